Background: an optimization exercise with open tools, aiming at small area, a short achievable clock period and few clock cycles. Do not read the settings as production practice.
Function was checked by simulation only, so behaviour that the tests miss may differ from the original.
Order is by start time. A run may have started before the one above it ended, and the first run may already hold edits.
Some runs may be left out. An edit can pass the tests and still lose a function that they never use.
Power figures rest on the tool's default switching activity, not on a simulated workload.

==> design.v <==
`timescale 1ns / 1ps
module register 
    #(
        parameter width = 32
    )
    (
    input clk, rst, WE,
    input [width-1:0] din,
    output reg [width-1:0] dout
    );
    always @(posedge clk) begin
        if (rst)
            dout <= {width{1'b0}};
        else if (WE) begin
            dout[width-1:0] <= din[width-1:0];
        end
    end
endmodule
`timescale 1ns / 1ps
module ALU(
    input [3:0] ALUop,
    input [31:0] x, y,
    output reg [31:0] R, 
    output equal
    );
    always @(*) begin
        case (ALUop)
            4'h0: R = x << y[4:0];
            4'h1: R = $signed(x) >>> y[4:0];
            4'h2: R = x >> y[4:0];
            4'h5: R = x + y;
            4'h6: R = x - y;
            4'h7: R = x & y;
            4'h8: R = x | y;
            4'h9: R = x ^ y;
            4'ha: R = ~(x | y);
            4'hb: R = {31'b0, $signed(x) < $signed(y)};
            4'hc: R = {31'b0, x < y};
            default: R = 32'h0;
        endcase
    end
    assign equal = (x==y);
endmodule
`timescale 1ns / 1ps
module ControlUnit(
    input [5:0] op,
    input [5:0] func,
    input [4:0] rs,
    output Read_rt,Beq,Bne,Bgez,MemWrite,MemtoReg,Unsigned,ALUsrc,I_ins,Jr,Shift,
    output [3:0] ALUop,
    output Jump,Jal,RegWrite,Syscall,Sh
    );
    wire add,addu,and_,sll,srl,sra,jr,syscall,sub,or_,nor_,slt,subu,sltu;
    wire j,jal,beq,bne,addi,addiu,slti,andi,ori,sltiu,bgez,lw,sw,sh;
    assign add=(op==6'b0)&&(func==6'b100000);
    assign addu=(op==6'b0)&&(func==6'b100001);
    assign and_=(op==6'b0)&&(func==6'b100100);
    assign sll=(op==6'b0)&&(func==6'b000000);
    assign srl=(op==6'b0)&&(func==6'b000010);
    assign sra=(op==6'b0)&&(func==6'b000011);
    assign jr=(op==6'b0)&&(func==6'b001000);
    assign syscall=(op==6'b0)&&(func==6'b001100);
    assign sub=(op==6'b0)&&(func==6'b100010);
    assign or_=(op==6'b0)&&(func==6'b100101);
    assign nor_=(op==6'b0)&&(func==6'b100111);
    assign slt=(op==6'b0)&&(func==6'b101010);
    assign subu=(op==6'b0)&&(func==6'b100011);
    assign sltu=(op==6'b0)&&(func==6'b101011);
    assign j=(op==6'b000010);
    assign jal=(op==6'b000011);
    assign beq=(op==6'b000100);
    assign bne=(op==6'b000101);
    assign addi=(op==6'b001000);
    assign addiu=(op==6'b001001);
    assign slti=(op==6'b001010);
    assign andi=(op==6'b001100);  
    assign ori=(op==6'b001101);
    assign sltiu=(op==6'b001011);
    assign bgez=(op==6'b000001);
    assign lw=(op==6'b100011);
    assign sw=(op==6'b101011);
    assign sh=(op==6'b101001); 
    assign Shift=sll|srl|sra;
    assign Read_rt=Shift;
    assign Jal=jal;
    assign Jr=jr;
    assign Jump=j|jal;
    assign I_ins=addi|addiu|lw|slti|andi|ori|sltiu;
    assign Bne=bne;
    assign Beq=beq;
    assign Bgez=bgez;
    assign ALUsrc=addi|addiu|lw|sw|sh|slti|andi|ori|sltiu;
    assign MemWrite=sh|sw;
    assign MemtoReg=lw;
    assign Sh=sh;
    assign Unsigned=sltu|addiu|sltiu|addu|subu;
    assign Syscall=syscall;
    assign RegWrite=jal|lw|sltu|addu|add|and_|sub|or_|nor_|slt|addi|addiu|lw|slti|andi|ori|sll|srl|sra|subu|sltiu;
    assign ALUop=(sll?4'd0:0)|
    (add|addu|addi|sh|addiu|sw|lw?4'd5:0)|
    (sra?4'd1:0)|
    (beq|bne|sub|subu?4'd6:0)|
    (srl?4'd2:0)|
    (andi|and_?4'd7:0)|
    (nor_?4'd10:0)|
    (or_|ori?4'd8:0)|
    (sltu|sltiu?4'd12:0)|
    (slti|slt|bgez?4'd11:0);
endmodule
`timescale 1ns / 1ps
module Hazard_Unit(
    input [4:0] WR_EX,WR_MEM,R1_ID,R2_ID,
    input I_ins,Shift,LW,
    input RegWrite_EX,RegWrite_MEM,
    output Stall_ID,LOCK_ID,LOCK_IF,Forward_R1,Forward_R2,Forward_R1_2,Forward_R2_2
    );
    wire [4:0] R1_F=Shift?5'b0:R1_ID;
    wire [4:0] R2_F=I_ins?5'b0:R2_ID;
    assign Forward_R1=RegWrite_EX&(WR_EX!=5'b0)&(WR_EX==R1_F);
    assign Forward_R1_2=RegWrite_MEM&(WR_MEM!=5'b0)&(WR_MEM==R1_F);
    assign Forward_R2=RegWrite_EX&(WR_EX!=5'b0)&(WR_EX==R2_F);
    assign Forward_R2_2=RegWrite_MEM&(WR_MEM!=5'b0)&(WR_MEM==R2_F);
    assign Stall_ID=LW&(Forward_R1|Forward_R2);
    assign LOCK_ID=LW&(Forward_R1|Forward_R2);
    assign LOCK_IF=LW&(Forward_R1|Forward_R2);
endmodule
`timescale 1ns / 1ps
module RegFile(
    input CLK, WE,
    input [4:0] R1, R2, RW,
    input [31:0] Din,
    output [31:0] A,B
    );
    reg [31:0] regs[1:31];
    wire W = WE & (RW != 5'd0);
    assign A = (R1 == 5'd0) ? 32'b0 : (W && RW == R1) ? Din : regs[R1];
    assign B = (R2 == 5'd0) ? 32'b0 : (W && RW == R2) ? Din : regs[R2];
    always @(posedge CLK) begin
        if (W) begin
            regs[RW] <= Din;
        end
    end
endmodule
`timescale 1ns / 1ps
module IF_ID(
    input CLK,rst,ENABLE,CLR,
    input [31:0] PC_in,IR_in,
    input predict_IF,
    output [31:0] PC_out,IR_out,
    output predict_ID
    );
    wire predict_in_temp=CLR?1'b0:predict_IF;
    wire predict_out_temp;
    register #(.width(1)) predict(CLK, rst, ENABLE, predict_in_temp, predict_out_temp);
    assign predict_ID=predict_out_temp;
    wire [31:0] PC_in_temp=CLR?32'b0:PC_in;
    wire [31:0] PC_out_temp;
    register #(.width(32)) PC(CLK, rst, ENABLE, PC_in_temp, PC_out_temp);
    assign PC_out=PC_out_temp;
    wire [31:0] IR_in_temp=CLR?32'b0:IR_in;
    wire [31:0] IR_out_temp;
    register #(.width(32)) IR(CLK, rst, ENABLE, IR_in_temp, IR_out_temp);
    assign IR_out=IR_out_temp;
endmodule
`timescale 1ns / 1ps
module ID_EX(
    input CLK,rst,CLR,
    input [31:0] PC_in,IR_in,R1_in,R2_in,IMM_in,
    input [4:0] WR_in,
    input [12:0] EX_in,
    input [3:0] M_in,
    input [1:0] WB_in,
    input predict_ID,
    output [31:0] PC_out,IR_out,R1_out,R2_out,IMM_out,
    output [4:0] WR_out,
    output [12:0] EX_out,
    output [3:0] M_out,
    output [1:0] WB_out,
    output predict_EX
    );
    wire ENABLE=1'b1;
    wire predict_in_temp=CLR?1'b0:predict_ID;
    wire predict_out_temp;
    register #(.width(1)) predict(CLK, rst, ENABLE, predict_in_temp, predict_out_temp);
    assign predict_EX=predict_out_temp;
    wire [31:0] PC_in_temp=CLR?32'b0:PC_in;
    wire [31:0] PC_out_temp;
    register #(.width(32)) PC(CLK, rst, ENABLE, PC_in_temp, PC_out_temp);
    assign PC_out=PC_out_temp;
    wire [31:0] IR_in_temp=CLR?32'b0:IR_in;
    wire [31:0] IR_out_temp;
    register #(.width(32)) IR(CLK, rst, ENABLE, IR_in_temp, IR_out_temp);
    assign IR_out=IR_out_temp;
    wire [31:0] R1_in_temp=CLR?32'b0:R1_in;
    wire [31:0] R1_out_temp;
    register #(.width(32)) R1(CLK, rst, ENABLE, R1_in_temp, R1_out_temp);
    assign R1_out=R1_out_temp;
    wire [31:0] R2_in_temp=CLR?32'b0:R2_in;
    wire [31:0] R2_out_temp;
    register #(.width(32)) R2(CLK, rst, ENABLE, R2_in_temp, R2_out_temp);
    assign R2_out=R2_out_temp;
    wire [31:0] IMM_in_temp=CLR?32'b0:IMM_in;
    wire [31:0] IMM_out_temp;
    register #(.width(32)) IMM(CLK, rst, ENABLE, IMM_in_temp, IMM_out_temp);
    assign IMM_out=IMM_out_temp;
    wire [4:0] WR_in_temp=CLR?5'b0:WR_in;
    wire [4:0] WR_out_temp;
    register #(.width(5)) WR(CLK, rst, ENABLE, WR_in_temp, WR_out_temp);
    assign WR_out=WR_out_temp;     
    wire [12:0] EX_in_temp=CLR?13'b0:EX_in;
    wire [12:0] EX_out_temp;
    register #(.width(13)) EX(CLK, rst, ENABLE, EX_in_temp, EX_out_temp);
    assign EX_out=EX_out_temp;  
    wire [3:0] M_in_temp=CLR?4'b0:M_in;
    wire [3:0] M_out_temp;
    register #(.width(4)) M(CLK, rst, ENABLE, M_in_temp, M_out_temp);
    assign M_out=M_out_temp;  
    wire [1:0] WB_in_temp=CLR?2'b0:WB_in;
    wire [1:0] WB_out_temp;
    register #(.width(2)) WB(CLK, rst, ENABLE, WB_in_temp, WB_out_temp);
    assign WB_out=WB_out_temp;  
endmodule
`timescale 1ns / 1ps
module EX_MEM(
    input CLK,rst,
    input [31:0] PC_in,IR_in,B_in,ALUout_in,
    input [4:0] WR_in,
    input [3:0] M_in,
    input [1:0] WB_in,
    input HALT_in,
    input [31:0] Jal_data_in,
    output [31:0] PC_out,IR_out,B_out,ALUout_out,
    output [4:0] WR_out,
    output [3:0] M_out,
    output [1:0] WB_out,
    output HALT_out,
    output [31:0] Jal_data_out
    );
    wire ENABLE=1'b1;
    wire CLR=1'b0;
    wire [31:0] Jal_data_in_temp=CLR?32'b0:Jal_data_in;
    wire [31:0] Jal_data_out_temp;
    register #(.width(32)) Jal_data(CLK, rst, ENABLE, Jal_data_in_temp, Jal_data_out_temp);
    assign Jal_data_out=Jal_data_out_temp;
    wire [31:0] PC_in_temp=CLR?32'b0:PC_in;
    wire [31:0] PC_out_temp;
    register #(.width(32)) PC(CLK, rst, ENABLE, PC_in_temp, PC_out_temp);
    assign PC_out=PC_out_temp;
    wire [31:0] IR_in_temp=CLR?32'b0:IR_in;
    wire [31:0] IR_out_temp;
    register #(.width(32)) IR(CLK, rst, ENABLE, IR_in_temp, IR_out_temp);
    assign IR_out=IR_out_temp;
    wire [31:0] B_in_temp=CLR?32'b0:B_in;
    wire [31:0] B_out_temp;
    register #(.width(32)) B(CLK, rst, ENABLE, B_in_temp, B_out_temp);
    assign B_out=B_out_temp;
    wire [31:0] ALUout_in_temp=CLR?32'b0:ALUout_in;
    wire [31:0] ALUout_out_temp;
    register #(.width(32)) ALUout(CLK, rst, ENABLE, ALUout_in_temp, ALUout_out_temp);
    assign ALUout_out=ALUout_out_temp;
    wire [4:0] WR_in_temp=CLR?5'b0:WR_in;
    wire [4:0] WR_out_temp;
    register #(.width(5)) WR(CLK, rst, ENABLE, WR_in_temp, WR_out_temp);
    assign WR_out=WR_out_temp;     
    wire [3:0] M_in_temp=CLR?4'b0:M_in;
    wire [3:0] M_out_temp;
    register #(.width(4)) M(CLK, rst, ENABLE, M_in_temp, M_out_temp);
    assign M_out=M_out_temp;  
    wire [1:0] WB_in_temp=CLR?2'b0:WB_in;
    wire [1:0] WB_out_temp;
    register #(.width(2)) WB(CLK, rst, ENABLE, WB_in_temp, WB_out_temp);
    assign WB_out=WB_out_temp; 
    wire HALT_in_temp=CLR?1'b0:HALT_in;
    wire HALT_out_temp;
    register #(.width(1)) HALT(CLK, rst, ENABLE, HALT_in_temp, HALT_out_temp);
    assign HALT_out=HALT_out_temp; 
endmodule
`timescale 1ns / 1ps
module MEM_WB(
    input CLK,rst,
    input [31:0] PC_in,IR_in,WriteData_in,Display_in,
    input [4:0] WR_in,
    input [1:0] WB_in,
    input HALT_in,
    output [31:0] PC_out,IR_out,WriteData_out,Display_out,
    output [4:0] WR_out,
    output [1:0] WB_out,
    output HALT_out
    );
    wire ENABLE=1'b1;
    wire CLR=1'b0;
    wire [31:0] PC_in_temp=CLR?32'b0:PC_in;
    wire [31:0] PC_out_temp;
    register #(.width(32)) PC(CLK, rst, ENABLE, PC_in_temp, PC_out_temp);
    assign PC_out=PC_out_temp;
    wire [31:0] IR_in_temp=CLR?32'b0:IR_in;
    wire [31:0] IR_out_temp;
    register #(.width(32)) IR(CLK, rst, ENABLE, IR_in_temp, IR_out_temp);
    assign IR_out=IR_out_temp;
    wire [31:0] WriteData_in_temp=CLR?32'b0:WriteData_in;
    wire [31:0] WriteData_out_temp;
    register #(.width(32)) WriteData(CLK, rst, ENABLE, WriteData_in_temp, WriteData_out_temp);
    assign WriteData_out=WriteData_out_temp;
    wire [31:0] Display_in_temp=CLR?32'b0:Display_in;
    wire [31:0] Display_out_temp;
    register #(.width(32)) Display(CLK, rst, ENABLE, Display_in_temp, Display_out_temp);
    assign Display_out=Display_out_temp;
    wire [4:0] WR_in_temp=CLR?5'b0:WR_in;
    wire [4:0] WR_out_temp;
    register #(.width(5)) WR(CLK, rst, ENABLE, WR_in_temp, WR_out_temp);
    assign WR_out=WR_out_temp;     
    wire [1:0] WB_in_temp=CLR?2'b0:WB_in;
    wire [1:0] WB_out_temp;
    register #(.width(2)) WB(CLK, rst, ENABLE, WB_in_temp, WB_out_temp);
    assign WB_out=WB_out_temp; 
    wire HALT_in_temp=CLR?1'b0:HALT_in;
    wire HALT_out_temp;
    register #(.width(1)) HALT(CLK, rst, ENABLE, HALT_in_temp, HALT_out_temp);
    assign HALT_out=HALT_out_temp; 
endmodule
`timescale 1ns / 1ps
module predictor(
    input CLK, rst,
    input [31:0] PC_now,PC_to,PC_happen,
    input branch_jump,predict_EX,
    output [31:0] preaddr,
    output predict_IF
    );
    reg [7:0] valid;
    reg [31:0] PC [0:7];
    reg [31:0] PC_TO [0:7];
    reg [1:0] state [0:7];
    reg [2:0] count;
    wire match0=(PC[0]==PC_now)&valid[0]?1'b1:1'b0;
    wire match1=(PC[1]==PC_now)&valid[1]?1'b1:1'b0;
    wire match2=(PC[2]==PC_now)&valid[2]?1'b1:1'b0;
    wire match3=(PC[3]==PC_now)&valid[3]?1'b1:1'b0;
    wire match4=(PC[4]==PC_now)&valid[4]?1'b1:1'b0;
    wire match5=(PC[5]==PC_now)&valid[5]?1'b1:1'b0;
    wire match6=(PC[6]==PC_now)&valid[6]?1'b1:1'b0;
    wire match7=(PC[7]==PC_now)&valid[7]?1'b1:1'b0;
    wire match=match0|match1|match2|match3|match4|match5|match6|match7;
    wire [2:0] match_No=match7?3'd7:match6?3'd6:match5?3'd5:match4?3'd4:
                        match3?3'd3:match2?3'd2:match1?3'd1:match0?3'd0:3'd0;
    wire match0_EX=(PC[0]==PC_happen)&valid[0]?1'b1:1'b0;
    wire match1_EX=(PC[1]==PC_happen)&valid[1]?1'b1:1'b0;
    wire match2_EX=(PC[2]==PC_happen)&valid[2]?1'b1:1'b0;
    wire match3_EX=(PC[3]==PC_happen)&valid[3]?1'b1:1'b0;
    wire match4_EX=(PC[4]==PC_happen)&valid[4]?1'b1:1'b0;
    wire match5_EX=(PC[5]==PC_happen)&valid[5]?1'b1:1'b0;
    wire match6_EX=(PC[6]==PC_happen)&valid[6]?1'b1:1'b0;
    wire match7_EX=(PC[7]==PC_happen)&valid[7]?1'b1:1'b0;
    wire match_EX=match0_EX|match1_EX|match2_EX|match3_EX|match4_EX|match5_EX|match6_EX|match7_EX;
    wire [2:0] match_No_EX=match7_EX?3'd7:match6_EX?3'd6:match5_EX?3'd5:match4_EX?3'd4:
                        match3_EX?3'd3:match2_EX?3'd2:match1_EX?3'd1:match0_EX?3'd0:3'd0;
    wire [1:0] old_state = state[match_No_EX];
    wire [1:0] new_state = match_EX ?
                              (predict_EX ?
                                (old_state==2'b00)?2'b00:old_state-2'b1:
                                (old_state==2'b11)?2'b11:old_state+2'b1) :
                              2'b01;
    always @ (posedge CLK)
    begin
        if (rst)
        begin
            valid <= 8'b0;
            count <= 3'd0;
        end
        else if(branch_jump)
        begin
            if(match_EX)
                valid[match_No_EX] <= 1'b0;
            valid[count] <= 1'b1;
            count <= count+3'd1;
        end
    end
    always @ (posedge CLK)
    begin
        if(branch_jump)
        begin
            PC[count] <= PC_happen;
            PC_TO[count] <= PC_to;
            state[count] <= new_state;
        end
    end
    assign predict_IF=match&(state[match_No][1]==1'b1)?1'b1:1'b0;
    assign preaddr=predict_IF?PC_TO[match_No]:32'b0;
endmodule
`timescale 1ns / 1ps
module cpu(
        input clk,
        input rst,
        output [9:0] imem_addr,
        input [31:0] imem_rdata,
        output [9:0] dmem_addr,
        output [31:0] dmem_wdata,
        output [1:0] dmem_we,
        input [31:0] dmem_rdata,
        output reg [31:0] display_out,
        output reg display_valid,
        output halted
    );
    wire CLK=clk;
    wire HALT;
    wire Syscall_Display;
    wire [31:0] Display;
    always @(posedge CLK)
        begin
            if (rst) display_valid <= 1'b0;
            else display_valid <= Syscall_Display;
            if(Syscall_Display) display_out <= Display;
        end
    wire branch;
    wire [31:0] PC_jump;
    wire [31:0] PC_in_temp;
    wire [31:0] PC_out_temp;
    wire LOCK_IF;
    register #(.width(32)) PC(CLK, rst, ~LOCK_IF, PC_in_temp, PC_out_temp);
    wire [31:0] PC_IF;
    wire [31:0] IR_IF;
    wire [31:0] PC_EX,preaddr;
    wire predict_IF;
    wire predict_ID;
    wire predict_EX;
    wire branch_jump=branch^predict_EX;
    wire Jr;
    predictor predictor(CLK,rst,PC_IF,PC_in_temp,PC_EX,branch_jump&~Jr,predict_EX,preaddr,predict_IF);
    assign PC_in_temp=branch_jump?(predict_EX?PC_EX:PC_jump):predict_IF?preaddr:(PC_out_temp+32'h4);
    assign PC_IF=PC_out_temp+32'h4;
    assign imem_addr=PC_out_temp[11:2];
    assign IR_IF=imem_rdata;
    wire [31:0] PC_ID;
    wire [31:0] IR_ID;
    wire LOCK_ID;
    IF_ID IF_ID(
        CLK,rst,~LOCK_ID,branch_jump,
        PC_IF,IR_IF,predict_IF,
        PC_ID,IR_ID,predict_ID
        );
    wire [5:0] op=IR_ID[31:26];
    wire [4:0] rs=IR_ID[25:21];
    wire [4:0] rt=IR_ID[20:16];
    wire [4:0] rd=IR_ID[15:11];
    wire [5:0] func=IR_ID[5:0];
    wire Read_rt,Beq_ID,Bne_ID,Bgez_ID,MemWrite_ID,MemtoReg_ID,Unsigned,ALUsrc_ID,I_ins,Jr_ID,Shift_ID;
    wire [3:0] ALUop_ID;
    wire Jump_ID,Jal,RegWrite_ID,Syscall,Sh_ID;
    ControlUnit ControlUnit(
        op,
        func,
        rs,
        Read_rt,Beq_ID,Bne_ID,Bgez_ID,MemWrite_ID,MemtoReg_ID,Unsigned,ALUsrc_ID,I_ins,Jr_ID,Shift_ID,
        ALUop_ID,
        Jump_ID,Jal,RegWrite_ID,Syscall,Sh_ID
        );
    wire [12:0] EX_in={1'b0,Syscall,ALUop_ID,Jump_ID,Shift_ID,Jr_ID,ALUsrc_ID,Bgez_ID,Bne_ID,Beq_ID};
    wire [3:0] M_in_ID={Sh_ID,Jal,MemtoReg_ID,MemWrite_ID};
    wire [1:0] WB_in_ID={Syscall,RegWrite_ID};
    wire RegWrite;
    wire [4:0] R1_ID=Syscall?5'h2:rs;
    wire [4:0] R2_ID=Syscall?5'h4:rt;
    wire [4:0] RW;
    wire [31:0] Din;
    wire WE=RegWrite?1'b1:1'b0;
    wire [31:0] A,B;
    RegFile RegFile(
            CLK, WE,
            R1_ID, R2_ID, RW,
            Din,
            A,B
            );
    wire [31:0] R;
    wire [31:0] Fwd_EX;
    wire [31:0] WriteData_in;
    wire Forward_R1,Forward_R2,Forward_R1_2,Forward_R2_2;
    wire [31:0] IMM_in=Unsigned?
                        {{16{1'b0}}, IR_ID[15:0]}:
                        {{16{IR_ID[15]}}, IR_ID[15:0]};
    wire [4:0] WR_in_ID=Jal?5'h1f:I_ins?rt:rd;
    wire [31:0] R1_in=Forward_R1?Fwd_EX:Forward_R1_2?WriteData_in:A;
    wire [31:0] R2_in=Forward_R2?Fwd_EX:Forward_R2_2?WriteData_in:B;
    wire [31:0] IR_EX;
    wire [31:0] R1;
    wire [31:0] R2;
    wire [12:0] EX_out;
    wire [4:0] WR_out_EX;
    wire [3:0] M_out_EX;
    wire [1:0] WB_out_EX;
    wire Stall_ID;
    wire [31:0] imm;
    wire HALT_in;
    wire stop;
    ID_EX ID_EX(
         CLK,rst,branch_jump|Stall_ID|HALT_in|stop,
         PC_ID,IR_ID,R1_in,R2_in,IMM_in,
         WR_in_ID,
         EX_in,
         M_in_ID,
         WB_in_ID,
         predict_ID,
         PC_EX,IR_EX,R1,R2,imm,
         WR_out_EX,
         EX_out,
         M_out_EX,
         WB_out_EX,
         predict_EX
         );
    wire [31:0] sa={{27{1'b0}},IR_EX[10:6]};
    wire [25:0] addr=IR_EX[25:0];
    wire Beq=EX_out[0];
    wire Bne=EX_out[1];    
    wire Bgez=EX_out[2];    
    wire ALUsrc=EX_out[3];    
    assign Jr=EX_out[4];    
    wire Shift=EX_out[5];    
    wire Jump=EX_out[6];    
    wire [10:7] ALUop=EX_out[10:7]; 
    wire Syscall_EX=EX_out[11]; 
    wire [4:0] WR_EX=WR_out_EX[4:0];
    wire LW=M_out_EX[1];
    wire Jal_EX=M_out_EX[2];
    wire [31:0] X=Shift?R2:R1;
    wire [31:0] Y=Bgez?32'b0:Shift?sa:ALUsrc?imm:Syscall_EX?32'ha:R2;
    wire Equal;
    ALU ALU(
        ALUop,
        X, Y,
        R,
        Equal
        );
    assign Fwd_EX=Jal_EX?PC_EX:R;
    wire bne_beq=(Bgez&~R[0])|(Beq&Equal)|(Bne&~Equal);
    assign branch=Jr|Jump|bne_beq;
    assign PC_jump=Jr?R1:bne_beq?PC_EX+(imm<<2):Jump?{PC_EX[31:28],addr,2'b00}:PC_EX;
    assign HALT_in=Equal&Syscall_EX;
    wire [31:0] Jal_data_in=PC_EX;
    register #(.width(1)) stop_reg(CLK, rst, HALT_in, 1'b1, stop);
    wire [31:0] PC_MEM;
    wire [31:0] IR_MEM;
    wire [31:0] B_out;
    wire [31:0] ALUout_out;
    wire [4:0] WR_out_MEM;
    wire [3:0] M_out_MEM;
    wire [1:0] WB_out_MEM;
    wire HALT_out_MEM;
    wire [31:0] Jal_data_out;
    EX_MEM EX_MEM(
        CLK,rst,
        PC_jump,IR_EX,R2,R,
        WR_out_EX,
        M_out_EX,
        WB_out_EX,
        HALT_in,
        Jal_data_in,
        PC_MEM,IR_MEM,B_out,ALUout_out,
        WR_out_MEM,
        M_out_MEM,
        WB_out_MEM,
        HALT_out_MEM,
        Jal_data_out
        );
    wire MemWrite=M_out_MEM[0];
    wire MemtoReg=M_out_MEM[1];
    wire Jal_MEM=M_out_MEM[2];
    wire sh=M_out_MEM[3];
    wire [31:0] Data=dmem_rdata;
    assign dmem_addr=ALUout_out[11:2];
    assign dmem_wdata=B_out;
    assign dmem_we={MemWrite, sh?1'b0:MemWrite};
    wire [4:0] WR_MEM=WR_out_MEM;
    assign WriteData_in=Jal_MEM?Jal_data_out:MemtoReg?Data:ALUout_out;
    wire [31:0] PC_WB;
    wire [31:0] IR_WB;
    wire [31:0] WriteData_out;
    wire [31:0] Display_out;
    wire [4:0] WR_out_WB;
    wire [1:0] WB_out_WB;
    wire HALT_out_WB;
    MEM_WB MEM_WB(
        CLK,rst,
        PC_MEM,IR_MEM,WriteData_in,B_out,
        WR_out_MEM,
        WB_out_MEM,
        HALT_out_MEM,
        PC_WB,IR_WB,WriteData_out,Display_out,
        WR_out_WB,
        WB_out_WB,
        HALT_out_WB
        );
     assign RegWrite=WB_out_WB[0];
     assign Syscall_Display=WB_out_WB[1];
     assign Din=WriteData_out;
     assign Display=Display_out;
     assign RW=WR_out_WB;
     register #(.width(1)) HALT_reg(CLK, rst, HALT_out_WB, 1'b1, HALT);
     assign halted=HALT;
    Hazard_Unit Hazard_Unit( 
        WR_EX,WR_MEM,R1_ID,R2_ID,
        I_ins,Read_rt,LW,
        WB_out_EX[0],WB_out_MEM[0],
        Stall_ID,LOCK_ID,LOCK_IF,Forward_R1,Forward_R2,Forward_R1_2,Forward_R2_2
        );
endmodule
==> run.sh <==
#!/bin/bash
# synth_recipe.tcl (not shown) runs the flow's synth.tcl, then flattens the netlist and writes it again
# the make line also repeats each setting of config.mk as NAME=value (left out here)
make -C /OpenROAD-flow-scripts/flow DESIGN_CONFIG=/design/flow/config.mk WORK_HOME=/design/flow/orfs CLKGATE_MAP_FILE= SYNTH_SCRIPT=/design/flow/synth_recipe.tcl finish
==> config.mk <==
export PLATFORM = sky130hd
export DESIGN_NAME = cpu
export DESIGN_NICKNAME = cpu
export VERILOG_FILES = /design/flow/design.v
export SDC_FILE = /design/flow/constraint.sdc
export NUM_CORES = 4
export LEC_CHECK = 0
export CAP_MARGIN = 20
export CORE_MARGIN = 2
export CORE_UTILIZATION = 40
export SLEW_MARGIN = 20
==> constraint.sdc <==
create_clock -name core_clock -period 10.0 [get_ports {clk}]
set_input_delay 2.0000 -clock core_clock [delete_from_list [all_inputs] [get_ports {clk}]]
set_output_delay 2.0000 -clock core_clock [all_outputs]
set_load 0.01 [all_outputs]
==> results of run 1 <==
-- cell type report --
type	instances	area, sq um
antenna	19	47.55
clock buffer	278	5997
clock inverter	124	1446
fill	24990	147800
inverter	190	713.2
multi-input combinational	7571	50050
sequential	1989	55400
tap	3570	4467
timing repair buffer	539	4622
-- layout by cell type (no fill, tap or decap), types with 40 or more instances in the layout --
cell type and instances:
nand3_1 478, clkbuf_16 219, o221ai_1 102, nand2b_1 57, clkdlybuf4s50_1 152, o211ai_1 118, buf_4 369, and3_1 49
nand4_1 112, mux2i_1 517, mux2_2 202, a21oi_1 650, a221o_1 84, o21ai_0 456, nor2b_1 192, xor2_1 275
a2111oi_0 80, and2_1 89, a311oi_1 40, nor3_1 159, inv_1 184, a211oi_1 176, dfxtp_1 408, nor2_4 41
or3_1 45, o22ai_1 122, nor2_1 758, a221oi_1 140, ha_1 135, o2111ai_1 66, nand2_1 1196, nor4_1 130
a31oi_1 157, xnor2_1 233, edfxtp_1 1552
-- cell families (layout without fill, tap and decap cells) --
family | Yosys count | in the layout
flip-flops | 1989 | 1989
buffers and inverters | 1050 | 1131
AND/OR/NAND/NOR | 3538 | 3538
other | 0 | 19
AO/OA/AOI/OAI | 2603 | 2603
multiplexers | 729 | 729
adder cells (fa/ha/maj) | 140 | 140
XOR/XNOR | 561 | 561
-- stage by stage --
stage	utilization [%]	cells	cell area [sq um]	setup TNS (ns)
2_1_floorplan	-	10610	108700	-9.259
3_3_place_gp	42.55	13860	115100	0
3_5_place_dp	42.58	13860	115200	0
4_1_cts	45.33	14260	122600	0
5_1_grt	45.36	14260	122700	0
6_report	45.37	14280	122700	0
-- cell usage after synthesis (39+ instances only) --
cell type / n
edfxtp_1: 1552
nand2_1: 1205
nor2_1: 804
clkbuf_1: 653
a21oi_1: 651
mux2i_1: 519
nand3_1: 478
o21ai_0: 460
dfxtp_1: 437
xor2_1: 276
xnor2_1: 242
mux2_2: 202
nor2b_1: 192
inv_1: 185
a211oi_1: 179
nor3_1: 164
a31oi_1: 158
a221oi_1: 141
nor4_1: 138
ha_1: 135
buf_1: 132
o22ai_1: 122
o211ai_1: 118
nand4_1: 112
o221ai_1: 102
and2_1: 97
a221o_1: 84
a2111oi_0: 83
o2111ai_1: 66
nand2b_1: 60
and3_1: 49
or3_1: 47
a311oi_1: 41
o21a_1: 39
-- worst max path at each step --
stage / from / to / cells past startpoint
finish: ID_EX.EX.dout[3]$_SDFF_PP0_ / predictor.PC[7][12]$_DFFE_PP_ / 24
CTS: ID_EX.EX.dout[3]$_SDFF_PP0_ / predictor.PC[7][12]$_DFFE_PP_ / 24
detailed placement: ID_EX.EX.dout[3]$_SDFF_PP0_ / predictor.PC[7][12]$_DFFE_PP_ / 24
floorplan: ID_EX.EX.dout[3]$_SDFF_PP0_ / predictor.PC[3][0]$_DFFE_PP_ / 24
global placement: ID_EX.EX.dout[3]$_SDFF_PP0_ / predictor.PC[7][7]$_DFFE_PP_ / 24
global route: ID_EX.EX.dout[3]$_SDFF_PP0_ / predictor.PC[7][12]$_DFFE_PP_ / 24
-- routing by layer --
metal	up-vias	GRT usage, %
li1	39670	-
met1	48000	50.73
met2	7210	54.30
met3	1405	10.36
met4	22	18.91
met5	-	0
-- where the power goes --
group / leakage, nW / total (mW) / switching [mW] / internal, mW
Combinational: 21.4 / 4.13 / 2.93 / 1.20
Sequential: 18.0 / 9.57 / 0.372 / 9.20
Clock: 3.64 / 8.49 / 3.57 / 4.92
Total: 43.1 / 22.2 / 6.87 / 15.3
-- registers in the layout, summed over array words and instances, names as in the netlist, 16 cells and up --
register	count
ID_EX.R2.dout	32
PC.dout	32
IF_ID.PC.dout	32
display_out	32
ID_EX.R1.dout	32
EX_MEM.Jal_data.dout	32
EX_MEM.ALUout.dout	32
IF_ID.IR.dout	32
predictor.PC_TO	256
predictor.state	16
MEM_WB.Display.dout	32
ID_EX.PC.dout	32
predictor.PC	256
RegFile.regs	992
EX_MEM.B.dout	32
MEM_WB.WriteData.dout	32
ID_EX.IMM.dout	16
-- worst reg2reg max path, cell delays in order, from the launching register on --
cell,delay [ns]
dfxtp_1,0.96
buf_4,0.38
a221oi_1,0.13
or3_2,0.54
ha_1,0.43
inv_1,0.12
o21ai_0,0.10
a21o_1,0.25
a221oi_1,0.52
o31ai_1,0.17
buf_4,0.19
a31o_2,0.27
a2111oi_0,0.47
mux2_2,0.41
o2111ai_1,0.32
buf_4,0.23
o21a_1,0.11
buf_4,0.30
nand3_1,0.15
buf_4,0.24
xnor2_2,0.15
nor2_1,0.57
nand2_1,0.40
nor2_4,0.77
buf_4,0.56
==> run_results.csv, run 1 <==
group,metric,value,unit
synthesis,synth_ff_type,"edfxtp_1",
critical_path,worst-path-buf-inv,7,
clocking,cts_made_buffers,217,
hold_path,whs_endpoint,"ID_EX.PC.dout[12]$_SDFF_PP0_",
critical_path,critPathMaxFanout,33,
job,maxCapViolCount,0,
critical_path,r2r_start,"ID_EX.EX.dout[3]$_SDFF_PP0_",
route,route.met3.wl,69410,microns
sta,period_needed,9.180,ns
clocking,root_buffer,"clkbuf_16",
sta,slew_headroom,10.01,%
synthesis,synthArstFlopShare,0,%
sta,hold_viol_final,0,
sta,clock_skew,0.1225,ns
synthesis,synth_xor_area_share,5.050,%
critical_path,critPathSlowestCell,"dfxtp_1",
placement,place.gp.congestion,1.054,
synthesis,syn_nets,10810,
synthesis,synthAdderAreaFrac,1.627,%
critical_path,timing.critical_path.mode_cell,"buf_4",
route,num_vias,96300,
critical_path,crit_type,"reg2reg",
synthesis,synth_edf_count,1552,
floorplanning,row_count,191,
synthesis,netlist.area_leader.share,42.87,%
final_layout,nets,10710,
route,drt-initial-drc-count,15770,
synthesis,synthMuxAreaShare,6.964,%
sta,fmax,108.9,MHz
placement,io_buffers,153,
route,first_pass_iters,9,
clocking,cts_resized,0,
grt,grt_max_degree,126,
route,wl_per_cell,37.66,microns
route,drt-total-wl,537800,microns
power,power.leakage,43.05,nW
synthesis,synth-simple-area-share,15.46,%
critical_path,reg2reg_depth,24,
critical_path,cp-start-kind,"flip-flop",
power,power_density,180.8,nW/um^2
sta,hold_slack,0.3792,ns
hold_path,hp-class,"reg2reg",
clocking,postCtsSetupBuffers,0,
floorplanning,dieArea,276000,sq um
synthesis,synth_top_family_by_area,"compound AO/OA/AOI/OAI gates",
critical_path,crit_family,"simple AND/OR/NAND/NOR gates",
route,met1_length,210600,microns
sta,setup_viol,0,
placement,hpwl,364500,microns
synthesis,syn_avg_cell_area,10.25,sq um
hold_path,holdCritStartpoint,"IF_ID.PC.dout[12]$_SDFFE_PP0N_",
synthesis,yosysWarnings,10,
placement,post-place-ws,1.139,ns
synthesis,ys_seq_elements,1989,
clocking,clock_latency,0.96,ns
critical_path,r2r_setup_slack,0.82,ns
synthesis,synth_area_leaders,"edfxtp_1 43%, dfxtp_1 8.0%, mux2i_1 4.8%",
critical_path,end_kind,"flip-flop",
grt,grt_overflow,0,
floorplanning,die_h,525.3,microns
grt,grt_pass1_vias,89000,
clocking,htree_num_levels,4,
sta,min_period_over_period,91.80,%
route,route.met2.wl,225400,microns
sta,rsz0062_at_grt,"false",
hold_path,whs_path_depth,1,
floorplanning,top_level_ports,154,
floorplanning,die_w,525.3,microns
clocking,hold_buffers,0,
grt,grt_pass1_wl,731100,microns
route,viasPerCell,6.744,
floorplanning,core,270500,sq um
clocking,cts.sinks,1989,
grt,track_usage,37.36,%
sta,slew_violations,0,
route,detail-route-antenna-nets,0,
route,drcViolationCount,0,
synthesis,synth.distinct_cells,105,
final_layout,area_growth,12.90,%
critical_path,reg2reg_to,"predictor.PC[7][12]$_DFFE_PP_",
grt,grt_antenna_before_repair,39,
synthesis,synth_compound_area_share,16.19,%
clocking,cts.path.max_buffers,4,
synthesis,yosysSeqAreaShare,50.91,%
critical_path,cp_data_required_time,10.50,ns
clocking,clk_pin_slew,0.07,ns
critical_path,worst_path_largest_cell_delay,0.96,ns
floorplanning,initial_core_util,40.19,%
synthesis,syn_area,108700,sq um
critical_path,path_cells,"buf_4 -> a221oi_1 -> or3_2 -> ha_1 -> inv_1 -> o21ai_0 -> a21o_1 -> a221oi_1 -> o31ai_1 -> buf_4 -> a31o_2 -> a2111oi_0 -> mux2_2 -> o2111ai_1 -> buf_4 -> o21a_1 -> buf_4 -> nand3_1 -> buf_4 -> xnor2_2 -> nor2_1 -> nand2_1 -> nor2_4 -> buf_4",
outcome,outcome,"finished clean",
sta,finalWorstSetupSlack,0.8199,ns
critical_path,arrival,9.68,ns
power,vdd_drop_max,0.1629,mV
power,finalPower,22.19,mW
final_layout,drive_above_1_share,10.93,%
route,highest_layer,"met5",
synthesis,syn_inst,10610,
synthesis,synth_top_cell_by_area,"edfxtp_1",
clocking,cts_tree,"yes",
sta,tightestPinTransition,1.331,ns
Testbench counts, summed over its fixed seeds: cycles 90,814.
==> run 2, diff against run 1 <==
==> design.v (replaced) <==
`timescale 1ns / 1ps
module ALU(
    input [9:0] op,
    input [31:0] x, y,
    input [4:0] sa,
    output [31:0] R
    );
    wire sub = op[1] | op[5] | op[6];
    wire [32:0] s = {1'b0, x} + {1'b0, sub ? ~y : y} + {32'b0, sub};
    wire ltu = ~s[32];
    wire lts = (x[31] ^ y[31]) ? x[31] : s[31];
    wire [31:0] shl = y << sa;
    wire [31:0] shr = $signed({op[9] & y[31], y}) >>> sa;
    assign R = ({32{op[0] | op[1]}} & s[31:0])
             | ({32{op[2]}} & (x & y))
             | ({32{op[3]}} & (x | y))
             | ({32{op[4]}} & ~(x | y))
             | {31'b0, (op[5] & lts) | (op[6] & ltu)}
             | ({32{op[7]}} & shl)
             | ({32{op[8] | op[9]}} & shr[31:0]);
endmodule
`timescale 1ns / 1ps
module RegFile(
    input CLK, WE,
    input [4:0] R1, R2, RW,
    input [31:0] Din,
    output [31:0] A, B,
    output [31:0] R2v, R4v, R31v
    );
    reg [31:0] regs[1:31];
    assign A = (R1 == 5'd0) ? 32'b0 : regs[R1];
    assign B = (R2 == 5'd0) ? 32'b0 : regs[R2];
    assign R2v  = regs[2];
    assign R4v  = regs[4];
    assign R31v = regs[31];
    always @(posedge CLK) begin
        if (WE && RW != 5'd0)
            regs[RW] <= Din;
    end
endmodule
`timescale 1ns / 1ps
module cpu(
        input clk,
        input rst,
        output [9:0] imem_addr,
        input [31:0] imem_rdata,
        output [9:0] dmem_addr,
        output [31:0] dmem_wdata,
        output [1:0] dmem_we,
        input [31:0] dmem_rdata,
        output reg [31:0] display_out,
        output reg display_valid,
        output halted
    );
    reg [31:0] pc;       
    reg [31:0] ir;       
    reg        valid;    
    reg        pred;     
    reg [31:0] alt;      
    reg        halt_r;
    assign halted = halt_r;
    wire [5:0] op = ir[31:26];
    wire [5:0] fn = ir[5:0];
    wire [4:0] rs = ir[25:21];
    wire [4:0] rt = ir[20:16];
    wire [4:0] rd = ir[15:11];
    wire rtype  = (op == 6'h00);
    wire e_add  = rtype & ((fn == 6'h20) | (fn == 6'h21));
    wire e_sub  = rtype & ((fn == 6'h22) | (fn == 6'h23));
    wire e_and  = rtype & (fn == 6'h24);
    wire e_or   = rtype & (fn == 6'h25);
    wire e_nor  = rtype & (fn == 6'h27);
    wire e_slt  = rtype & (fn == 6'h2a);
    wire e_sltu = rtype & (fn == 6'h2b);
    wire e_sll  = rtype & (fn == 6'h00);
    wire e_srl  = rtype & (fn == 6'h02);
    wire e_sra  = rtype & (fn == 6'h03);
    wire e_jr   = rtype & (fn == 6'h08);
    wire e_sys  = rtype & (fn == 6'h0c);
    wire e_jal  = (op == 6'h03);
    wire e_beq  = (op == 6'h04);
    wire e_bne  = (op == 6'h05);
    wire e_bgez = (op == 6'h01);
    wire e_addi = (op == 6'h08);
    wire e_addiu= (op == 6'h09);
    wire e_slti = (op == 6'h0a);
    wire e_sltiu= (op == 6'h0b);
    wire e_andi = (op == 6'h0c);
    wire e_ori  = (op == 6'h0d);
    wire e_lw   = (op == 6'h23);
    wire e_sw   = (op == 6'h2b);
    wire e_sh   = (op == 6'h29);
    wire r_alu  = e_add | e_sub | e_and | e_or | e_nor | e_slt | e_sltu | e_sll | e_srl | e_sra;
    wire i_alu  = e_addi | e_addiu | e_slti | e_sltiu | e_andi | e_ori;
    wire zext   = e_addiu | e_sltiu;
    wire [31:0] A, B, R2v, R4v, R31v;
    wire [31:0] wdata;
    wire [4:0]  wr = e_jal ? 5'd31 : rtype ? rd : rt;
    wire        we = valid & (r_alu | i_alu | e_lw | e_jal);
    RegFile RegFile(
        .CLK(clk), .WE(we),
        .R1(rs), .R2(rt), .RW(wr),
        .Din(wdata),
        .A(A), .B(B),
        .R2v(R2v), .R4v(R4v), .R31v(R31v)
    );
    wire [31:0] imm = {{16{ir[15] & ~zext}}, ir[15:0]};
    wire [31:0] y = i_alu ? imm : B;
    wire [9:0] aluop = {e_sra, e_srl, e_sll, e_sltu | e_sltiu, e_slt | e_slti,
                        e_nor, e_or | e_ori, e_and | e_andi, e_sub, e_add | e_addi | e_addiu};
    wire [31:0] R;
    ALU ALU(.op(aluop), .x(A), .y(y), .sa(ir[10:6]), .R(R));
    assign wdata = e_lw ? dmem_rdata : e_jal ? alt : R;
    wire [11:0] ea = A[11:0] + ir[11:0];
    assign dmem_addr  = ea[11:2];
    assign dmem_wdata = B;
    assign dmem_we    = {2{valid & (e_sw | e_sh)}} & {1'b1, ~e_sh};
    wire taken    = (e_beq & (A == B)) | (e_bne & (A != B)) | (e_bgez & ~A[31]);
    wire br_miss  = (e_beq | e_bne | e_bgez) & (taken ^ pred);
    wire jr_miss  = e_jr & (A != pc);
    wire redirect = valid & (br_miss | jr_miss);
    wire [31:0] rtgt = e_jr ? A : alt;
    wire sys      = valid & e_sys;
    wire halt_now = sys & (R2v == 32'd10);
    assign imem_addr = pc[11:2];
    wire [31:0] inst = imem_rdata;
    wire [31:0] pc4  = pc + 32'd4;
    wire [31:0] btgt = pc4 + {{14{inst[15]}}, inst[15:0], 2'b00};
    wire [31:0] jtgt = {pc4[31:28], inst[25:0], 2'b00};
    wire f_j   = (inst[31:27] == 5'b00001);
    wire f_br  = ((inst[31:26] == 6'h04) | (inst[31:26] == 6'h05) | (inst[31:26] == 6'h01)) & inst[15];
    wire f_jr  = (inst[31:26] == 6'h00) & (inst[5:0] == 6'h08);
    wire f_taken = f_j | f_br | f_jr;
    wire [31:0] f_next = f_j ? jtgt : f_br ? btgt : f_jr ? R31v : pc4;
    always @(posedge clk) begin
        if (rst) begin
            pc            <= 32'd0;
            valid         <= 1'b0;
            halt_r        <= 1'b0;
            display_valid <= 1'b0;
        end else begin
            pc            <= redirect ? rtgt : f_next;
            valid         <= ~(redirect | halt_now | halt_r);
            if (halt_now) halt_r <= 1'b1;
            display_valid <= sys;
        end
        if (sys) display_out <= R4v;
        ir   <= inst;
        pred <= f_taken;
        alt  <= f_taken ? pc4 : btgt;
    end
endmodule
==> run 2 against run 1 <==
Count of clock-buffer cells in the layout shrank 147; register-to-register slack improved by 0.70 ns; sequential power down 45%; clock power is 44% lower; worst setup slack improved by 0.70 ns; clock skew fell by 0.055 ns; core utilization is 0.44 points higher; critical path type unchanged; largest cell class unchanged.
==> run_results.csv, run 2 <==
group,metric,value,unit
power,p_clk_share,38.9,%
critical_path,reg2reg_depth,23,
power,seqPwrFrac,43.3,%
final_layout,fin_area,71400,sq um
sta,fin_setup_tns,0,ns
sta,fmax,117.9,MHz
final_layout,post-route-util,45.82,%
critical_path,crit_type,"reg2reg",
route,num_vias,48240,
placement,place.gp.congestion,1.033,
synthesis,synth.distinct_cells,99,
power,pwr-share-comb,17.8,%
clocking,hold_buffers,0,
placement,post-place-ws,1.886,ns
final_layout,layout.cells.non_filler,6942,
synthesis,synth_area_leaders,"edfxtp_1 49%, mux4_2 15%, mux2i_1 4.0%",
final_layout,regMostFlops,"RegFile.regs",
clocking,cts_tree,"yes",
route,drcViolationCount,0,
final_layout,area_growth,14.09,%
critical_path,critPathMaxFanout,35,
grt,grt_overflow,0,
clocking,cts_made_buffers,116,
synthesis,syn_nets,4755,
hold_path,hp-class,"reg2reg",
clocking,clock_latency,0.80,ns
synthesis,yosysSeqAreaShare,52.33,%
clocking,clk_pin_slew,0.06,ns
sta,tightestPinTransition,1.225,ns
power,p_int,8.638,mW
placement,io_buffers,153,
synthesis,synthArstFlopShare,0,%
power,power.leakage,24.36,nW
synthesis,syn_avg_cell_area,13.56,sq um
sta,hold_viol_final,0,
final_layout,layout_common_cells,"1024 x edfxtp_1, 413 x mux4_2, 312 x nand2_1, 252 x mux2i_1, 242 x a21oi_1",
sta,period_needed,8.483,ns
power,swShare,28.81,%
job,maxCapViolCount,0,
synthesis,synth_edf_count,1024,
synthesis,yosysMostFrequentCell,"edfxtp_1",
synthesis,synth_top_cell_by_area,"edfxtp_1",
floorplanning,dieArea,159600,sq um
sta,min_period_over_period,84.83,%
outcome,outcome,"finished clean",
critical_path,end_kind,"flip-flop",
clocking,cts_resized,0,
critical_path,cp_data_required_time,10.45,ns
floorplanning,core,155800,sq um
clocking,cts.path.max_buffers,3,
sta,clock_skew,0.06750,ns
sta,slew_headroom,18.31,%
sta,finalWorstSetupSlack,1.517,ns
sta,hold_slack,0.4016,ns
floorplanning,row_count,145,
clocking,root_buffer,"clkbuf_16",
final_layout,largest_reg_flops,992,
floorplanning,initial_core_util,40.16,%
critical_path,arrival,8.93,ns
floorplanning,die_w,399.6,microns
route,wl_per_cell,40.23,microns
route,detail-route-antenna-nets,0,
grt,grt_pass1_wl,380100,microns
synthesis,yosysWarnings,2,
floorplanning,die_h,399.6,microns
sta,rsz0062_at_grt,"false",
clocking,cts.sinks,1124,
grt,track_usage,34.50,%
final_layout,nets,4921,
sta,slew_violations,0,
clocking,htree_num_levels,3,
hold_path,whs_path_depth,0,
synthesis,syn_inst,4614,
power,p_sw,3.496,mW
power,vdd_drop_max,0.1533,mV
route,viasPerCell,6.949,
grt,grt_pass1_vias,45780,
clocking,postCtsSetupBuffers,0,
route,drt-total-wl,279300,microns
grt,grt_antenna_before_repair,19,
grt,grt_max_degree,113,
synthesis,ys_seq_elements,1124,
synthesis,synth_ff_type,"edfxtp_1",
placement,dpl_cell_area,67250,sq um
critical_path,cp-start-kind,"flip-flop",
synthesis,synth.top_cells.by_count,"1024 x edfxtp_1, 413 x mux4_2, 313 x nand2_1",
final_layout,layout_commonest_cell,"edfxtp_1",
synthesis,syn_area,62580,sq um
route,first_pass_iters,8,
power,power_density,169.9,nW/um^2
power,finalPower,12.13,mW
route,drt-initial-drc-count,7336,
synthesis,netlist.area_leader.share,49.13,%
placement,hpwl,192600,microns
final_layout,drive_above_1_share,22.39,%
floorplanning,top_level_ports,154,
placement,dp.cells,6719,
sta,setup_viol,0,
run 2: changes by cell type after synthesis, moves of 126 or more:
cell      previous run  this run
a21oi_1            651       247
a31oi_1            158        27
clkbuf_1           653       164
dfxtp_1            437       100
edfxtp_1          1552      1024
mux2i_1            519       252
mux4_2               1       413
nand2_1           1205       313
nand3_1            478        62
nor2_1             804       269
nor2b_1            192        29
o21ai_0            460       178
xnor2_1            242       116
xor2_1             276        58
run 2: cell families after synthesis:
kind of cell	after synthesis	share of synthesized area [%]
AND/OR/NAND/NOR	944	7.065
flip-flops	1124	52.33
AO/OA/AOI/OAI	1108	12.24
adder cells (fa/ha/maj)	75	1.523
XOR/XNOR	174	2.435
multiplexers	781	20.99
buffers and inverters	408	3.423
run 2: per-layer routing:
| layer | GRT usage (%) | part of all wire, % | up-vias |
|---|---|---|---|
| li1 | - | - | 18930 |
| met1 | 45.44 | 37 | 24770 |
| met2 | 50.48 | 43 | 3656 |
| met3 | 8.173 | 12 | 865 |
| met4 | 23.59 | 8.2 | 18 |
| met5 | 0 | 0.043 | - |
run 2: power groups by stage:
stage               Combinational (mW)  Sequential (mW)  Clock [mW]
floorplan                         1.22             5.29           0
detailed placement                2.08             5.35           0
global placement                  2.09             5.35           0
global route                      2.21             5.25        4.91
finish                            2.16             5.26        4.72
CTS                               2.09             5.25        4.74
run 2: final timing paths:
path | start | to | slack [ns]
hold reg to reg | pc[0]$_SDFFE_PP0P_ | alt[0]$_DFF_P_ | 0.40
setup reg to reg | ir[16]$_DFF_P_ | RegFile.regs[29][0]$_DFFE_PP_ | 1.52
setup / recovery | ir[16]$_DFF_P_ | RegFile.regs[29][0]$_DFFE_PP_ | 1.52
hold / removal | pc[0]$_SDFFE_PP0P_ | alt[0]$_DFF_P_ | 0.40
run 2: critical path, stage by stage, from the launching register on:
cell      delay (ns)
dfxtp_4         0.85
buf_12          0.32
or3b_1          0.67
o22ai_1         0.31
o21ai_0         0.60
a22oi_1         0.20
and2_1          0.35
nand2_1         0.15
o21ai_0         0.20
xnor2_1         0.19
ha_1            0.38
o21ai_0         0.11
nand2b_1        0.10
and3_1          0.40
o41a_1          0.26
o21ai_0         0.34
a21oi_1         0.39
nor3_1          0.15
o41ai_1         1.04
nand4_1         0.17
o211ai_1        0.20
a221oi_1        0.12
o32a_1          0.36
buf_4           0.23
run 2: area by class of cell:
cell class / instances / area, sq um
Inverter: 66 / 247.7
Fill cell: 13760 / 84440
Multi-Input combinational cell: 3082 / 28180
Antenna cell: 2 / 5.005
Clock buffer: 131 / 2959
Clock inverter: 89 / 1159
Sequential cell: 1124 / 32780
Timing Repair Buffer: 390 / 3493
Tap cell: 2058 / 2575
Testbench counts for the RTL of run 2, summed over its fixed seeds: cycles 78,813.
==> run 3, diff against run 2 <==
==> design.v (replaced) <==
`timescale 1ns / 1ps
module addp #(parameter N = 32, parameter L = 5) (
    input  [N-1:0] a, b,
    input          cin,
    output [N-1:0] s,
    output         cout
    );
    wire [N-1:0] p = a ^ b;
    wire [N-1:0] g0 = a & b;
    wire [N-1:0] G [0:L];
    wire [N-1:0] P [0:L];
    assign G[0] = {g0[N-1:1], g0[0] | (p[0] & cin)};
    assign P[0] = p;
    genvar l, i;
    generate
        for (l = 0; l < L; l = l + 1) begin : lv
            for (i = 0; i < N; i = i + 1) begin : bt
                if ((i >> l) & 1) begin : cmb
                    localparam integer J = ((i >> l) << l) - 1;
                    assign G[l+1][i] = G[l][i] | (P[l][i] & G[l][J]);
                    assign P[l+1][i] = P[l][i] & P[l][J];
                end else begin : pass
                    assign G[l+1][i] = G[l][i];
                    assign P[l+1][i] = P[l][i];
                end
            end
        end
    endgenerate
    wire [N:0] c = {G[L], cin};
    assign s = p ^ c[N-1:0];
    assign cout = c[N];
endmodule
module ALU(
    input [9:0] op,
    input [31:0] x, y,
    input [4:0] sa,
    output [31:0] Sa, Sd,
    output lts, ltu,
    output [31:0] Re
    );
    wire ca, cd;
    addp #(32, 5) add(.a(x), .b(y),  .cin(1'b0), .s(Sa), .cout(ca));
    addp #(32, 5) dif(.a(x), .b(~y), .cin(1'b1), .s(Sd), .cout(cd));
    assign ltu = ~cd;
    assign lts = (x[31] ^ y[31]) ? x[31] : Sd[31];
    wire [31:0] shl = y << sa;
    wire [31:0] shr = $signed({op[9] & y[31], y}) >>> sa;
    assign Re = ({32{op[2]}} & (x & y))
              | ({32{op[3]}} & (x | y))
              | ({32{op[4]}} & ~(x | y))
              | ({32{op[7]}} & shl)
              | ({32{op[8] | op[9]}} & shr[31:0]);
endmodule
`timescale 1ns / 1ps
module RegFile(
    input CLK, WE,
    input [31:1] R1H,
    input [4:0] R2, RW,
    input [31:0] Din,
    output reg [31:0] A, B,
    output [31:0] R31v
    );
    reg [31:0] regs[1:31];
    integer k;
    always @(*) begin
        A = 32'b0;
        B = 32'b0;
        for (k = 1; k < 32; k = k + 1) begin
            A = A | ({32{R1H[k]}} & regs[k]);
            B = B | ({32{R2 == k}} & regs[k]);
        end
    end
    assign R31v = regs[31];
    always @(posedge CLK) begin
        if (WE && RW != 5'd0)
            regs[RW] <= Din;
    end
endmodule
`timescale 1ns / 1ps
module cpu(
        input clk,
        input rst,
        output [9:0] imem_addr,
        input [31:0] imem_rdata,
        output [9:0] dmem_addr,
        output [31:0] dmem_wdata,
        output [1:0] dmem_we,
        input [31:0] dmem_rdata,
        output reg [31:0] display_out,
        output reg display_valid,
        output halted
    );
    reg [31:0] pc;       
    reg        halt_r;
    assign halted = halt_r;
    assign imem_addr = pc[11:2];
    wire [31:0] inst = imem_rdata;
    wire [5:0]  f_op = inst[31:26];
    wire [5:0]  f_fn = inst[5:0];
    wire f_rtype  = (f_op == 6'h00);
    wire f_add    = f_rtype & ((f_fn == 6'h20) | (f_fn == 6'h21));
    wire f_sub    = f_rtype & ((f_fn == 6'h22) | (f_fn == 6'h23));
    wire f_and    = f_rtype & (f_fn == 6'h24);
    wire f_or     = f_rtype & (f_fn == 6'h25);
    wire f_nor    = f_rtype & (f_fn == 6'h27);
    wire f_slt    = f_rtype & (f_fn == 6'h2a);
    wire f_sltu   = f_rtype & (f_fn == 6'h2b);
    wire f_sll    = f_rtype & (f_fn == 6'h00);
    wire f_srl    = f_rtype & (f_fn == 6'h02);
    wire f_sra    = f_rtype & (f_fn == 6'h03);
    wire f_jr     = f_rtype & (f_fn == 6'h08);
    wire f_sys    = f_rtype & (f_fn == 6'h0c);
    wire f_j      = (f_op == 6'h02);
    wire f_jal    = (f_op == 6'h03);
    wire f_beq    = (f_op == 6'h04);
    wire f_bne    = (f_op == 6'h05);
    wire f_bgez   = (f_op == 6'h01);
    wire f_addi   = (f_op == 6'h08);
    wire f_addiu  = (f_op == 6'h09);
    wire f_slti   = (f_op == 6'h0a);
    wire f_sltiu  = (f_op == 6'h0b);
    wire f_andi   = (f_op == 6'h0c);
    wire f_ori    = (f_op == 6'h0d);
    wire f_lw     = (f_op == 6'h23);
    wire f_sw     = (f_op == 6'h2b);
    wire f_sh     = (f_op == 6'h29);
    wire f_ralu   = f_add | f_sub | f_and | f_or | f_nor | f_slt | f_sltu | f_sll | f_srl | f_sra;
    wire f_ialu   = f_addi | f_addiu | f_slti | f_sltiu | f_andi | f_ori;
    wire [9:0] f_aluop = {f_sra, f_srl, f_sll, f_sltu | f_sltiu, f_slt | f_slti,
                          f_nor, f_or | f_ori, f_and | f_andi, f_sub, f_add | f_addi | f_addiu};
    wire [4:0] f_wr   = f_jal ? 5'd31 : f_rtype ? inst[15:11] : inst[20:16];
    wire [4:0] f_rs   = f_sys ? 5'd2 : inst[25:21];
    reg  [31:1] f_rsh;
    integer h;
    always @(*) for (h = 1; h < 32; h = h + 1) f_rsh[h] = (f_rs == h);
    wire       f_we   = (f_ralu | f_ialu | f_lw | f_jal) & (f_wr != 5'd0);
    wire [31:0] pc4  = pc + 32'd4;
    wire [29:0] btgt_w;
    wire        btgt_co;
    addp #(30, 5) badd(.a(pc[31:2]), .b({{14{inst[15]}}, inst[15:0]}), .cin(1'b1), .s(btgt_w), .cout(btgt_co));
    wire [31:0] btgt = {btgt_w, pc[1:0]};
    wire [31:0] jtgt = {pc4[31:28], inst[25:0], 2'b00};
    wire [31:0] R31v;
    wire f_jump  = f_j | f_jal;
    wire f_bpred = f_bne | f_bgez | (f_beq & (inst[15] | (inst[25:21] == inst[20:16])));
    wire f_taken = f_jump | f_bpred | f_jr;
    wire [31:0] f_next = f_jump ? jtgt : f_bpred ? btgt : f_jr ? R31v : pc4;
    wire [31:0] f_alt  = f_jr ? R31v : f_taken ? pc4 : btgt;
    reg        d_valid, d_pred;
    reg [25:0] d_ir;
    reg [31:1] d_rsh;    
    reg [31:0] d_alt;
    reg [9:0]  d_aluop;
    reg [4:0]  d_wr;
    reg d_ialu, d_sext, d_we, d_lw, d_jal, d_st, d_sh, d_beq, d_bne, d_bgez, d_jr, d_sys;
    wire [4:0] d_rs = d_ir[25:21];
    wire [4:0] d_rt = d_ir[20:16];
    reg        e_valid, e_pred;
    reg [31:0] e_A, e_Y, e_alt;     
    reg [4:0]  e_sa;
    reg [9:0]  e_ea;     
    reg [9:0]  aluop;
    reg [4:0]  e_wr;
    reg e_we, e_lw, e_jal, e_st, e_sh, e_beq, e_bne, e_bgez, e_jr, e_sys;
    wire [31:0] rA, rB;
    wire [31:0] wdata;
    wire        e_wen = e_valid & e_we;
    reg        w_we;
    reg [4:0]  w_wr;
    reg [31:0] w_data;
    RegFile RegFile(
        .CLK(clk), .WE(w_we),
        .R1H(d_rsh), .R2(d_rt), .RW(w_wr),
        .Din(w_data),
        .A(rA), .B(rB),
        .R31v(R31v)
    );
    wire fwdA  = e_wen & (e_wr == d_rs);
    wire fwdB  = e_wen & (e_wr == d_rt);
    wire wfwdA = w_we & (w_wr == d_rs);
    wire wfwdB = w_we & (w_wr == d_rt);
    wire [31:0] d_rA = wfwdA ? w_data : rA;
    wire [31:0] d_rB = wfwdB ? w_data : rB;
    wire [31:0] d_A = ({32{fwdA & aluop[0]}} & Sa) | ({32{fwdA & aluop[1]}} & Sd)
                    | ({32{fwdA}} & (wd_cmp | wd_early)) | ({32{~fwdA}} & d_rA);
    wire [31:0] d_B = ({32{fwdB & aluop[0]}} & Sa) | ({32{fwdB & aluop[1]}} & Sd)
                    | ({32{fwdB}} & (wd_cmp | wd_early)) | ({32{~fwdB}} & d_rB);
    wire [31:0] d_Y = d_ialu ? {{16{d_ir[15] & d_sext}}, d_ir[15:0]} : d_B;
    wire [11:0] d_ea;
    wire        d_ea_co;
    addp #(12, 4) eadd(.a(d_rA[11:0]), .b(d_ir[11:0]), .cin(1'b0), .s(d_ea), .cout(d_ea_co));
    wire [31:0] Sa, Sd, Re;
    wire        lts, ltu;
    ALU ALU(.op(aluop), .x(e_A), .y(e_Y), .sa(e_sa), .Sa(Sa), .Sd(Sd), .lts(lts), .ltu(ltu), .Re(Re));
    wire [31:0] wd_early = e_lw ? dmem_rdata : e_jal ? e_alt : Re;
    wire [31:0] wd_cmp   = {31'b0, (aluop[5] & lts) | (aluop[6] & ltu)};
    assign wdata = ({32{aluop[0]}} & Sa) | ({32{aluop[1]}} & Sd) | wd_cmp | wd_early;
    assign dmem_addr  = e_ea;
    assign dmem_wdata = e_Y;
    assign dmem_we    = {2{e_valid & e_st}} & {1'b1, ~e_sh};
    wire taken    = (e_beq & (e_A == e_Y)) | (e_bne & (e_A != e_Y)) | (e_bgez & ~e_A[31]);
    wire br_miss  = (e_beq | e_bne | e_bgez) & (taken ^ e_pred);
    wire jr_miss  = e_jr & (e_A != e_alt);
    wire redirect = e_valid & (br_miss | jr_miss);
    wire [31:0] rtgt = e_jr ? e_A : e_alt;
    wire sys      = e_valid & e_sys;
    wire halt_now = sys & (e_A == 32'd10);
    wire kill     = redirect | halt_now | halt_r;
    wire f_mem    = f_lw | f_sw | f_sh;
    wire stall    = f_mem & d_valid & d_we & (d_wr == inst[25:21]);
    always @(posedge clk) begin
        if (rst) begin
            pc            <= 32'd0;
            d_valid       <= 1'b0;
            e_valid       <= 1'b0;
            halt_r        <= 1'b0;
            display_valid <= 1'b0;
            w_we          <= 1'b0;
        end else begin
            w_we          <= e_wen;
            if (redirect | ~stall) pc <= redirect ? rtgt : f_next;
            d_valid       <= ~(kill | stall);
            e_valid       <= d_valid & ~kill;
            if (halt_now) halt_r <= 1'b1;
            display_valid <= sys;
        end
        if (sys) display_out <= e_Y;
        w_wr   <= e_wr;
        w_data <= wdata;
        d_ir    <= {f_rs, f_sys ? 5'd4 : inst[20:16], inst[15:0]};
        d_rsh   <= f_rsh;
        d_pred  <= f_taken;
        d_alt   <= f_alt;
        d_aluop <= f_aluop;
        d_ialu  <= f_ialu;
        d_sext  <= ~(f_addiu | f_sltiu);
        d_we    <= f_we;
        d_wr    <= f_wr;
        d_lw    <= f_lw;
        d_jal   <= f_jal;
        d_st    <= f_sw | f_sh;
        d_sh    <= f_sh;
        d_beq   <= f_beq;
        d_bne   <= f_bne;
        d_bgez  <= f_bgez;
        d_jr    <= f_jr;
        d_sys   <= f_sys;
        e_A     <= d_A;
        e_Y     <= d_Y;
        e_sa    <= d_ir[10:6];
        e_ea    <= d_ea[11:2];
        e_pred  <= d_pred;
        e_alt   <= d_alt;
        aluop   <= d_aluop;
        e_we    <= d_we;
        e_wr    <= d_wr;
        e_lw    <= d_lw;
        e_jal   <= d_jal;
        e_st    <= d_st;
        e_sh    <= d_sh;
        e_beq   <= d_beq;
        e_bne   <= d_bne;
        e_bgez  <= d_bgez;
        e_jr    <= d_jr;
        e_sys   <= d_sys;
    end
endmodule
==> flow/run.sh (new file) <==
#!/bin/bash
# The standard layout, with timing repair aiming at 6 ns of setup slack
# (a 4 ns period) instead of 0 at the design's 10 ns clock.
set -euo pipefail
bash standard.sh SETUP_SLACK_MARGIN=6 finish > standard_flow.log 2>&1
==> standard.sh (new file) <==
#!/bin/bash
# synth_recipe.tcl (not shown) runs the flow's synth.tcl, then flattens the netlist and writes it again
# the make line also repeats each setting of config.mk as NAME=value (left out here)
make -C /OpenROAD-flow-scripts/flow DESIGN_CONFIG=/design/flow/config.mk WORK_HOME=/design/flow/orfs CLKGATE_MAP_FILE= SYNTH_SCRIPT=/design/flow/synth_recipe.tcl "${@:-finish}"
--- a/config.mk
+++ b/config.mk
@@ -9,3 +9,6 @@
 export CORE_MARGIN = 2
-export CORE_UTILIZATION = 40
+export CORE_UTILIZATION = 50
+export CTS_BUF_LIST = sky130_fd_sc_hd__clkbuf_8
+export CTS_CLUSTER_DIAMETER = 50
+export CTS_CLUSTER_SIZE = 15
 export SLEW_MARGIN = 20
removed: run.sh
==> run 3 against run 2 <==
Clock skew is 0.0041 ns lower; global-route usage is 13 points higher; synthesized cell count is 14% higher; sequential share of layout area is 5.5 points higher; non-clock buffer count is 11 higher; highest routed layer unchanged; critical path type unchanged; first-iteration DRC count is 57% higher; sequential power is 26% higher; combinational power is 3% lower; total power is 4.0% higher; fmax is 100% higher.
==> run_results.csv, run 3 <==
group,metric,value,unit
synthesis,yosysSeqAreaShare,58.22,%
sta,clock_skew,0.06339,ns
synthesis,syn_avg_cell_area,12.16,sq um
power,vdd_drop_max,0.1311,mV
hold_path,hp-class,"reg2reg",
floorplanning,row_count,131,
synthesis,synth_ff_type,"edfxtp_1",
route,num_vias,56550,
sta,finalWorstSetupSlack,5.861,ns
critical_path,r2r_setup_slack,5.86,ns
placement,post-place-ws,4.174,ns
clocking,clk_pin_slew,0.10,ns
placement,io_buffers,153,
final_layout,layout_common_cells,"1024 x edfxtp_1, 618 x a22oi_1, 317 x nand2_1, 234 x nor2_1, 221 x dfxtp_1",
job,maxCapViolCount,0,
synthesis,yosysMostFrequentCell,"edfxtp_1",
clocking,htree_num_levels,4,
sta,hold_viol_final,0,
sta,hold_slack,0.3266,ns
synthesis,syn_inst,5271,
route,drt-initial-drc-count,11490,
grt,grt_pass1_wl,430800,microns
clocking,hold_buffers,0,
floorplanning,initial_core_util,50.33,%
synthesis,syn_area,64090,sq um
critical_path,arrival,4.97,ns
floorplanning,dieArea,131100,sq um
route,drcViolationCount,0,
grt,grt_pass1_vias,52090,
grt,grt_max_degree,87,
floorplanning,die_h,362.0,microns
critical_path,cp_data_required_time,10.83,ns
floorplanning,top_level_ports,154,
critical_path,cp-start-kind,"flip-flop",
final_layout,largest_reg_flops,992,
grt,track_usage,47.87,%
outcome,outcome,"finished clean",
floorplanning,die_w,362.0,microns
clocking,clock_latency,0.94,ns
sta,rsz0062_at_grt,"true",
grt,grt_overflow,0,
clocking,cts_made_buffers,142,
synthesis,synth_area_leaders,"edfxtp_1 48%, dfxtp_1 10%, a22oi_1 7.2%",
critical_path,path_cells,"or3b_2 -> nor2_4 -> buf_4 -> a22oi_1 -> nand2_1 -> nor3_1 -> a31oi_1 -> a21oi_1 -> o21ai_0",
final_layout,regMostFlops,"RegFile.regs",
synthesis,netlist.area_leader.share,47.98,%
placement,hpwl,184400,microns
sta,slew_violations,0,
synthesis,synth.distinct_cells,102,
sta,setup_viol,0,
synthesis,yosysWarnings,5,
floorplanning,core,127400,sq um
critical_path,end_kind,"flip-flop",
final_layout,area_growth,13.89,%
clocking,root_buffer,"clkbuf_8",
synthesis,synth_edf_count,1024,
route,drt-total-wl,323000,microns
final_layout,nets,5652,
clocking,cts.path.max_buffers,3,
critical_path,crit_type,"reg2reg",
route,wl_per_cell,44.72,microns
critical_path,critPathMaxFanout,25,
synthesis,synthArstFlopShare,0,%
route,detail-route-antenna-nets,0,
placement,dpl_cell_area,67980,sq um
sta,min_period_over_period,41.39,%
sta,fmax,241.6,MHz
route,first_pass_iters,9,
placement,place.gp.congestion,1.047,
final_layout,drive_above_1_share,16.77,%
grt,grt_antenna_before_repair,22,
sta,slew_headroom,10.39,%
synthesis,synth.top_cells.by_count,"1024 x edfxtp_1, 618 x a22oi_1, 328 x dfxtp_1",
final_layout,fin_area,73000,sq um
final_layout,layout_commonest_cell,"edfxtp_1",
power,power_density,172.9,nW/um^2
synthesis,syn_nets,5490,
sta,fin_setup_tns,0,ns
route,viasPerCell,7.828,
clocking,cts.sinks,1352,
sta,tightestPinTransition,1.330,ns
clocking,cts_tree,"yes",
power,power.leakage,25.34,nW
critical_path,worst_path_largest_cell_delay,0.76,ns
critical_path,critPathSlowestCell,"a31oi_1",
synthesis,synth_top_cell_by_area,"edfxtp_1",
sta,period_needed,4.139,ns
synthesis,ys_seq_elements,1352,
[run 3: cell count changes after synthesis, sizes merged, moves of 62 or more]
cell / before / now
a22oi: 64 / 618
mux4: 413 / 69
dfxtp: 100 / 328
mux2i: 252 / 99
a22o: 7 / 145
nand4: 27 / 134
clkbuf: 164 / 267
a221oi: 85 / 181
inv: 64 / 151
mux2: 116 / 33
a222oi: 5 / 69
nand3: 62 / 124
[run 3: cell type report]
class	instances	area (sq um)
antenna	11	27.53
clock inverter	110	919.6
timing repair buffer	401	3874
inverter	155	618.1
fill	10520	54360
tap	1662	2079
clock buffer	151	2078
sequential	1352	37560
multi-input combinational	3381	25830
[run 3: critical path, delay by kind of cell (launching register included)]
| kind | cells | cell delay, ns |
|---|---|---|
| AO/OA/AOI/OAI | 4 | 1.35 |
| buffers and inverters | 1 | 0.72 |
| flip-flops | 1 | 0.68 |
| AND/OR/NAND/NOR | 4 | 1.30 |
[run 3: final timing paths]
check                                          from         endpoint  depth (start not counted)
worst max-delay path            d_ir[20]$_SDFF_PP0_  e_Y[22]$_DFF_P_                          9
worst min-delay path                   d_st$_DFF_P_     e_st$_DFF_P_                          0
worst max register to register  d_ir[20]$_SDFF_PP0_  e_Y[22]$_DFF_P_                          9
worst min register to register         d_st$_DFF_P_     e_st$_DFF_P_                          0
[run 3: stage by stage]
stage | power, mW | utilization [%] | std cells
after floorplan | 7.665 | - | 5271
after detailed placement | 8.546 | 53.38 | 6856
after CTS | 12.44 | 56.66 | 7170
after global routing | 12.89 | 57.30 | 7214
final | 12.62 | 57.32 | 7223
after global placement | 8.542 | 53.38 | 6856
[run 3: what timing repair did]
action | in CTS | in global routing
setup endpoints to repair | 208 | 97
resized for setup | 236 | 111
pin swaps | 24 | 26
setup buffers | 49 | 39
gates cloned | 4 | 3
[run 3: kinds of logic (layout without fill, tap and decap cells)]
family / count (synthesis) / count (layout) / share of synthesized area [%]
AND/OR/NAND/NOR: 1158 / 1159 / 8.623
AO/OA/AOI/OAI: 1721 / 1721 / 19.90
multiplexers: 201 / 201 / 4.551
adder cells (fa/ha/maj): 153 / 153 / 3.209
buffers and inverters: 539 / 817 / 3.483
other: 0 / 11 / 0
XOR/XNOR: 147 / 147 / 2.009
flip-flops: 1352 / 1352 / 58.22
[run 3: layer usage]
metal,global-route usage [%],vias up,part of all wire [%]
met1,58.17,27280,33
met4,35.63,24,10
met2,68.21,6050,41
met3,19.46,1861,16
met5,0.5179,-,0.088
li1,-,21330,-
[run 3: power breakdown]
group          switching [mW]  total, mW  internal [mW]
logic                    1.30       2.10          0.801
clock network            2.26       3.91           1.65
registers               0.349       6.61           6.26
Testbench counts for the RTL of run 3, summed over its fixed seeds: cycles 80,205.
==> run 4, diff against run 3 <==
--- a/design.v
+++ b/design.v
@@ -88,4 +88,4 @@
         input [31:0] dmem_rdata,
-        output reg [31:0] display_out,
-        output reg display_valid,
+        output [31:0] display_out,
+        output display_valid,
         output halted
@@ -207,2 +207,4 @@
     wire halt_now = sys & (e_A == 32'd10);
+    assign display_valid = sys;
+    assign display_out   = e_Y;
     wire kill     = redirect | halt_now | halt_r;
@@ -216,3 +218,2 @@
             halt_r        <= 1'b0;
-            display_valid <= 1'b0;
             w_we          <= 1'b0;
@@ -224,5 +225,3 @@
             if (halt_now) halt_r <= 1'b1;
-            display_valid <= sys;
         end
-        if (sys) display_out <= e_Y;
         w_wr   <= e_wr;
==> run 4 against run 3 <==
Still clean; worst setup slack got worse by 0.11 ns; routed wire length up 0.34%; synthesized cell count grew 1.3%.
==> run_results.csv, run 4 <==
group,metric,value,unit
placement,hpwl,189000,microns
hold_path,hp-class,"reg2reg",
sta,period_needed,4.252,ns
synthesis,syn_area,63130,sq um
synthesis,synthAdderAreaFrac,3.258,%
route,viasPerCell,7.791,
power,swShare,30.55,%
route,drt-initial-drc-count,11170,
floorplanning,die_h,359.3,microns
critical_path,arrival,5.12,ns
synthesis,syn_avg_cell_area,11.82,sq um
clocking,cts_tree,"yes",
grt,grt_pass1_vias,51750,
floorplanning,dieArea,129100,sq um
critical_path,cp_data_required_time,10.87,ns
critical_path,cp-start-kind,"flip-flop",
sta,clock_skew,0.1117,ns
power,p_int,8.628,mW
critical_path,critPathMaxFanout,19,
route,detail-route-antenna-nets,0,
synthesis,synth.distinct_cells,91,
grt,grt_max_degree,69,
placement,place.gp.congestion,0.9977,
clocking,htree_num_levels,4,
route,num_vias,56420,
synthesis,synth_top_cell_by_area,"edfxtp_1",
final_layout,nets,5707,
synthesis,synthMuxAreaShare,3.994,%
grt,met2_usage,69.74,%
synthesis,yosysMostFrequentCell,"edfxtp_1",
sta,setup_viol,0,
power,power_density,172.6,nW/um^2
sta,slew_headroom,14.59,%
job,maxCapViolCount,0,
clocking,cts.path.max_buffers,3,
final_layout,fillers,10440,
grt,gr-usage-met1,57.45,%
power,p_sw,3.795,mW
grt,grtUsageMet3,20.77,%
critical_path,crit_type,"reg2reg",
final_layout,largest_reg_flops,992,
placement,io_buffers,153,
synthesis,synth-simple-area-share,9.099,%
critical_path,end_kind,"flip-flop",
final_layout,fin_area,71980,sq um
synthesis,synth_xor_area_share,2.053,%
power,vdd_drop_max,0.1464,mV
power,seqPwrFrac,51.8,%
clocking,cts.sinks,1319,
floorplanning,die_w,359.3,microns
power,pwr-share-comb,17.4,%
clocking,hold_buffers,0,
floorplanning,initial_core_util,50.34,%
floorplanning,row_count,130,
floorplanning,core,125400,sq um
synthesis,synth_compound_area_share,20.34,%
synthesis,syn_nets,5561,
synthesis,yosysWarnings,5,
synthesis,synth_ff_type,"edfxtp_1",
synthesis,netlist.area_leader.share,47.19,%
outcome,outcome,"finished clean",
synthesis,synth_edf_count,992,
clocking,root_buffer,"clkbuf_8",
clocking,clock_latency,0.98,ns
synthesis,yosysSeqAreaShare,57.56,%
route,wl_per_cell,44.75,microns
route,drcViolationCount,0,
synthesis,ys_seq_elements,1319,
final_layout,drive_above_1_share,16.62,%
grt,grt_busiest_layer,"met2",
grt,grt_antenna_before_repair,16,
grt,track_usage,48.39,%
sta,rsz0062_at_grt,"true",
synthesis,synth_top_family_by_area,"compound AO/OA/AOI/OAI gates",
synthesis,synth_area_leaders,"edfxtp_1 47%, dfxtp_1 10%, a22oi_1 7.4%",
power,power.leakage,25.14,nW
sta,slew_violations,0,
grt,grt_pass1_wl,430100,microns
power,p_clk_share,30.8,%
final_layout,area_growth,14.02,%
route,drt-total-wl,324100,microns
clocking,cts_made_buffers,132,
final_layout,layout_commonest_cell,"edfxtp_1",
sta,hold_viol_final,0,
floorplanning,top_level_ports,154,
synthesis,synthArstFlopShare,0,%
synthesis,syn_inst,5342,
final_layout,regMostFlops,"RegFile.regs",
sta,fin_setup_tns,0,ns
sta,fmax,235.2,MHz
sta,min_period_over_period,42.52,%
sta,hold_slack,0.3152,ns
sta,tightestPinTransition,1.271,ns
grt,grt_overflow,0,
final_layout,layout_common_cells,"992 x edfxtp_1, 618 x a22oi_1, 301 x nand2_1, 288 x nor2_1, 224 x a21oi_1",
clocking,clk_pin_slew,0.09,ns
placement,dpl_cell_area,66930,sq um
route,first_pass_iters,12,
synthesis,synth.top_cells.by_count,"992 x edfxtp_1, 619 x a22oi_1, 358 x nor2_1",
[run 4: changes by cell type after synthesis, sizes merged, moves of 19 or more]
cell	before	now
nor3	92	114
mux2	33	54
a21oi	216	235
mux4	69	39
edfxtp	1024	992
clkbuf	267	310
nor2	316	358
[run 4: path summary, 6_finish.rpt]
check,slack (ns),cells after the start,end,from
worst min-delay path,0.32,0,aluop[3]$_DFF_P_,d_aluop[3]$_DFF_P_
worst max-delay path,5.75,9,e_Y[14]$_DFF_P_,d_ir[19]$_SDFF_PP0_
worst max register to register,5.75,9,e_Y[14]$_DFF_P_,d_ir[19]$_SDFF_PP0_
worst min register to register,0.32,0,aluop[3]$_DFF_P_,d_aluop[3]$_DFF_P_
[run 4: critical path: stages (launching register included)]
cell and delay, ns:
dfxtp_1 0.66, nand3_1 0.48, nor2_4 0.94, buf_4 0.64
a222oi_1 0.20, nand3_1 0.13, nor2_1 0.05, a31oi_1 0.63
mux2i_1 0.19, o21ai_0 0.19
[run 4: power groups by stage]
stage / clock network, mW / registers (mW) / logic [mW]
floorplan: 0 / 6.39 / 1.12
global placement: 0 / 6.58 / 1.82
detailed placement: 0 / 6.58 / 1.82
CTS: 3.79 / 6.42 / 2.01
global route: 4.00 / 6.44 / 2.24
finish: 3.82 / 6.44 / 2.16
[run 4: routing by layer]
metal | wire [microns] | up-vias
li1 | - | 21440
met2 | 133000 | 5912
met4 | 32590 | 18
met1 | 105100 | 27230
met5 | 346 | -
met3 | 53010 | 1819
[run 4: metrics by stage]
stage,setup WS (ns),instances,utilization [%],total power [mW]
finish,5.748,7241,57.40,12.42
global route,5.816,7234,57.38,12.68
CTS,5.820,7196,56.81,12.23
detailed placement,4.120,6892,53.37,8.399
global placement,4.144,6892,53.37,8.394
floorplan,5.430,5342,-,7.509
[run 4: cell type report]
| cell class | count | area, sq um | area share (%) |
|---|---|---|---|
| Sequential cell | 1319 | 36630 | 50.88 |
| Multi-Input combinational cell | 3455 | 25820 | 35.88 |
| Timing Repair Buffer | 427 | 3938 | 5.470 |
| Tap cell | 1650 | 2064 | 2.868 |
| Clock buffer | 137 | 1886 | 2.620 |
| Clock inverter | 92 | 979.7 | 1.361 |
| Inverter | 151 | 625.6 | 0.8691 |
| Antenna cell | 8 | 20.02 | 0.02781 |
| Timing Repair inverter | 2 | 17.52 | 0.02434 |
[run 4: logic make-up (layout without fill, tap and decap cells)]
| kind of cell | after synthesis | in the layout |
|---|---|---|
| other | 0 | 8 |
| adders and majority gates | 153 | 153 |
| muxes | 196 | 196 |
| AOI/OAI and AO/OA | 1738 | 1738 |
| and+or+nand+nor | 1217 | 1220 |
| xor gates and xnor gates | 148 | 148 |
| buffers and inverters | 571 | 809 |
| DFF | 1319 | 1319 |
[run 4: what timing repair did]
item | CTS | global route
gates resized for setup | 335 | 108
cloned | 3 | 3
setup buffers | 72 | 34
setup endpoints to repair | 251 | 97
pin swaps | 31 | 35
Testbench counts for the RTL of run 4, summed over its fixed seeds: cycles 80,205.
==> run 5, diff against run 4 <==
--- a/design.v
+++ b/design.v
@@ -56,4 +56,4 @@
     input CLK, WE,
-    input [31:1] R1H,
-    input [4:0] R2, RW,
+    input [31:1] R1H, R2H,
+    input [4:0] RW,
     input [31:0] Din,
@@ -69,3 +69,3 @@
             A = A | ({32{R1H[k]}} & regs[k]);
-            B = B | ({32{R2 == k}} & regs[k]);
+            B = B | ({32{R2H[k]}} & regs[k]);
         end
@@ -132,5 +132,10 @@
     wire [4:0] f_rs   = f_sys ? 5'd2 : inst[25:21];
-    reg  [31:1] f_rsh;
+    wire [4:0] f_rt   = f_sys ? 5'd4 : inst[20:16];
+    reg  [31:1] f_rsh, f_rth;
     integer h;
-    always @(*) for (h = 1; h < 32; h = h + 1) f_rsh[h] = (f_rs == h);
+    always @(*)
+        for (h = 1; h < 32; h = h + 1) begin
+            f_rsh[h] = (f_rs == h);
+            f_rth[h] = (f_rt == h);
+        end
     wire       f_we   = (f_ralu | f_ialu | f_lw | f_jal) & (f_wr != 5'd0);
@@ -151,2 +156,3 @@
     reg [31:1] d_rsh;    
+    reg [31:1] d_rth;    
     reg [31:0] d_alt;
@@ -172,3 +178,3 @@
         .CLK(clk), .WE(w_we),
-        .R1H(d_rsh), .R2(d_rt), .RW(w_wr),
+        .R1H(d_rsh), .R2H(d_rth), .RW(w_wr),
         .Din(w_data),
@@ -228,4 +234,5 @@
         w_data <= wdata;
-        d_ir    <= {f_rs, f_sys ? 5'd4 : inst[20:16], inst[15:0]};
+        d_ir    <= {f_rs, f_rt, inst[15:0]};
         d_rsh   <= f_rsh;
+        d_rth   <= f_rth;
         d_pred  <= f_taken;
==> run 5 against run 4 <==
Sequential share of layout area is 0.59 points higher; count of clock-buffer cells in the layout is 4 higher; die area increased by 0.87%; total power increased by 1.9%; first-iteration DRC count grew 4.7%.
==> run_results.csv, run 5 <==
group,metric,value,unit
synthesis,yosysSeqAreaShare,58.03,%
final_layout,largest_reg_flops,992,
grt,grt_pass1_vias,52360,
placement,io_buffers,153,
final_layout,regMostFlops,"RegFile.regs",
power,power_density,174.9,nW/um^2
sta,finalWorstSetupSlack,5.763,ns
sta,period_needed,4.237,ns
synthesis,synth_top_cell_by_area,"edfxtp_1",
sta,tightestPinTransition,1.324,ns
outcome,outcome,"finished clean",
placement,hpwl,188200,microns
floorplanning,die_h,360.9,microns
route,num_vias,56770,
final_layout,layout_common_cells,"992 x edfxtp_1, 346 x a22oi_1, 311 x a221oi_1, 280 x a22o_1, 272 x nor2_1",
synthesis,synth_edf_count,992,
job,maxCapViolCount,0,
synthesis,synthArstFlopShare,0,%
critical_path,cp_data_required_time,10.85,ns
grt,track_usage,48.76,%
critical_path,crit_type,"reg2reg",
hold_path,hp-class,"reg2reg",
synthesis,netlist.area_leader.share,46.77,%
sta,rsz0062_at_grt,"true",
placement,post-place-ws,3.955,ns
power,power.leakage,25.39,nW
route,drt-total-wl,326400,microns
placement,place.gp.congestion,0.9966,
synthesis,synth.distinct_cells,77,
synthesis,yosysWarnings,5,
sta,min_period_over_period,42.37,%
critical_path,critPathMaxFanout,3,
clocking,cts_tree,"yes",
floorplanning,core,126100,sq um
floorplanning,top_level_ports,154,
critical_path,end_kind,"flip-flop",
sta,slew_violations,0,
floorplanning,die_w,360.9,microns
final_layout,post-route-util,57.42,%
critical_path,cp-start-kind,"flip-flop",
synthesis,synth_area_leaders,"edfxtp_1 47%, dfxtp_1 11%, a221oi_1 4.3%",
clocking,cts.sinks,1350,
clocking,root_buffer,"clkbuf_8",
route,drcViolationCount,0,
clocking,cts.path.max_buffers,3,
route,drt-initial-drc-count,11700,
route,detail-route-antenna-nets,0,
synthesis,syn_nets,5472,
sta,fmax,236.0,MHz
final_layout,fillers,10450,
synthesis,syn_avg_cell_area,12.12,sq um
synthesis,ys_seq_elements,1350,
clocking,htree_num_levels,4,
sta,setup_viol,0,
power,finalPower,12.66,mW
floorplanning,dieArea,130200,sq um
synthesis,synth_ff_type,"edfxtp_1",
synthesis,synth.top_cells.by_count,"992 x edfxtp_1, 358 x dfxtp_1, 347 x a22oi_1",
grt,grt_pass1_wl,435600,microns
grt,grt_overflow,0,
route,wl_per_cell,45.39,microns
route,viasPerCell,7.895,
power,vdd_drop_max,0.1809,mV
sta,clock_skew,0.05592,ns
floorplanning,initial_core_util,50.52,%
clocking,clock_latency,0.99,ns
clocking,hold_buffers,0,
final_layout,nets,5632,
final_layout,layout_commonest_cell,"edfxtp_1",
final_layout,seq_area,37260,sq um
sta,fin_setup_tns,0,ns
grt,grt_max_degree,79,
grt,grt_antenna_before_repair,23,
route,first_pass_iters,10,
sta,hold_slack,0.3286,ns
floorplanning,row_count,130,
final_layout,drive_above_1_share,16.53,%
sta,slew_headroom,11.73,%
clocking,cts_made_buffers,135,
final_layout,multi_input_area,25520,sq um
clocking,clk_pin_slew,0.09,ns
final_layout,area_growth,13.66,%
synthesis,yosysMostFrequentCell,"edfxtp_1",
synthesis,syn_area,63680,sq um
synthesis,syn_inst,5253,
sta,hold_viol_final,0,
critical_path,arrival,5.09,ns
run 5: area by class of cell:
class | count | share of cell area [%]
timing repair inverter | 1 | 0.006914
clock buffer | 141 | 2.681
inverter | 168 | 0.9282
multi-input combinational | 3324 | 35.26
clock inverter | 106 | 1.308
tap | 1650 | 2.852
sequential | 1350 | 51.48
timing repair buffer | 433 | 5.428
antenna | 17 | 0.05877
run 5: critical path, stage by stage, from the launching register on:
cell and delay [ns]:
dfxtp_2 0.35, buf_8 0.15, clkinvlp_4 0.19, ha_4 0.28, or4_4 0.56, nor3_4 0.20, a211o_1 0.21, a21o_1 0.20
a21oi_4 0.08, nor2_2 0.12, nor2_1 0.07, o21ai_2 0.14, a21oi_2 0.09, fa_1 0.56, o21ai_2 0.07, a21oi_1 0.14
o21a_1 0.17, o311ai_4 0.15, a221o_1 0.36
run 5: layer usage:
metal | vias to the layer above | wire length (microns) | GRT usage, %
li1 | 21370 | - | -
met1 | 27330 | 104800 | 57.45
met2 | 6035 | 131100 | 68.61
met3 | 1993 | 54910 | 22.23
met4 | 36 | 35150 | 38.65
met5 | - | 390 | 0.8139
run 5: final timing paths:
| check | from | endpoint | slack (ns) | depth (start not counted) |
|---|---|---|---|---|
| worst max-delay path | e_Y[12]$_DFF_P_ | e_Y[31]$_DFF_P_ | 5.76 | 18 |
| worst min-delay path | d_st$_DFF_P_ | e_st$_DFF_P_ | 0.33 | 0 |
| worst max register to register | e_Y[12]$_DFF_P_ | e_Y[31]$_DFF_P_ | 5.76 | 18 |
| worst min register to register | d_st$_DFF_P_ | e_st$_DFF_P_ | 0.33 | 0 |
run 5: repair_timing:
action,4_1_cts,5_1_grt
setup buffers,93,21
pin swaps,23,16
hold endpoints to repair,0,0
cloned,6,0
endpoints found under the setup margin,300,142
resized for setup,300,117
run 5: metrics by stage:
stage / cells / area (sq um)
finish: 7190 / 72390
global route: 7181 / 72360
CTS: 7152 / 71740
detailed placement: 6806 / 67280
global placement: 6806 / 67280
floorplan: 5253 / 63810
run 5: kinds of logic after synthesis:
family	Yosys count	share of synthesized area, %
AO/OA/AOI/OAI	1728	20.58
AND/OR/NAND/NOR	1098	8.167
XOR/XNOR	148	2.035
adder cells (fa/ha/maj)	153	3.230
buffers and inverters	582	3.729
flip-flops	1350	58.03
multiplexers	194	4.226
run 5: power by group:
group	internal, mW	switching [mW]	total [mW]
sequential	6.24	0.377	6.62
combinational	0.876	1.33	2.21
clock	1.65	2.19	3.84
Testbench counts for the RTL of run 5, summed over its fixed seeds: cycles 80,205.
==> run 6, diff against run 5 <==
--- a/design.v
+++ b/design.v
@@ -56,4 +56,4 @@
     input CLK, WE,
-    input [31:1] R1H, R2H,
-    input [4:0] RW,
+    input [31:1] R1H,
+    input [4:0] R2, RW,
     input [31:0] Din,
@@ -69,3 +69,3 @@
             A = A | ({32{R1H[k]}} & regs[k]);
-            B = B | ({32{R2H[k]}} & regs[k]);
+            B = B | ({32{R2 == k}} & regs[k]);
         end
@@ -132,10 +132,5 @@
     wire [4:0] f_rs   = f_sys ? 5'd2 : inst[25:21];
-    wire [4:0] f_rt   = f_sys ? 5'd4 : inst[20:16];
-    reg  [31:1] f_rsh, f_rth;
+    reg  [31:1] f_rsh;
     integer h;
-    always @(*)
-        for (h = 1; h < 32; h = h + 1) begin
-            f_rsh[h] = (f_rs == h);
-            f_rth[h] = (f_rt == h);
-        end
+    always @(*) for (h = 1; h < 32; h = h + 1) f_rsh[h] = (f_rs == h);
     wire       f_we   = (f_ralu | f_ialu | f_lw | f_jal) & (f_wr != 5'd0);
@@ -156,3 +151,2 @@
     reg [31:1] d_rsh;    
-    reg [31:1] d_rth;    
     reg [31:0] d_alt;
@@ -178,3 +172,3 @@
         .CLK(clk), .WE(w_we),
-        .R1H(d_rsh), .R2H(d_rth), .RW(w_wr),
+        .R1H(d_rsh), .R2(d_rt), .RW(w_wr),
         .Din(w_data),
@@ -234,5 +228,4 @@
         w_data <= wdata;
-        d_ir    <= {f_rs, f_rt, inst[15:0]};
+        d_ir    <= {f_rs, f_sys ? 5'd4 : inst[20:16], inst[15:0]};
         d_rsh   <= f_rsh;
-        d_rth   <= f_rth;
         d_pred  <= f_taken;
==> flow/run.sh (replaced) <==
#!/bin/bash
# The standard layout, with timing repair aiming at 6.15 ns of setup slack
# (a 3.85 ns period) instead of 0 at the design's 10 ns clock.
set -euo pipefail
bash standard.sh SETUP_SLACK_MARGIN=6.15 finish > standard_flow.log 2>&1
==> run 6 against run 5 <==
Still clean on timing, DRC and antenna; die area fell by 0.86%; core utilization rose by 0.67 points; synthesized cell count rose by 1.7%; count of clock-buffer cells in the layout fell by 1; area after synthesis fell by 0.87%; largest cell class unchanged; sequential share of layout area fell by 1.2 points; register-to-register slack improved by 0.15 ns; final cell count rose by 1.4%; first-iteration DRC count rose by 3.8%.
==> run_results.csv, run 6 <==
group,metric,value,unit
critical_path,worst-path-buf-inv,2,
outcome,outcome,"finished clean",
synthesis,synth_top_cell_by_area,"edfxtp_1",
floorplanning,initial_core_util,50.34,%
sta,min_period_over_period,40.88,%
critical_path,critPathMaxFanout,3,
route,drt-total-wl,328500,microns
synthesis,netlist.area_leader.share,47.19,%
sta,slew_violations,0,
synthesis,synthArstFlopShare,0,%
synthesis,syn_area,63130,sq um
clocking,root_buffer,"clkbuf_8",
floorplanning,die_h,359.3,microns
synthesis,yosysSeqAreaShare,57.56,%
critical_path,reg2reg_depth,16,
sta,fin_setup_tns,0,ns
final_layout,layout.cells.non_filler,7292,
final_layout,fillers,10450,
critical_path,crit_family,"compound AO/OA/AOI/OAI gates",
power,finalPower,12.42,mW
clocking,cts_tree,"yes",
synthesis,synth.top_cells.by_count,"992 x edfxtp_1, 619 x a22oi_1, 358 x nor2_1",
synthesis,yosysWarnings,5,
clocking,hold_buffers,0,
placement,place.gp.congestion,1.009,
hold_path,whs_path_depth,0,
final_layout,area_growth,15.40,%
final_layout,layout_commonest_cell,"edfxtp_1",
critical_path,path_cells,"buf_6 -> clkinvlp_4 -> ha_4 -> or3_4 -> or3_4 -> o2111ai_4 -> a311oi_4 -> o21ai_2 -> nand2_1 -> a21oi_2 -> nor2_2 -> fa_2 -> o21ai_2 -> a21oi_2 -> o211ai_1 -> a221o_1",
grt,grt_antenna_before_repair,24,
grt,grt_pass1_vias,52230,
hold_path,whs_endpoint,"e_sys$_DFF_P_",
synthesis,yosysMostFrequentCell,"edfxtp_1",
critical_path,r2r_start,"e_Y[15]$_DFF_P_",
hold_path,hp-class,"reg2reg",
route,drt-initial-drc-count,12140,
placement,io_buffers,153,
job,maxCapViolCount,0,
route,num_vias,56960,
critical_path,startpoint,"e_Y[15]$_DFF_P_",
critical_path,reg2reg_to,"e_Y[31]$_DFF_P_",
sta,fmax,244.6,MHz
clocking,clk_pin_slew,0.10,ns
clocking,htree_num_levels,4,
placement,dp.cells,6883,
grt,track_usage,48.94,%
floorplanning,dieArea,129100,sq um
clocking,cts.sinks,1319,
grt,grt_max_degree,71,
critical_path,cp_data_required_time,10.83,ns
floorplanning,row_count,130,
placement,hpwl,187100,microns
route,first_pass_iters,12,
sta,slew_headroom,11.76,%
hold_path,holdCritStartpoint,"d_sys$_DFF_P_",
route,drcViolationCount,0,
sta,rsz0062_at_grt,"true",
critical_path,critPathSlowestCell,"fa_2",
sta,period_needed,4.088,ns
sta,hold_viol_final,0,
power,power.leakage,25.61,nW
floorplanning,core,125400,sq um
critical_path,end_kind,"flip-flop",
final_layout,regMostFlops,"RegFile.regs",
final_layout,layout_common_cells,"992 x edfxtp_1, 618 x a22oi_1, 302 x nand2_1, 286 x nor2_1, 246 x buf_4",
route,wl_per_cell,45.04,microns
floorplanning,die_w,359.3,microns
synthesis,synth.distinct_cells,91,
synthesis,ys_seq_elements,1319,
critical_path,arrival,4.92,ns
synthesis,syn_avg_cell_area,11.82,sq um
synthesis,synth_edf_count,992,
sta,tightestPinTransition,1.310,ns
clocking,clock_latency,0.96,ns
synthesis,syn_nets,5561,
power,vdd_drop_max,0.1546,mV
final_layout,nets,5752,
sta,setup_viol,0,
synthesis,syn_inst,5342,
critical_path,worst_path_largest_cell_delay,0.56,ns
final_layout,drive_above_1_share,18.66,%
clocking,cts_made_buffers,134,
critical_path,crit_type,"reg2reg",
route,detail-route-antenna-nets,0,
sta,hold_slack,0.3258,ns
grt,grt_pass1_wl,435300,microns
critical_path,cp-start-kind,"flip-flop",
grt,grt_overflow,0,
floorplanning,top_level_ports,154,
sta,clock_skew,0.06486,ns
synthesis,synth_area_leaders,"edfxtp_1 47%, dfxtp_1 10%, a22oi_1 7.4%",
route,viasPerCell,7.811,
critical_path,r2r_setup_slack,5.91,ns
final_layout,largest_reg_flops,992,
synthesis,synth_ff_type,"edfxtp_1",
clocking,cts.path.max_buffers,3,
power,power_density,170.4,nW/um^2
==> run 6: changes by cell type in the layout (fill, tap and decap cells not counted), sizes merged, moves of 28 or more <==
cell	before	now
buf	282	320
dfxtp	358	327
dlygate4sd2	46	91
clkdlybuf4s50	85	38
nor2	309	358
a22o	280	145
nand2	254	308
a221oi	316	177
a22oi	347	619
nand4	148	120
==> run 6: kinds of logic (layout without fill, tap and decap cells) <==
kind of cell | count (synthesis) | count (layout) | share of synthesized area (%)
AO/OA/AOI/OAI | 1738 | 1739 | 20.34
flip-flops | 1319 | 1319 | 57.56
AND/OR/NAND/NOR | 1217 | 1219 | 9.099
buffers and inverters | 571 | 857 | 3.696
multiplexers | 196 | 196 | 3.994
adder cells (fa/ha/maj) | 153 | 153 | 3.258
XOR/XNOR | 148 | 148 | 2.053
other | 0 | 11 | 0
==> run 6: report_power, final <==
part,switching [mW],internal (mW),leakage (nW)
clock network,2.10,1.65,1.49
logic,1.37,0.866,12.2
registers,0.345,6.09,11.9
==> run 6: stage by stage <==
step | instance area [sq um] | setup WS (ns) | util [%]
3_3_place_gp | 66920 | 4.197 | 53.36
2_1_floorplan | 63480 | 5.430 | -
3_5_place_dp | 66920 | 4.171 | 53.36
6_report | 72850 | 5.912 | 58.09
5_1_grt | 72830 | 5.843 | 58.07
4_1_cts | 71340 | 5.896 | 56.89
==> run 6: worst max path at each step <==
stage | to | slack, ns | depth (start not counted)
after floorplan | pc[30]$_SDFFE_PP0P_ | 5.43 | 14
after global placement | pc[30]$_SDFFE_PP0P_ | 4.20 | 11
after detailed placement | pc[30]$_SDFFE_PP0P_ | 4.17 | 11
after CTS | e_Y[31]$_DFF_P_ | 5.90 | 16
after global routing | e_Y[31]$_DFF_P_ | 5.84 | 16
final | e_Y[31]$_DFF_P_ | 5.91 | 16
==> run 6: area by class of cell <==
type	count	area [sq um]	area share [%]
flip-flops and latches	1319	36660	50.32
multi-input cells	3455	26250	36.03
repair buffers	471	4400	6.040
well taps	1650	2064	2.834
clock buffers	140	1927	2.645
clock inverters	94	885.9	1.216
inverters	151	635.6	0.8725
diodes	11	27.53	0.03779
repair inverters	1	8.758	0.01202
==> run 6: metal layers <==
metal | track usage [%] | part of all wire [%] | up-vias
li1 | - | - | 21550
met1 | 58.54 | 32 | 27390
met2 | 69.26 | 40 | 6014
met3 | 21.16 | 17 | 1989
met4 | 37.59 | 11 | 24
met5 | 1.036 | 0.11 | -
==> run 6: what timing repair did <==
action,4_1_cts,5_1_grt
endpoints found under the hold margin,0,0
pin swaps,41,73
endpoints found under the setup margin,261,105
cloned,5,4
gates resized for setup,406,215
buffers inserted,94,61
==> run 6: worst reg2reg max path, cell delays in order (launching register included) <==
cell and delay [ns]:
dfxtp_4 0.42, buf_6 0.12, clkinvlp_4 0.17, ha_4 0.27
or3_4 0.34, or3_4 0.41, o2111ai_4 0.28, a311oi_4 0.15
o21ai_2 0.19, nand2_1 0.08, a21oi_2 0.15, nor2_2 0.06
fa_2 0.56, o21ai_2 0.06, a21oi_2 0.10, o211ai_1 0.22
a221o_1 0.38
Testbench counts for the RTL of run 6, summed over its fixed seeds: cycles 80,205.
==> run 7, diff against run 6 <==
--- a/design.v
+++ b/design.v
@@ -88,4 +88,4 @@
         input [31:0] dmem_rdata,
-        output [31:0] display_out,
-        output display_valid,
+        output reg [31:0] display_out,
+        output reg display_valid,
         output halted
@@ -207,4 +207,2 @@
     wire halt_now = sys & (e_A == 32'd10);
-    assign display_valid = sys;
-    assign display_out   = e_Y;
     wire kill     = redirect | halt_now | halt_r;
@@ -218,2 +216,3 @@
             halt_r        <= 1'b0;
+            display_valid <= 1'b0;
             w_we          <= 1'b0;
@@ -225,3 +224,5 @@
             if (halt_now) halt_r <= 1'b1;
+            display_valid <= sys;
         end
+        if (sys) display_out <= e_Y;
         w_wr   <= e_wr;
==> run 7 against run 6 <==
Combinational power rose by 2%; worst hold slack gained 0.0040 ns; first-iteration DRC count decreased by 3.1%; core utilization grew 0.44 points; via count rose by 0.48%; sequential power up 2%.
==> run_results.csv, run 7 <==
group,metric,value,unit
synthesis,yosysSeqAreaShare,58.22,%
critical_path,end_kind,"flip-flop",
final_layout,fillers,10380,
power,vdd_drop_max,0.1415,mV
clocking,hold_buffers,0,
synthesis,netlist.area_leader.share,47.98,%
grt,grt_overflow,0,
floorplanning,core,127400,sq um
power,power_density,172.3,nW/um^2
grt,grt_pass1_vias,52700,
final_layout,layout_common_cells,"1024 x edfxtp_1, 617 x a22oi_1, 317 x nand2_1, 242 x buf_4, 231 x nor2_1",
power,swShare,30.90,%
sta,fin_setup_tns,0,ns
final_layout,seq_area,37620,sq um
placement,place.gp.congestion,1.040,
sta,slew_violations,0,
power,p_clk_share,31.2,%
power,power.leakage,26.16,nW
final_layout,largest_reg_flops,992,
synthesis,syn_area,64090,sq um
floorplanning,row_count,131,
synthesis,syn_nets,5490,
synthesis,synth_ff_type,"edfxtp_1",
floorplanning,top_level_ports,154,
clocking,htree_num_levels,4,
route,num_vias,57230,
synthesis,ys_seq_elements,1352,
sta,rsz0062_at_grt,"true",
hold_path,hp-class,"reg2reg",
clocking,cts_tree,"yes",
clocking,clk_pin_slew,0.09,ns
synthesis,synth.top_cells.by_count,"1024 x edfxtp_1, 618 x a22oi_1, 328 x dfxtp_1",
grt,grt_antenna_before_repair,30,
floorplanning,die_h,362.0,microns
sta,hold_viol_final,0,
clocking,cts.path.max_buffers,3,
clocking,cts_made_buffers,141,
clocking,cts.sinks,1352,
sta,period_needed,3.995,ns
synthesis,yosysMostFrequentCell,"edfxtp_1",
sta,setup_viol,0,
floorplanning,initial_core_util,50.33,%
power,p_sw,3.970,mW
synthesis,synth.distinct_cells,102,
critical_path,cp_data_required_time,10.86,ns
synthesis,synthArstFlopShare,0,%
critical_path,crit_type,"reg2reg",
sta,finalWorstSetupSlack,6.005,ns
synthesis,synth_top_cell_by_area,"edfxtp_1",
final_layout,drive_above_1_share,19.32,%
critical_path,crit_family,"simple AND/OR/NAND/NOR gates",
final_layout,multi_input_area,26340,sq um
synthesis,synth_edf_count,1024,
sta,clock_skew,0.05322,ns
synthesis,yosysWarnings,5,
synthesis,syn_avg_cell_area,12.16,sq um
route,drt-total-wl,329900,microns
route,first_pass_iters,10,
sta,fmax,250.3,MHz
critical_path,critPathMaxFanout,26,
synthesis,syn_inst,5271,
route,drcViolationCount,0,
floorplanning,dieArea,131100,sq um
route,drt-initial-drc-count,11760,
synthesis,synth_area_leaders,"edfxtp_1 48%, dfxtp_1 10%, a22oi_1 7.2%",
power,seqPwrFrac,51.2,%
grt,grt_busiest_layer,"met2",
job,maxCapViolCount,0,
clocking,root_buffer,"clkbuf_8",
grt,grt_max_degree,77,
floorplanning,die_w,362.0,microns
grt,grt_pass1_wl,438200,microns
power,pwr-share-comb,17.6,%
final_layout,layout_commonest_cell,"edfxtp_1",
final_layout,nets,5734,
clocking,clock_latency,0.95,ns
placement,post-place-ws,4.199,ns
sta,slew_headroom,23.42,%
route,viasPerCell,7.832,
final_layout,regMostFlops,"RegFile.regs",
sta,tightestPinTransition,1.144,ns
power,p_int,8.875,mW
grt,track_usage,48.86,%
critical_path,critPathSlowestCell,"a31oi_1",
critical_path,path_cells,"nand3b_1 -> nor2_4 -> buf_6 -> a22oi_1 -> nand4_1 -> nor3_1 -> a31oi_1 -> a21oi_1 -> o21ai_0",
route,wl_per_cell,45.14,microns
critical_path,worst_path_largest_cell_delay,0.79,ns
grt,grtUsageMet3,22.29,%
critical_path,worst-path-buf-inv,1,
placement,hpwl,187900,microns
final_layout,post-route-util,58.53,%
grt,met2_usage,68.43,%
grt,gr-usage-met1,57.56,%
critical_path,cp-start-kind,"flip-flop",
route,detail-route-antenna-nets,0,
final_layout,area_growth,16.31,%
placement,io_buffers,153,
outcome,outcome,"finished clean",
sta,min_period_over_period,39.95,%
critical_path,arrival,4.85,ns
-- run 7: changes by cell type in the layout (fill, tap and decap cells not counted), sizes merged, moves of 10 or more --
cell | previous run | this run
nor2 | 358 | 316
edfxtp | 992 | 1024
mux4 | 39 | 69
nor3 | 114 | 92
mux2 | 54 | 33
a21oi | 235 | 216
inv | 187 | 205
nand4 | 120 | 134
clkdlybuf4s50 | 38 | 51
nand2 | 308 | 321
clkbuf | 151 | 163
dlygate4sd2 | 91 | 79
o221ai | 24 | 12
o22ai | 16 | 26
-- run 7: area by class of cell --
class / count / share of cell area, %
Inverter: 155 / 0.8392
Tap cell: 1662 / 2.790
Sequential cell: 1352 / 50.47
Multi-Input combinational cell: 3382 / 35.33
Antenna cell: 19 / 0.06378
Timing Repair Buffer: 483 / 6.395
Clock inverter: 101 / 1.287
Clock buffer: 153 / 2.825
-- run 7: power groups by stage --
stage	registers [mW]	logic [mW]	clock network, mW
after floorplan	6.57	1.10	0
after global placement	6.74	1.81	0
after detailed placement	6.74	1.81	0
after CTS	6.57	2.02	3.98
after global routing	6.58	2.33	4.19
final	6.57	2.27	4.01
-- run 7: worst paths after layout --
path                       startpoint                to  slack (ns)  cells after the start
setup / recovery  d_ir[19]$_SDFF_PP0_   e_Y[27]$_DFF_P_        6.00                      9
hold reg to reg      d_alt[4]$_DFF_P_  e_alt[4]$_DFF_P_        0.33                      0
setup reg to reg  d_ir[19]$_SDFF_PP0_   e_Y[27]$_DFF_P_        6.00                      9
hold / removal       d_alt[4]$_DFF_P_  e_alt[4]$_DFF_P_        0.33                      0
-- run 7: per-stage QoR --
step / cell area, sq um / power, mW / hold WS [ns] / std cells
6_report: 74540 / 12.84 / 0.3298 / 7307
5_1_grt: 74510 / 13.11 / 0.3220 / 7294
4_1_cts: 73050 / 12.57 / 0.3308 / 7215
3_5_place_dp: 68140 / 8.548 / 0.3128 / 6870
3_3_place_gp: 68140 / 8.546 / 0.3117 / 6870
2_1_floorplan: 64420 / 7.670 / 0.3096 / 5271
-- run 7: what timing repair did --
| action | 4_1_cts | 5_1_grt |
|---|---|---|
| setup endpoints to repair | 263 | 96 |
| setup buffers | 82 | 69 |
| gates cloned | 9 | 4 |
| pin swaps | 34 | 88 |
| gates resized for setup | 381 | 206 |
-- run 7: layer usage --
metal | vias up | part of all wire [%]
met4 | 22 | 11
li1 | 21530 | -
met1 | 27500 | 32
met3 | 1998 | 17
met2 | 6186 | 40
met5 | - | 0.095
-- run 7: cell families (layout without fill, tap and decap cells) --
logic type | count (synthesis) | in the layout | share of synthesized area, %
other | 0 | 19 | 0
flip-flops | 1352 | 1352 | 58.22
multiplexers | 201 | 201 | 4.551
buffers and inverters | 539 | 892 | 3.483
AO/OA/AOI/OAI | 1721 | 1721 | 19.90
adder cells (fa/ha/maj) | 153 | 153 | 3.209
AND/OR/NAND/NOR | 1158 | 1160 | 8.623
XOR/XNOR | 147 | 147 | 2.009
Testbench counts for the RTL of run 7, summed over its fixed seeds: cycles 80,205.

-- afterwards: timing with drivers on the ports --
Ports are ideal in the flow. The routed layouts listed here were re-timed in OpenROAD.
Step 1, drivers: a clkbuf_16 drives clk and a buf_2 each remaining input, both assumed.
Step 2 times the ports against the registers' clock, not the clock port: input delays grow and output delays shrink by t, the midpoint of the rising clock arrivals with the driver on.
a / b / c = ideal ports / drivers / drivers and shift; a / b = the first two.
run	t (ns)	slack for setup (ns)	worst setup path after step 2	clock arrival spread, ns	pins driven straight from the clock port
run 1	0.999	0.820 / 0.820 / 0.820	register to register	0.127 / 0.127	1
run 2	0.845	1.517 / 1.482 / 1.517	register to register	0.068 / 0.067	1
run 3	0.986	5.861 / 5.839 / 5.126	input to register	0.064 / 0.064	1
run 4	1.004	5.748 / 5.748 / 4.982	input to register	0.112 / 0.112	1
run 5	1.048	5.763 / 5.763 / 5.038	input to register	0.061 / 0.062	1
run 6	1.000	5.912 / 5.912 / 5.048	input to register	0.072 / 0.072	1
run 7	1.007	6.005 / 6.005 / 5.071	input to register	0.054 / 0.054	1
After both steps every run listed still meets setup and hold. The setup slack of run 7, which loses most, moves by 0.000 ns with the drivers and by -0.934 ns with both steps.
